This design comes from an exercise in tuning for small area on the open sky130 flow, not from production work.
In this exercise RTL edits were held to simulation tests only and were not proved equivalent to the original.
Runs are listed by start time; runs that overlapped did not see each other's results, and the first one shown may already differ from the original design.
Some runs may be left out. An edit can pass the tests and still lose a function that they never use.
Power is estimated from default activity; no workload was simulated.

`flow/constraint.sdc`:
```
create_clock -name core_clock -period 20.0 [get_ports {spi_clk}]
set_input_delay 4.0000 -clock core_clock [delete_from_list [all_inputs] [get_ports {spi_clk}]]
set_output_delay 4.0000 -clock core_clock [all_outputs]
set_load 0.01 [all_outputs]
```
`flow/design.v`:
```
module spi_slave (
    input  wire        rst_n,
    input  wire        spi_clk,
    input  wire        mosi,
    output reg         miso,
    input  wire        csb,
    input  wire        ldb,        
    input  wire [10:0] sensor_data_0,
    input  wire [10:0] sensor_data_1,
    input  wire [10:0] sensor_data_2,
    input  wire [10:0] sensor_data_3,
    input  wire [10:0] sensor_data_4,
    input  wire [10:0] sensor_data_5,
    input  wire [10:0] sensor_data_6,
    input  wire [10:0] sensor_data_7,
    input  wire [10:0] sensor_data_8,
    input  wire [10:0] sensor_data_9,
    input  wire [10:0] sensor_data_10,
    input  wire [10:0] sensor_data_11,
    input  wire [10:0] sensor_data_12,
    input  wire [10:0] sensor_data_13,
    input  wire [10:0] sensor_data_14,
    input  wire [10:0] sensor_data_15
);
    typedef enum reg [2:0] {
        IDLE       = 3'b000,   
        RW_BIT     = 3'b001,   
        ADDR_BITS  = 3'b010,   
        DATA_BITS  = 3'b100    
    } spi_state_t;
    spi_state_t current_state, next_state;
    reg [15:0] shift_reg;
    reg [4:0]  bit_counter;
    reg        read_mode;
    reg [3:0]  target_addr;
    reg [3:0]  addr_shift;
    reg [10:0] read_data_reg;
    reg        addr_received;
    reg        transaction_active;
    reg [10:0] internal_ram [0:15];
    integer i;
    always @(negedge spi_clk or negedge rst_n) begin
        if (!rst_n) begin
            current_state <= IDLE;
        end else if (csb) begin
            current_state <= IDLE;
        end else begin
            current_state <= next_state;
        end
    end
    always @(*) begin
        next_state = current_state;
        case (current_state)
            IDLE: begin
                if (!csb) begin
                    next_state = RW_BIT;
                end
            end
            RW_BIT: begin
                if (bit_counter >= 5'd0) begin
                    next_state = ADDR_BITS;
                end
            end
            ADDR_BITS: begin
                if (bit_counter > 5'd4) begin
                    next_state = DATA_BITS;
                end
            end
            DATA_BITS: begin
                if (bit_counter >= 5'd15) begin
                    next_state = RW_BIT;   
                end
            end
            default: begin
                next_state = IDLE;
            end
        endcase
    end
    always @(negedge spi_clk or negedge rst_n) begin
        if (!rst_n) begin
            shift_reg <= 16'b0;
            bit_counter <= 5'b0;
            transaction_active <= 1'b0;
            read_mode <= 1'b0;
            target_addr <= 4'b0;
            addr_shift <= 4'b0;
            read_data_reg <= 11'b0;
            addr_received <= 1'b0;
            for (i = 0; i < 16; i = i + 1) begin
                internal_ram[i] <= 11'h0;
            end
        end else if (csb) begin
            transaction_active <= 1'b0;
            bit_counter <= 5'b0;
            read_mode <= 1'b0;
            addr_received <= 1'b0;
            addr_shift <= 4'b0;
            target_addr <= 4'b0;
            shift_reg <= 16'b0;
            read_data_reg <= 11'b0;
        end else begin
            if (bit_counter <= 5'd4 && !ldb) begin
                internal_ram[0] <= sensor_data_0;
                internal_ram[1] <= sensor_data_1;
                internal_ram[2] <= sensor_data_2;
                internal_ram[3] <= sensor_data_3;
                internal_ram[4] <= sensor_data_4;
                internal_ram[5] <= sensor_data_5;
                internal_ram[6] <= sensor_data_6;
                internal_ram[7] <= sensor_data_7;
                internal_ram[8] <= sensor_data_8;
                internal_ram[9] <= sensor_data_9;
                internal_ram[10] <= sensor_data_10;
                internal_ram[11] <= sensor_data_11;
                internal_ram[12] <= sensor_data_12;
                internal_ram[13] <= sensor_data_13;
                internal_ram[14] <= sensor_data_14;
                internal_ram[15] <= sensor_data_15;
            end else begin
                case (current_state)
                    IDLE: begin
                        if (!transaction_active) begin
                            transaction_active <= 1'b1;
                            bit_counter <= 5'b0;
                            shift_reg <= 16'b0;
                            addr_received <= 1'b0;
                            addr_shift <= 4'b0;
                        end
                    end
                    RW_BIT: begin
                        if (bit_counter == 5'd0) begin
                            read_mode <= mosi;
                            addr_shift <= 4'b0000;
                        end
                        shift_reg <= {shift_reg[14:0], mosi};
                        bit_counter <= bit_counter + 1'b1;
                    end
                    ADDR_BITS: begin
                        if (bit_counter >= 5'd1 && bit_counter <= 5'd4) begin
                            addr_shift <= {addr_shift[2:0], mosi};
                            if (bit_counter == 5'd4) begin
                                target_addr <= {addr_shift[2:0], mosi};
                                addr_received <= 1'b1;
                                if (read_mode) begin
                                    read_data_reg <= internal_ram[{addr_shift[2:0], mosi}];
                                end
                            end
                        end
                        shift_reg <= {shift_reg[14:0], mosi};
                        bit_counter <= bit_counter + 1'b1;
                    end
                    DATA_BITS: begin
                        if (bit_counter == 5'd15) begin
                            if (!read_mode) begin
                                internal_ram[target_addr] <= {shift_reg[9:0], mosi};
                            end
                            bit_counter <= 5'b0;   
                        end else begin
                            shift_reg <= {shift_reg[14:0], mosi};
                            bit_counter <= bit_counter + 1'b1;
                        end
                    end
                    default: begin
                    end
                endcase
            end
        end
    end
    always @(posedge spi_clk or negedge rst_n) begin
        if (!rst_n) begin
            miso <= 1'b0;
        end else begin
            if (transaction_active && read_mode && !csb) begin
                if (addr_received) begin
                    if (bit_counter >= 5'd5 && bit_counter <= 5'd15) begin
                        case (bit_counter - 5'd5)
                            5'd0:  miso <= read_data_reg[10];
                            5'd1:  miso <= read_data_reg[9];
                            5'd2:  miso <= read_data_reg[8];
                            5'd3:  miso <= read_data_reg[7];
                            5'd4:  miso <= read_data_reg[6];
                            5'd5:  miso <= read_data_reg[5];
                            5'd6:  miso <= read_data_reg[4];
                            5'd7:  miso <= read_data_reg[3];
                            5'd8:  miso <= read_data_reg[2];
                            5'd9:  miso <= read_data_reg[1];
                            5'd10: miso <= read_data_reg[0];
                            default: miso <= 1'b0;
                        endcase
                    end else begin
                        miso <= 1'b0;
                    end
                end else begin
                    miso <= 1'b0;
                end
            end else begin
                miso <= 1'b0;
            end
        end
    end
endmodule
```
`flow/config.mk`:
```
export PLATFORM = sky130hd
export DESIGN_NAME = spi_slave
export DESIGN_NICKNAME = spi_slave
export VERILOG_FILES = /design/flow/design.v
export SDC_FILE = /design/flow/constraint.sdc
export NUM_CORES = 4
export LEC_CHECK = 0
export CAP_MARGIN = 20
export CORE_MARGIN = 2
export CORE_UTILIZATION = 40
export SLEW_MARGIN = 20
```
`flow/run.sh`:
```
#!/bin/bash
# synth_recipe.tcl (not shown) runs the flow's synth.tcl, then flattens the netlist and writes it again
# the make line also repeats each setting of config.mk as NAME=value (left out here)
make -C /OpenROAD-flow-scripts/flow DESIGN_CONFIG=/design/flow/config.mk WORK_HOME=/design/flow/orfs CLKGATE_MAP_FILE= SYNTH_SCRIPT=/design/flow/synth_recipe.tcl finish
```
==> run notes, run 1 <==
* CP max stage cell: buf_4
* Root buf cell: clkbuf_16
* Lkg Pwr at 5.84 nW
* Top cells by area, synth: dfrtn_1 (47%), a21oi_1 (9.3%), nand2_1 (7.3%), o21ai_0 (7.1%), o21ai_1 (2.1%)
* DP HPWL at 29700 um
* Max-slew violations at 0
* Port bufs at approximately 180
* CP startpoint: ldb
* Worst hold path class: reg2reg
* Yosys top cell by area: dfrtn_1
* Top Layer Used: met4
* Post-synth EDFFs at 0
* Worst path bufs/invs at 2
* Critical path's largest stage delay at 0.88 ns
* Area share of the largest cell type after synthesis at 0.465
* Routability Congestion at between 0.9 and 1
* Post-synthesis mux area share at 0.0289
* Reg-to-reg slack, setup at between 7 and 8 ns
* Status: timing/DRC/antenna clean
* M1 WL at 17400 um
* Largest register FFs at ~180
* I/O pin count at 182
* N_diodes at 0
* Area growth from synthesis to final layout at 24.8%
* Post-synthesis register bit count at 216
* Final WL at 41800 um
* Number of warnings issued by yosys at 2
* Pin count of the biggest net entering global routing at 112
* WL met3 at 2910 um
* Crit path cell chain: clkdlybuf4s50_1, nor3_4, buf_4, nor2b_2, a21oi_1, o21ai_0
* Initial Utilization at 0.405
* Syn_nets at 1503
* Pwr dens at 83.6 nW/um2
* RR Startpoint: bit_counter[0]
* Slew margin rel. at 0.179
* CP startpoint kind: primary input
* Post-synth ARST share at 1.00
* ANT nets after route at 0
* Clock Tree Buf Depth at 3
* Mean number of vias per cell at roughly 5.8
* Final count of negative-setup-slack endpoints at 0
* Main synth FF type: dfrtn_1
* R2r endpoint: miso
* Post-Synth Simple-Gate Area at 0.157
* Hold WS at about 0.42 ns
* Syn Inst Count at about 1300
* Initial drt markers at 1103
* CP max FO at 105
* Die height at ~170 um
* Wire length per cell at 22.8 um
* Synth unique cells at 78
* Layout Skew at 0.00930 ns
* Reg clk slew, reported paths at about 0.04 ns
* Layout cells sized above 1 at 0.0814
* Worst Path Arrival at 6.83 ns
* WS Path Type: in2reg
* CTS sink count at 216
* Synth cell count leaders: nand2_1 (225), a21oi_1 (215), dfrtn_1 (215), o21ai_0 (165), clkbuf_1 (56)
* Crit path required time at 10.36 ns
* Grt total ovfl at 0
* Worst setup EP type: flop
* Syn_area_per_cell at 8.80 um2
* Post-synthesis xor/xnor area fraction at 0
* H-tree depth at 1
* Post-layout util at 0.505
* Min-delay src: shift_reg[9]
* # nets final at roughly 1600
* Non-Filler Instances at 1834
* Inst Count DP at around 1800
* DRC at 0
* Num rows at 62
* CTS tree: built
* Metal2 WL at 19200 um
* Complex-gate fraction of the synthesized area at 0.277
* GRT Util Overall at 0.274
* Vias in the first global route at 10300
* Unrepaired setup endpoints after global routing: false
* Cell area after synthesis at ~12000 um2
* Post-Synth Adder-Cell Area at 0.00866
* Hold Path Sink: shift_reg[9]
* Worst vdd ir at 0.0504 mV
* Die span in x at roughly 170 um
* Antenna violations before repair at 0
* Via count at 10600
* Max cap viols at 0
* Post-CTS setup buffer count at 0
* Count leader, synth: nand2_1
* Post_cts resized at 0
* Hold path cells at 2
* DRT Pass-1 Iters at 5
* Worst Tran Pin Value at between 1 and 1.5 ns
* Crit path max-delay family: buffers and inverters
* Register-to-Register Path Depth at 7
* Sequential share of the synthesized area at 0.468
* Setup TNS at 0 ns
* CTS Hold Bufs at 0
* Final Hold Fails at 0
* Area of the core at 28500 um2
* First-pass GRT wire length at roughly 63000 um
* Die ar. at 30300 um2
* CTS Buf Count at 25
* Largest family of logic cells by synthesized area: compound AO/OA/AOI/OAI gates
* Clock latency (worst-skew pair) at 0.53 ns
[area by class of cell]
class | instances | area (um2)
sequential | 216 | 5410
inverter | 13 | 48.8
tap | 384 | 480
clock inverter | 16 | 265
multi-input combinational | 965 | 5500
timing repair buffer | 212 | 2060
clock buffer | 28 | 667
fill | 2749 | 14100
[metrics by stage]
stage          cell area (um2)  total power [mW]  setup WS (ns)
4_1_cts                  14400              1.21           3.53
2_1_floorplan            11600             0.598           4.39
3_5_place_dp             13500             0.689           2.96
6_report                 14400              1.21           3.53
3_3_place_gp             13500             0.686           3.09
5_1_grt                  14400              1.25           3.28
[where the power goes]
group	internal (mW)	total, mW	switching [mW]
clock network	0.330	0.521	0.192
registers	0.484	0.520	0.0364
logic	0.0745	0.164	0.0900
total	0.888	1.21	0.318
[worst reg2reg max path, stage by stage, from the launching register on]
cell	delay, ns
dfrtn_1	0.43
inv_1	0.16
ha_1	0.26
nor4bb_1	0.29
o21ai_0	0.12
a2111oi_0	0.45
a41oi_1	0.10
a31oi_1	0.14
[metal layers]
metal,vias to the layer above,track usage
li1,4950,-
met4,0,0.131
met1,5094,0.372
met3,111,0.0424
met2,468,0.430
met5,-,0
[cells by family after synthesis]
| logic type | Yosys count |
|---|---|
| flops | 216 |
| fa+ha+maj | 8 |
| compound gates | 552 |
| mux | 27 |
| buf+inv | 133 |
| simple gates | 378 |
[cells in the final DEF, fill, tap and decap left out, types with 5 or more instances in the layout]
| cell | n |
|---|---|
| inv_1 | 11 |
| nor2b_2 | 7 |
| a31oi_1 | 7 |
| dfrtn_1 | 215 |
| mux2i_1 | 12 |
| nand2b_1 | 6 |
| nor2b_1 | 20 |
| nand2_1 | 225 |
| nor3_1 | 10 |
| a22oi_1 | 16 |
| and2_1 | 6 |
| buf_4 | 29 |
| o2bb2ai_1 | 16 |
| clkinv_2 | 6 |
| and3_1 | 7 |
| nor3b_1 | 8 |
| clkbuf_16 | 25 |
| bufinv_16 | 7 |
| a2111oi_0 | 7 |
| nor4_1 | 5 |
| o21ai_1 | 49 |
| nor4b_1 | 6 |
| a32oi_1 | 10 |
| a21oi_1 | 213 |
| nand3_1 | 19 |
| a22o_1 | 18 |
| mux2_2 | 11 |
| o21ai_0 | 165 |
| nor2_1 | 27 |
| clkdlybuf4s50_1 | 179 |
| ha_1 | 8 |
| a32o_1 | 6 |
[worst max-delay path by stage]
stage	endpoint	slack (ns)	cells after the start
CTS	internal_ram[10][7]	3.53	6
global placement	internal_ram[10][7]	3.09	6
global route	internal_ram[8][7]	3.28	6
detailed placement	internal_ram[10][7]	2.96	6
floorplan	read_data_reg[4]	4.39	7
finish	internal_ram[8][7]	3.53	6
==> run 2: changes to the inputs <==
==> flow/design.v (replaced) <==
module spi_slave (
    input  wire        rst_n,
    input  wire        spi_clk,
    input  wire        mosi,
    output reg         miso,
    input  wire        csb,
    input  wire        ldb,
    input  wire [10:0] sensor_data_0,
    input  wire [10:0] sensor_data_1,
    input  wire [10:0] sensor_data_2,
    input  wire [10:0] sensor_data_3,
    input  wire [10:0] sensor_data_4,
    input  wire [10:0] sensor_data_5,
    input  wire [10:0] sensor_data_6,
    input  wire [10:0] sensor_data_7,
    input  wire [10:0] sensor_data_8,
    input  wire [10:0] sensor_data_9,
    input  wire [10:0] sensor_data_10,
    input  wire [10:0] sensor_data_11,
    input  wire [10:0] sensor_data_12,
    input  wire [10:0] sensor_data_13,
    input  wire [10:0] sensor_data_14,
    input  wire [10:0] sensor_data_15
);
    wire [175:0] sensors = {sensor_data_15, sensor_data_14, sensor_data_13, sensor_data_12,
                            sensor_data_11, sensor_data_10, sensor_data_9,  sensor_data_8,
                            sensor_data_7,  sensor_data_6,  sensor_data_5,  sensor_data_4,
                            sensor_data_3,  sensor_data_2,  sensor_data_1,  sensor_data_0};
    reg  [3:0]  cnt;         
    reg         started;     
    reg         skip;        
    reg         active;      
    reg         rd;          
    reg  [3:0]  addr;        
    reg  [9:0]  sh;          
    reg         clr;         
    reg  [10:0] mem [0:15];
    wire load  = !csb && !ldb && (cnt <= 4'd4);
    wire step  = !csb && !load && started;    
    wire wr    = !csb && (cnt == 4'd15) && !rd;
    wire [10:0] wdata = {sh, mosi};
    reg  [3:0]  cnt_d;
    reg  [3:0]  addr_d;
    always @(*) begin
        cnt_d = cnt;
        if (csb)
            cnt_d = 4'd0;
        else if (step)
            cnt_d = cnt + 4'd1;
        addr_d = addr;
        if (step && cnt >= 4'd1 && cnt <= 4'd4)
            addr_d = {addr[2:0], mosi};
    end
    always @(posedge spi_clk or negedge rst_n) begin
        if (!rst_n) begin
            cnt     <= 4'd0;
            started <= 1'b0;
            skip    <= 1'b0;
            active  <= 1'b0;
            rd      <= 1'b0;
        end else begin
            cnt <= cnt_d;
            if (csb) begin
                started <= 1'b0;
                skip    <= 1'b0;
                active  <= 1'b0;
                rd      <= 1'b0;
            end else begin
                started <= 1'b1;
                if (!started && !load)
                    active <= 1'b1;
                if (started && cnt == 4'd0) begin
                    if (load)
                        skip <= 1'b1;
                    else begin
                        skip <= 1'b0;
                        if (!skip)
                            rd <= mosi;
                    end
                end
            end
        end
    end
    always @(posedge spi_clk or negedge rst_n) begin
        if (!rst_n)
            clr <= 1'b1;
        else
            clr <= 1'b0;
    end
    always @(posedge spi_clk) begin
        sh   <= {sh[8:0], mosi};
        addr <= addr_d;
    end
    genvar w;
    generate
        for (w = 0; w < 16; w = w + 1) begin : g_word
            wire we = wr && addr == w;
            wire [10:0] nxt = ({11{load}} & sensors[11*w +: 11])
                            | ({11{we}} & wdata)
                            | ({11{!load && !we && !clr}} & mem[w]);
            always @(posedge spi_clk)
                mem[w] <= nxt;
        end
    endgenerate
    wire [10:0] word = mem[addr_d];
    wire [3:0]  bidx = ~cnt_d;
    wire        miso_d = active && !csb && rd && (cnt_d >= 4'd5) && word[bidx];
    always @(posedge spi_clk or negedge rst_n) begin
        if (!rst_n)
            miso <= 1'b0;
        else
            miso <= miso_d;
    end
endmodule
==> flow/flow/run.sh (new file) <==
#!/bin/bash
# Standard layout, with the port buffers made of buf_1 cells and a clock tree
# built from small clock buffers.
set -euo pipefail
export BUFFER_PORTS_ARGS="-buffer_cell sky130_fd_sc_hd__buf_1"
bash standard.sh finish > flow_standard.log 2>&1
==> flow/standard.sh (new file) <==
#!/bin/bash
# synth_recipe.tcl (not shown) runs the flow's synth.tcl, then flattens the netlist and writes it again
# the make line also repeats each setting of config.mk as NAME=value (left out here)
make -C /OpenROAD-flow-scripts/flow DESIGN_CONFIG=/design/flow/config.mk WORK_HOME=/design/flow/orfs CLKGATE_MAP_FILE= SYNTH_SCRIPT=/design/flow/synth_recipe.tcl "${@:-finish}"
--- a/flow/config.mk
+++ b/flow/config.mk
@@ -9,3 +9,3 @@
 export CORE_MARGIN = 2
-export CORE_UTILIZATION = 40
+export CORE_UTILIZATION = 55
 export SLEW_MARGIN = 20
removed: flow/run.sh
==> run 2 against run 1 <==
  * Still clean on timing, DRC and antenna
  * Clock skew is 0.0051 ns higher
  * Sequential share of layout area is 2.3 points higher
  * Non-clock buffer count is 19 lower
  * Cell area is 29% lower
==> run notes, run 2 <==
* # nets final at 1288 (-21%)
* Syn Inst Count at 994 (-24%)
* CTS sink count at 200 (-7.4%)
* Top cells by area, synth: dfxtp_1 (42%), a222oi_1 (21%), inv_1 (7.7%), clkbuf_1 (3.1%), a22oi_1 (2.7%)
* Wire length per cell at 26.0 um (+14%)
* Antenna violations before repair at 0 (unchanged)
* Post-synth EDFFs at 0 (unchanged)
* Status: timing/DRC/antenna clean
* Area share of the largest cell type after synthesis at 0.424 (-0.0418)
* Port bufs at 181 (unchanged)
* Max cap viols at 0 (unchanged)
* ANT nets after route at 0 (unchanged)
* First-pass GRT wire length at 51500 um (-18%)
* H-tree depth at 4 (+3)
* N_diodes at 0 (unchanged)
* Die ar. at 17400 um2 (-43%)
* Fin crit share at 0.341
* Area growth from synthesis to final layout at 13.7%
* Final count of negative-setup-slack endpoints at 0 (unchanged)
* Die height at 132 um (-24%)
* Largest register FFs at 176 (unchanged)
* Clock latency (worst-skew pair) at 0.44 ns (-0.09 ns)
* Crit path required time at 20.31 ns (+9.95 ns)
* Syn_nets at 1178 (-22%)
* GRT Util Overall at 0.389 (+0.115)
* CTS tree: built
* Count leader, synth: a222oi_1
* Grt total ovfl at 0 (unchanged)
* Lkg Pwr at 4.69 nW (-20%)
* Min Clock Period, post-route at 6.82 ns
* Post-synthesis register bit count at 200 (-7.4%)
* Final WL at 34600 um (-17%)
* Number of warnings issued by yosys at 2 (unchanged)
* I/O pin count at 182 (unchanged)
* Layout Skew at 0.0144 ns (+0.00510 ns)
* Pin count of the biggest net entering global routing at 99 (-12%)
* WS Path Type: in2reg
* Worst Path Arrival at 7.13 ns (+0.30 ns)
* Routability Congestion at 1.00 (+6.6%)
* Num rows at 46 (-26%)
* Inst Count DP at 1301 (-27%)
* Unrepaired setup endpoints after global routing: false
* Worst slack, placed at 12.73 ns (+9.77 ns)
* Most frequent cells in the layout: a222oi_1 (191), dfxtp_1 (190), inv_1 (185)
* Reg clk slew, reported paths at 0.08 ns (+0.04 ns)
* CP max FO at 18 (-83%)
* Initial Utilization at 0.563 (+0.158)
* Setup ws final at 13.18 ns (+9.66 ns)
* Cell area after synthesis at 8980 um2 (-22%)
* Main synth FF type: dfxtp_1
* Max-slew violations at 0 (unchanged)
* Area of the core at 15900 um2 (-44%)
* Worst hold path class: reg2reg
* Worst Tran Pin Value at 1.16 ns (-0.0429 ns)
* CP startpoint kind: primary input
* DP HPWL at 24400 um (-18%)
* Final Hold Fails at 0 (unchanged)
* Total design power at 0.995 mW (-18%)
* CTS Buf Count at 17 (-32%)
* Post-synth ARST share at 0.0500 (-0.950)
* Initial drt markers at 2247 (+100%)
* Mean number of vias per cell at 6.89 (+19%)
* Root buf cell: clkbuf_16
* FMAX at 147 MHz
* Post-CTS setup buffer count at 0 (unchanged)
* Sequential share of the synthesized area at 0.452 (-0.0159)
* Non-Filler Instances at 1332 (-27%)
* Worst vdd ir at 0.0577 mV (+15%)
* DRC at 0 (unchanged)
* CTS Hold Bufs at 0 (unchanged)
* Most common cell after layout, fill and taps aside: a222oi_1
* Synth cell count leaders: a222oi_1 (191), dfxtp_1 (190), inv_1 (185), clkbuf_1 (75), nand2_1 (52)
* Top reg by flops: mem
* Via count at 9181 (-14%)
* Vias in the first global route at 8647 (-16%)
* Setup TNS at 0 ns (unchanged)
* DRT Pass-1 Iters at 15 (+10)
* Worst setup EP type: flop
* Syn_area_per_cell at 9.03 um2 (+2.7%)
* Layout cells sized above 1 at 0.0556 (-0.0258)
* Slew margin rel. at 0.226 (+0.0464)
* Synth unique cells at 61 (-22%)
* Pwr dens at 97.5 nW/um2 (+17%)
* Post_cts resized at 0 (unchanged)
* Clock Tree Buf Depth at 2 (-1)
* Yosys top cell by area: dfxtp_1
* Die span in x at 132 um (-24%)
-- run 2: changes by cell type after synthesis, sizes merged, moves of 20 or more --
| cell | change |
|---|---|
| dfrtn | -215 |
| a21oi | -202 |
| o21ai | -194 |
| a222oi | +191 |
| dfxtp | +190 |
| inv | +174 |
| nand2 | -172 |
| buf | -33 |
| nor2 | +26 |
| nor2b | -22 |
| nand4 | +20 |
-- run 2: worst paths after layout --
path	from	endpoint	slack, ns	cells after the start
min reg2reg	mem[0][8]	mem[0][8]	0.48	2
min	mem[0][8]	mem[0][8]	0.48	2
max	csb	miso	13.18	10
min in group asynchronous	rst_n	cnt[2]	3.56	1
max in group asynchronous	rst_n	cnt[1]	16.01	1
max reg2reg	cnt[0]	miso	15.98	11
-- run 2: critical path, cell delays in order --
cell       delay (ns)
buf_1            0.35
nand2b_1         0.27
a21o_1           0.45
nor2_8           0.15
mux2_4           0.42
a2111oi_0        0.74
nand3_1          0.22
o31ai_1          0.28
o21a_1           0.16
o311ai_1         0.08
-- run 2: cell families after synthesis --
kind of cell / Yosys count / synth area share
xor gates and xnor gates: 3 / 0.00293
AOI/OAI and AO/OA: 302 / 0.301
other: 1 / 0.000418
buffers and inverters: 287 / 0.125
muxes: 6 / 0.00794
adders and majority gates: 3 / 0.00418
and+or+nand+nor: 192 / 0.106
DFF: 200 / 0.452
-- run 2: power by group --
| part | internal [mW] | switching, mW | total [mW] |
|---|---|---|---|
| Combinational | 0.0602 | 0.116 | 0.176 |
| Clock | 0.170 | 0.177 | 0.347 |
| Sequential | 0.429 | 0.0425 | 0.471 |
| Total | 0.659 | 0.336 | 0.995 |
-- run 2: through the flow --
stage | hold slack (ns) | cell area, um2 | util
finish | 0.484 | 10200 | 0.640
global route | 0.494 | 10200 | 0.640
CTS | 0.474 | 10200 | 0.640
detailed placement | 0.455 | 9590 | 0.602
global placement | 0.453 | 9590 | 0.602
floorplan | 0.329 | 8980 | -
-- run 2: metal layers --
layer  global-route usage  share of wire
met5                    0              0
met4                0.175          0.043
met3               0.0769           0.12
met2                0.623           0.46
met1                0.510           0.38
-- run 2: layout make-up --
class | count | area, um2
Clock inverter | 14 | 179
Tap cell | 216 | 270
Fill cell | 1436 | 5740
Clock buffer | 17 | 425
Inverter | 185 | 694
Sequential cell | 200 | 4060
Timing Repair Buffer | 193 | 769
Multi-Input combinational cell | 507 | 3810
==> run 3: changes to the inputs <==
==> flow/run.sh (new file) <==
#!/bin/bash
# synth_recipe.tcl (not shown) runs the flow's synth.tcl, then flattens the netlist and writes it again
# the make line also repeats each setting of config.mk as NAME=value (left out here)
make -C /OpenROAD-flow-scripts/flow DESIGN_CONFIG=/design/flow/config.mk WORK_HOME=/design/flow/orfs CLKGATE_MAP_FILE= SYNTH_SCRIPT=/design/flow/synth_recipe.tcl finish
removed: flow/flow/run.sh
removed: flow/standard.sh
==> run 3 against run 2 <==
  * Fmax decreased by 5.9%
  * Still clean
  * Critical path depth unchanged
  * Non-clock buffer count decreased by 2
  * Flip-flop and latch count unchanged
  * Critical endpoint unchanged
  * Global-route usage increased by 1.3 points
  * Routed wire length increased by 3.7%
  * Combinational power increased by 18%
==> run notes, run 3 <==
* FMAX at 138 MHz (-5.9%)
* RR Startpoint: cnt[0]
* CTS sink count at 200 (unchanged)
* Post-CTS setup buffer count at 0 (unchanged)
* Slew margin rel. at 0.178 (-0.0475)
* Largest register FFs at 176 (unchanged)
* Area growth from synthesis to final layout at 26.1%
* Min-delay src: mem[0][10]
* Hold Path Sink: mem[0][10]
* Top cells by area, synth: dfxtp_1 (42%), a222oi_1 (21%), inv_1 (7.7%), clkbuf_1 (3.1%), a22oi_1 (2.7%)
* Post-synth ARST share at 0.0500 (unchanged)
* NetSw at 0.340 mW (+1.2%)
* Synth unique cells at 61 (unchanged)
* CTS Hold Bufs at 0 (unchanged)
* Final WL at 35900 um (+3.7%)
* Setup ws final at 12.76 ns (-0.424 ns)
* Clk pwr share at 0.339 (-0.010)
* Initial Utilization at 0.563 (unchanged)
* Cell area after synthesis at 8980 um2 (unchanged)
* Lkg Pwr at 5.18 nW (+10%)
* # nets final at 1286 (-0.16%)
* Reg-to-reg slack, setup at 15.82 ns (-0.16 ns)
* Top reg by flops: mem
* Final Hold Fails at 0 (unchanged)
* CP startpoint kind: primary input
* P_int at 0.682 mW (+3.6%)
* Die span in x at 132 um (unchanged)
* Area share of the largest cell type after synthesis at 0.424 (unchanged)
* Crit path required time at 20.34 ns (+0.03 ns)
* CTS Buf Count at 17 (unchanged)
* Sequential share of the synthesized area at 0.452 (unchanged)
* Via count at 9438 (+2.8%)
* Pwr dens at 90.3 nW/um2 (-7.3%)
* Clock latency (worst-skew pair) at 0.45 ns (about the same)
* Antenna violations before repair at 0 (unchanged)
* Syn_nets at 1178 (unchanged)
* DRC at 0 (unchanged)
* ANT nets after route at 0 (unchanged)
* Post_cts resized at 0 (unchanged)
* Status: timing/DRC/antenna clean
* Filler cell count at 1267 (-12%)
* Worst slack, placed at 12.44 ns (-0.299 ns)
* Most common cell after layout, fill and taps aside: a222oi_1
* Die ar. at 17400 um2 (unchanged)
* Comb pwr share at 0.202 (+0.025)
* Final count of negative-setup-slack endpoints at 0 (unchanged)
* Worst setup EP type: flop
* Worst Tran Pin Value at 1.23 ns (+0.0755 ns)
* Register-to-Register Path Depth at 11 (unchanged)
* Reg area at 4060 um2 (unchanged)
* Pin count of the biggest net entering global routing at 106 (+7.1%)
* Worst hold path class: reg2reg
* H-tree depth at 4 (unchanged)
* Layout cells sized above 1 at 0.0530 (-0.00259)
* Root buf cell: clkbuf_16
* Count leader, synth: a222oi_1
* Most frequent cells in the layout: a222oi_1 (191), dfxtp_1 (190), inv_1 (185)
* Routability Congestion at 0.986 (-1.4%)
* Mean number of vias per cell at 7.10 (+3.0%)
* Clock Tree Buf Depth at 2 (unchanged)
* Area of the core at 15900 um2 (unchanged)
* Hold path cells at 2 (unchanged)
* Number of warnings issued by yosys at 2 (unchanged)
* Num rows at 46 (unchanged)
* Sequential fraction of design power at 0.459 (-0.015)
* Area of the multi-input gates at 3810 um2 (about the same)
* Grt total ovfl at 0 (unchanged)
* DP HPWL at 25300 um (+3.5%)
* Min Clock Period, post-route at 7.24 ns (+0.424 ns)
* Worst vdd ir at 0.0788 mV (+36%)
* Max cap viols at 0 (unchanged)
* Fin crit share at 0.362 (+0.0212)
* Port bufs at 181 (unchanged)
* Unrepaired setup endpoints after global routing: false
* CTS tree: built
* Worst Path Arrival at 7.58 ns (+0.45 ns)
* CP max FO at 18 (unchanged)
* GRT Util Overall at 0.402 (+0.0131)
* N_diodes at 0 (unchanged)
* Vias in the first global route at 8960 (+3.6%)
* Hold WS at 0.479 ns (-0.00523 ns)
* DRT Pass-1 Iters at 11 (-4)
* WS Path Type: in2reg
* Yosys top cell by area: dfxtp_1
* Setup TNS at 0 ns (unchanged)
* Reg clk slew, reported paths at 0.08 ns (about the same)
* First-pass GRT wire length at 53300 um (+3.5%)
* I/O pin count at 182 (unchanged)
* Max-slew violations at 0 (unchanged)
* Syn Inst Count at 994 (unchanged)
* Net Sw Frac at 0.333 (-0.00518)
* Main synth FF type: dfxtp_1
* R2r endpoint: miso
* Post-synth EDFFs at 0 (unchanged)
* Syn_area_per_cell at 9.03 um2 (unchanged)
* Wire length per cell at 27.0 um (+3.9%)
* Post-synthesis register bit count at 200 (unchanged)
* Synth cell count leaders: a222oi_1 (191), dfxtp_1 (190), inv_1 (185), clkbuf_1 (75), nand2_1 (52)
* Layout Skew at 0.0119 ns (-0.00250 ns)
* Die height at 132 um (unchanged)
* Initial drt markers at 2343 (+4.3%)
## run 3: metal layers
layer  up-vias  global-route usage  wire length (um)
met2       808               0.666             16700
met3       140              0.0865              4690
met5         -                   0                 0
met1      4468               0.500             12600
met4         0               0.193              1930
li1       4022                   -                 -
## run 3: cells by family (layout without fill, tap and decap cells)
kind of cell               count (synthesis)  in the layout  share of synthesized area
other                                      1              1                   0.000418
and+or+nand+nor                          192            192                      0.106
buffers and inverters                    287            407                      0.125
xor gates and xnor gates                   3              3                    0.00293
AOI/OAI and AO/OA                        302            302                      0.301
muxes                                      6              6                    0.00794
adders and majority gates                  3              3                    0.00418
DFF                                      200            200                      0.452
## run 3: area by class of cell
| type | count | share of cell area |
|---|---|---|
| sequential | 200 | 0.358 |
| multi-input combinational | 507 | 0.337 |
| timing repair buffer | 191 | 0.167 |
| inverter | 185 | 0.0614 |
| clock buffer | 17 | 0.0376 |
| tap | 216 | 0.0239 |
| clock inverter | 14 | 0.0155 |
## run 3: how the worst max path moves through the flow
stage          start   end  slack (ns)
5_1_grt          csb  miso       12.64
3_5_place_dp     csb  miso       12.44
4_1_cts          csb  miso       12.88
3_3_place_gp     csb  miso       12.54
2_1_floorplan    csb  miso       13.89
6_report         csb  miso       12.76
## run 3: power groups by stage
| stage | clock network [mW] | registers [mW] | logic [mW] |
|---|---|---|---|
| global placement | 0 | 0.475 | 0.197 |
| CTS | 0.349 | 0.466 | 0.199 |
| finish | 0.347 | 0.469 | 0.207 |
| floorplan | 0 | 0.450 | 0.130 |
| global route | 0.363 | 0.470 | 0.219 |
| detailed placement | 0 | 0.475 | 0.198 |
## run 3: critical path: stages
cell and delay (ns):
clkdlybuf4s50_1 0.59, nand2b_1 0.30, a21oi_4 0.45, nand3_1 0.26, o22ai_1 1.00, a221oi_1 0.27
nand4_1 0.13, o221ai_1 0.12, a211o_1 0.35, o311ai_1 0.09
## run 3: stage by stage
| stage | area [um2] | instances | util | power [mW] |
|---|---|---|---|---|
| 4_1_cts | 11300 | 1330 | 0.710 | 1.01 |
| 3_5_place_dp | 10700 | 1299 | 0.672 | 0.673 |
| 6_report | 11300 | 1330 | 0.710 | 1.02 |
| 5_1_grt | 11300 | 1330 | 0.710 | 1.05 |
| 3_3_place_gp | 10700 | 1299 | 0.672 | 0.672 |
| 2_1_floorplan | 8980 | 994 | - | 0.580 |
==> run 4: changes to the inputs <==
==> flow/flow/run.sh (new file) <==
#!/bin/bash
# Standard layout with three changes:
#  - synthesis is the standard flow's own script, with ABC run on an area-oriented script
#    (abc_area.script here) instead of ORFS's speed script;
#  - the port buffers are buf_1 cells;
#  - the clock tree is built from small clock buffers, without dummy loads.
set -euo pipefail
W=$PWD
export FLOW_WORK=$W
export MY_ABC_SCRIPT=$W/flow/abc_area.script
export BUFFER_PORTS_ARGS="-buffer_cell sky130_fd_sc_hd__buf_1"
export CTS_ARGS="-sink_clustering_enable -repair_clock_nets -dont_use_dummy_load -buf_list {sky130_fd_sc_hd__clkbuf_2 sky130_fd_sc_hd__clkbuf_4 sky130_fd_sc_hd__clkbuf_8}"
bash standard.sh SYNTH_SCRIPT=$W/flow/synth.tcl finish > flow_standard.log 2>&1
==> flow/flow/abc_area.script (new file) <==
&get -n
&st
&dch -f
&nf -a
&st
&dch -f
&nf -a
&put
==> flow/flow/synth.tcl (new file) <==
# The standard flow's synthesis script, with ABC given the script in MY_ABC_SCRIPT and no
# delay target. Everything else, registers included, is unchanged.
proc abc {args} {
  set i [lsearch $args -script]
  if {$i >= 0} { lset args [expr {$i+1}] $::env(MY_ABC_SCRIPT) }
  set i [lsearch $args -D]
  if {$i >= 0} { set args [lreplace $args $i [expr {$i+1}]] }
  yosys abc {*}$args
}
source $::env(FLOW_WORK)/synth_recipe.tcl
==> flow/standard.sh (new file) <==
#!/bin/bash
# synth_recipe.tcl (not shown) runs the flow's synth.tcl, then flattens the netlist and writes it again
# the make line also repeats each setting of config.mk as NAME=value (left out here)
make -C /OpenROAD-flow-scripts/flow DESIGN_CONFIG=/design/flow/config.mk WORK_HOME=/design/flow/orfs CLKGATE_MAP_FILE= SYNTH_SCRIPT=/design/flow/synth_recipe.tcl "${@:-finish}"
--- a/flow/config.mk
+++ b/flow/config.mk
@@ -9,3 +9,3 @@
 export CORE_MARGIN = 2
-export CORE_UTILIZATION = 55
+export CORE_UTILIZATION = 40
 export SLEW_MARGIN = 20
removed: flow/run.sh
==> run 4 against run 3 <==
  * Setup slack lost 2.1 ns
  * Utilization shrank 22 points
  * Final cell count decreased by 3.8%
  * Routed wire length decreased by 5.0%
  * Clock power decreased by 42%
  * Power fell by 13%
  * Synthesized cell count is 20% lower
  * Register-to-register slack lost 2.3 ns
  * Worst hold slack got worse by 0.0098 ns
  * Non-clock buffer count is 12 higher
  * Combinational power rose by 6%
  * Die area increased by 22%
  * Largest power group unchanged
  * Highest routed layer is now met5
==> run notes, run 4 <==
* Register-to-Register Path Depth at 14 (+3)
* CTS tree: built
* First-pass GRT wire length at 50000 um (-6.2%)
* Filler cell count at 1913 (+51%)
* Wire length per cell at 26.7 um (-1.2%)
* Reg-to-reg slack, setup at 13.51 ns (-2.31 ns)
* Hold path cells at 2 (unchanged)
* Post-synth EDFFs at 0 (unchanged)
* WL met3 at 3560 um (-24%)
* Worst Path Arrival at 9.61 ns (+2.03 ns)
* Top cells by area, synth: dfxtp_1 (48%), a222oi_1 (23%), clkinv_1 (8.7%), a22oi_1 (6.4%), dfrtp_1 (2.8%)
* Main synth FF type: dfxtp_1
* Top reg by flops: mem
* ANT nets after route at 0 (unchanged)
* CTS Buf Count at 17 (unchanged)
* Antenna violations before repair at 1 (+1)
* Hold WS at 0.469 ns (-0.00981 ns)
* Top Layer Used: met5
* H-tree depth at 4 (unchanged)
* Num rows at 51 (+11%)
* DRT Pass-1 Iters at 12 (+1)
* Syn Inst Count at 794 (-20%)
* Status: timing/DRC/antenna clean
* CP max FO at 11 (-7)
* Non-Filler Instances at 1279 (-3.8%)
* Post_cts resized at 0 (unchanged)
* Grt total ovfl at 0 (unchanged)
* WS Path Type: in2reg
* Routability Congestion at 0.979 (-0.72%)
* Yosys top cell by area: dfxtp_1
* Worst Tran Pin Value at 1.22 ns (-0.00853 ns)
* Initial Utilization at 0.409 (-0.154)
* CP startpoint kind: primary input
* Largest register FFs at 176 (unchanged)
* Port bufs at 181 (unchanged)
* Most frequent cells in the layout: dfxtp_1 (190), clkinv_1 (185), a222oi_1 (182)
* Layout Skew at 0.0385 ns (+0.0266 ns)
* Pwr dens at 92.3 nW/um2 (+2.2%)
* Worst setup EP type: flop
* FMAX at 107 MHz (-22%)
* Final WL at 34100 um (-5.0%)
* Die span in x at 145 um (+10%)
* Die ar. at 21100 um2 (+22%)
* Worst hold path class: reg2reg
* Root buf cell: clkbuf_8
* Mean number of vias per cell at 6.54 (-7.8%)
* Post-synthesis register bit count at 200 (unchanged)
* RR Startpoint: cnt[0]
* Syn_area_per_cell at 10.1 um2 (+11%)
* Pin count of the biggest net entering global routing at 97 (-8.5%)
* Synth unique cells at 37 (-39%)
* Metal2 WL at 15100 um (-9.6%)
* Unrepaired setup endpoints after global routing: false
* Slew margin rel. at 0.181 (+0.00267)
* Fin crit share at 0.466 (+0.104)
* Initial drt markers at 1757 (-25%)
* Final count of negative-setup-slack endpoints at 0 (unchanged)
* Vias in the first global route at 7884 (-12%)
* M1 WL at 14400 um (+14%)
* DRC at 0 (unchanged)
* Min Clock Period, post-route at 9.32 ns (+2.08 ns)
* Inst Count DP at 1262 (-2.8%)
* Via count at 8371 (-11%)
* Layout cells sized above 1 at 0.0621 (+0.00917)
* Max cap viols at 0 (unchanged)
* Cell area after synthesis at 7990 um2 (-11%)
* I/O pin count at 182 (unchanged)
* CTS sink count at 200 (unchanged)
* Count leader, synth: dfxtp_1
* Clock Tree Buf Depth at 2 (unchanged)
* Setup TNS at 0 ns (unchanged)
* Reg clk slew, reported paths at 0.08 ns (about the same)
* Syn_nets at 978 (-17%)
* Max-slew violations at 0 (unchanged)
* N_diodes at 0 (unchanged)
* Crit path required time at 20.29 ns (-0.05 ns)
* Min-delay src: mem[1][10]
* Post-synth ARST share at 0.0500 (unchanged)
* Worst vdd ir at 0.0598 mV (-24%)
* Most common cell after layout, fill and taps aside: dfxtp_1
* Sequential share of the synthesized area at 0.508 (+0.0560)
* Area share of the largest cell type after synthesis at 0.476 (+0.0525)
* Die height at 145 um (+10%)
* Area growth from synthesis to final layout at 20.1%
* R2r endpoint: miso
* # nets final at 1200 (-6.7%)
* GRT Util Overall at 0.314 (-0.0879)
* Final Hold Fails at 0 (unchanged)
* Post-CTS setup buffer count at 0 (unchanged)
* Hold Path Sink: mem[1][10]
* DP HPWL at 23800 um (-5.9%)
* Synth cell count leaders: dfxtp_1 (190), clkinv_1 (185), a222oi_1 (182), a22oi_1 (68), nor2_1 (37)
* Lkg Pwr at 3.22 nW (-38%)
* CTS Hold Bufs at 0 (unchanged)
* Clock latency (worst-skew pair) at 0.47 ns (+0.02 ns)
* Number of warnings issued by yosys at 2 (unchanged)
* Area of the core at 19500 um2 (+22%)
* Post-layout util at 0.491 (-0.219)
[run 4: cell count changes after synthesis, sizes merged, moves of 17 or more]
cell	change
clkinv	+185
nor4	+17
nand2	-41
clkbuf	-75
inv	-185
a22oi	+35
buf	-27
[run 4: worst max-delay path, stage by stage]
cell and delay (ns):
buf_1 0.17, clkinv_1 0.15, o311ai_0 0.29, or4_1 0.76
mux2i_2 0.92, clkinv_1 0.72, nor4_2 1.18, a22oi_1 0.22
nand4_1 0.21, o221ai_1 0.14, a22oi_1 0.18, a21boi_0 0.11
a2111oi_0 0.56
[run 4: worst max-delay path by stage]
stage | start | endpoint | slack [ns] | cells after the start
finish | csb | miso | 10.68 | 13
global route | csb | miso | 10.53 | 13
CTS | csb | miso | 10.75 | 13
detailed placement | csb | miso | 10.28 | 13
global placement | csb | miso | 10.37 | 13
floorplan | csb | mem[0][0] | 1.87 | 3
[run 4: area by class of cell]
type	count	area (um2)	share of cell area
sequential	200	4060	0.423
inverter	185	694	0.0724
multi-input combinational	409	3430	0.358
timing repair buffer	203	845	0.0880
tap	265	332	0.0346
clock buffer	17	234	0.0244
[run 4: metrics by stage]
step,area [um2],power (mW),setup slack [ns]
3_5_place_dp,9320,0.680,10.28
2_1_floorplan,7990,0.575,1.87
4_1_cts,9550,0.876,10.75
3_3_place_gp,9270,0.671,10.37
5_1_grt,9590,0.922,10.53
6_report,9590,0.886,10.68
[run 4: logic make-up (layout without fill, tap and decap cells)]
family,Yosys count,count (layout),share of synthesized area
compound gates,288,288,0.321
simple gates,111,111,0.0713
other cells,1,1,0.000469
xor+xnor,1,1,0.00110
flops,200,200,0.508
fa+ha+maj,3,3,0.00470
buf+inv,185,405,0.0869
mux,5,5,0.00642
[run 4: report_power, final]
part | total, mW | switching [mW] | internal, mW
Sequential | 0.465 | 0.0359 | 0.429
Clock | 0.202 | 0.126 | 0.0756
Combinational | 0.219 | 0.146 | 0.0722
[run 4: per-layer routing]
metal,track usage,vias up
li1,-,3693
met2,0.476,520
met3,0.0704,63
met5,0,-
met4,0.114,2
met1,0.439,4093
==> run 5: changes to the inputs <==
--- a/flow/config.mk
+++ b/flow/config.mk
@@ -7,5 +7,6 @@
 export LEC_CHECK = 0
-export CAP_MARGIN = 20
+export CAP_MARGIN = 0
 export CORE_MARGIN = 2
 export CORE_UTILIZATION = 40
-export SLEW_MARGIN = 20
+export GPL_TIMING_DRIVEN = 0
+export SLEW_MARGIN = 0
==> run 5 against run 4 <==
  * Critical path depth unchanged
  * Synthesized cell count unchanged
  * Global-route usage is 1.0 points lower
  * Sequential power is 1% lower
  * Via count is 0.51% lower
  * Clock power about the same
  * Register-to-register slack improved by 0.10 ns
  * Flip-flop and latch count unchanged
  * Clock-buffer cell count is the same
  * Die area did not move
  * Utilization is 0.39 points higher
  * Sequential share of layout area decreased by 0.33 points
  * Critical path type unchanged
  * Largest cell class unchanged
==> run notes, run 5 <==
* I/O pin count at 182 (unchanged)
* Synth cell count leaders: dfxtp_1 (190), clkinv_1 (185), a222oi_1 (182), a22oi_1 (68), nor2_1 (37)
* CTS sink count at 200 (unchanged)
* Syn Inst Count at 794 (unchanged)
* Worst vdd ir at 0.0671 mV (+12%)
* N_diodes at 0 (unchanged)
* Reg clk slew, reported paths at 0.09 ns (about the same)
* Routability Congestion at 0.950 (-3.0%)
* Filler cell count at 1964 (+2.7%)
* Syn_nets at 978 (unchanged)
* Status: timing/DRC/antenna clean
* Pwr dens at 91.7 nW/um2 (-0.61%)
* Area of the core at 19500 um2 (unchanged)
* Top reg by flops: mem
* ANT nets after route at 0 (unchanged)
* DRT Pass-1 Iters at 13 (+1)
* CTS Buf Count at 17 (unchanged)
* Complex-gate fraction of the synthesized area at 0.321 (unchanged)
* RR Startpoint: cnt[0]
* Non-Filler Instances at 1295 (+1.3%)
* Unrepaired setup endpoints after global routing: false
* Wire length per cell at 25.4 um (-4.8%)
* Die span in x at 145 um (unchanged)
* Most common cell after layout, fill and taps aside: dfxtp_1
* Crit path required time at 20.26 ns (-0.03 ns)
* Slew margin rel. at 0.120 (-0.0614)
* Post-Synth Simple-Gate Area at 0.0713 (unchanged)
* Crit path cell chain: buf_1, clkinv_1, o311ai_0, or4_1, mux2i_1, clkinv_1, nor4_2, a22oi_1, nand4_1, o22ai_1, a22oi_1, a21boi_0, a2111oi_0
* CP max FO at 10 (-1)
* Post-Synth Adder-Cell Area at 0.00470 (unchanged)
* Setup TNS at 0 ns (unchanged)
* Clock Tree Buf Depth at 2 (unchanged)
* Max-slew violations at 0 (unchanged)
* DP HPWL at 23600 um (-0.82%)
* Port bufs at 181 (unchanged)
* # nets final at 1216 (+1.3%)
* Post-synth EDFFs at 0 (unchanged)
* Area growth from synthesis to final layout at 21.1%
* Initial drt markers at 1834 (+4.4%)
* Area share of the largest cell type after synthesis at 0.476 (unchanged)
* Worst hold path class: reg2reg
* CP startpoint: csb
* Total design power at 0.887 mW (+0.19%)
* Root buf cell: clkbuf_8
* Post-synthesis mux area share at 0.00642 (unchanged)
* Initial Utilization at 0.409 (unchanged)
* Final count of negative-setup-slack endpoints at 0 (unchanged)
* Setup ws final at 10.62 ns (-0.0580 ns)
* Grt total ovfl at 0 (unchanged)
* Worst Tran Pin Value at 1.32 ns (+0.0917 ns)
* Post-synthesis xor/xnor area fraction at 0.00110 (unchanged)
* First-pass GRT wire length at 48600 um (-2.8%)
* Post-synthesis register bit count at 200 (unchanged)
* DRC at 0 (unchanged)
* Inst Count DP at 1278 (+1.3%)
* Worst setup EP type: flop
* Largest family of logic cells by synthesized area: compound AO/OA/AOI/OAI gates
* Min Clock Period, post-route at 9.38 ns (+0.0580 ns)
* Lkg Pwr at 3.33 nW (+3.4%)
* Post-CTS setup buffer count at 0 (unchanged)
* Layout Skew at 0.0396 ns (+0.00107 ns)
* Number of warnings issued by yosys at 2 (unchanged)
* CP startpoint kind: primary input
* WS Path Type: in2reg
* Count leader, synth: dfxtp_1
* Syn_area_per_cell at 10.1 um2 (unchanged)
* Layout cells sized above 1 at 0.0748 (+0.0126)
* Worst slack, placed at 10.27 ns (-0.00370 ns)
* Main synth FF type: dfxtp_1
* Largest register FFs at 176 (unchanged)
* Synth unique cells at 37 (unchanged)
* GRT Util Overall at 0.303 (-0.0104)
* Sequential share of the synthesized area at 0.508 (unchanged)
* Worst Path Arrival at 9.64 ns (+0.03 ns)
* Post-synth ARST share at 0.0500 (unchanged)
* Yosys top cell by area: dfxtp_1
* Vias in the first global route at 7909 (+0.32%)
* CP max stage cell: nor4_2
* Critical path's largest stage delay at 0.99 ns (-0.19 ns)
* Mean number of vias per cell at 6.43 (-1.7%)
* Num rows at 51 (unchanged)
* Post-layout util at 0.495 (+0.00391)
* Post_cts resized at 0 (unchanged)
* Crit path max-delay family: simple AND/OR/NAND/NOR gates
* Final WL at 32900 um (-3.6%)
* Pin count of the biggest net entering global routing at 20 (-79%)
* Most frequent cells in the layout: dfxtp_1 (190), clkinv_1 (185), a222oi_1 (182)
* CTS tree: built
* Final Hold Fails at 0 (unchanged)
* Worst path bufs/invs at 3 (unchanged)
* H-tree depth at 4 (unchanged)
* Clock latency (worst-skew pair) at 0.48 ns (about the same)
* Cell area after synthesis at 7990 um2 (unchanged)
* Area of the multi-input gates at 3360 um2 (-2.0%)
* Max cap viols at 0 (unchanged)
* Antenna violations before repair at 0 (-1)
* CTS Hold Bufs at 0 (unchanged)
* Die height at 145 um (unchanged)
* Die ar. at 21100 um2 (unchanged)
* Fin crit share at 0.469 (+0.00290)
* Via count at 8328 (-0.51%)
* FMAX at 107 MHz (-0.62%)
* Top cells by area, synth: dfxtp_1 (48%), a222oi_1 (23%), clkinv_1 (8.7%), a22oi_1 (6.4%), dfrtp_1 (2.8%)
* Reg area at 4060 um2 (unchanged)
* Min-delay src: mem[5][10]
## run 5: final cells by class
type | count | area share
clock buffer | 17 | 0.0242
inverter | 185 | 0.0718
multi-input combinational | 409 | 0.348
sequential | 200 | 0.419
tap | 265 | 0.0343
timing repair buffer | 219 | 0.102
## run 5: path summary, 6_finish.rpt
kind	endpoint	slack [ns]	depth (start not counted)
hold / removal	mem[5][10]	0.47	2
hold reg to reg	mem[5][10]	0.47	2
min in group asynchronous	cnt[2]	3.50	1
setup / recovery	miso	10.62	13
setup reg to reg	miso	13.61	14
max in group asynchronous	cnt[3]	16.13	1
## run 5: kinds of logic after synthesis
kind of cell               after synthesis
AOI/OAI and AO/OA                      288
DFF                                    200
buffers and inverters                  185
and+or+nand+nor                        111
muxes                                    5
adders and majority gates                3
other                                    1
xor gates and xnor gates                 1
## run 5: per-stage QoR
stage	hold WS (ns)	area [um2]
finish	0.471	9670
detailed placement	0.450	9430
global placement	0.443	9000
floorplan	0.432	7990
CTS	0.471	9670
global route	0.492	9670
## run 5: power breakdown
part | total, mW | internal, mW | switching (mW)
Sequential | 0.460 | 0.429 | 0.0302
Clock | 0.202 | 0.0756 | 0.127
Combinational | 0.225 | 0.0770 | 0.148
Total | 0.887 | 0.582 | 0.305
## run 5: worst reg2reg max path: stages (launching register included)
cell	delay, ns
dfrtp_1	0.40
clkinv_1	0.10
ha_1	0.22
nor2b_1	0.21
o311ai_0	0.29
or4_1	0.73
mux2i_1	0.92
clkinv_1	0.66
nor4_2	0.99
a22oi_1	0.30
nand4_1	0.26
o22ai_1	0.13
a22oi_1	0.21
a21boi_0	0.12
a2111oi_0	0.68
## run 5: metal layers
layer / global-route usage / share of wire / up-vias
met3: 0.0770 / 0.11 / 54
met1: 0.408 / 0.41 / 4026
li1: - / - / 3708
met4: 0.106 / 0.032 / 0
met5: 0 / 0 / -
met2: 0.475 / 0.45 / 540
==> run 6: changes to the inputs <==
--- a/flow/config.mk
+++ b/flow/config.mk
@@ -7,6 +7,5 @@
 export LEC_CHECK = 0
-export CAP_MARGIN = 0
+export CAP_MARGIN = 20
 export CORE_MARGIN = 2
-export CORE_UTILIZATION = 40
-export GPL_TIMING_DRIVEN = 0
-export SLEW_MARGIN = 0
+export CORE_UTILIZATION = 50
+export SLEW_MARGIN = 20
==> run 6 against run 5 <==
  * Routed wire length up 3.3%
  * Die area shrank 19%
  * Sequential power rose by 2%
  * Clock power decreased by 2%
  * First-iteration DRC count shrank 1.6%
  * Final cell count fell by 4.6%
  * Via count is 4.6% higher
  * Area after synthesis did not move
  * Global-route usage grew 9.2 points
  * Cell area is 1.4% lower
  * Largest cell class unchanged
  * Worst hold slack better by 0.0026 ns
==> run notes, run 6 <==
* Most frequent cells in the layout: dfxtp_1 (190), clkinv_1 (185), a222oi_1 (182)
* Pin count of the biggest net entering global routing at 101 (+410%)
* Max-slew violations at 0 (unchanged)
* Worst Path Arrival at 9.30 ns (-0.34 ns)
* I/O pin count at 182 (unchanged)
* Setup TNS at 0 ns (unchanged)
* Post-synth EDFFs at 0 (unchanged)
* WL met3 at 4190 um (+11%)
* Critical path's largest stage delay at 1.11 ns (+0.12 ns)
* Die span in x at 130 um (-10%)
* Post-synth ARST share at 0.0500 (unchanged)
* Mean number of vias per cell at 7.05 (+9.6%)
* Worst Tran Pin Value at 1.17 ns (-0.147 ns)
* Top cells by area, synth: dfxtp_1 (48%), a222oi_1 (23%), clkinv_1 (8.7%), a22oi_1 (6.4%), dfrtp_1 (2.8%)
* Syn Inst Count at 794 (unchanged)
* Unrepaired setup endpoints after global routing: false
* Most common cell after layout, fill and taps aside: dfxtp_1
* Crit path max-delay family: simple AND/OR/NAND/NOR gates
* First-pass GRT wire length at 49100 um (+1.1%)
* CTS Hold Bufs at 0 (unchanged)
* Reg-to-reg slack, setup at 13.89 ns (+0.28 ns)
* CP max FO at 11 (+1)
* Die height at 130 um (-10%)
* Number of warnings issued by yosys at 2 (unchanged)
* Via count at 8714 (+4.6%)
* CP max stage cell: nor4_2
* Post_cts resized at 0 (unchanged)
* Largest register FFs at 176 (unchanged)
* Final WL at 34000 um (+3.3%)
* Metal2 WL at 15300 um (+3.9%)
* Pwr dens at 91.6 nW/um2 (-0.14%)
* DRT Pass-1 Iters at 11 (-2)
* Fin crit share at 0.450 (-0.0189)
* R2r endpoint: miso
* Vias in the first global route at 8079 (+2.1%)
* Reg clk slew, reported paths at 0.08 ns (about the same)
* Min Clock Period, post-route at 9.00 ns (-0.379 ns)
* Grt total ovfl at 0 (unchanged)
* Hold path cells at 2 (unchanged)
* Die ar. at 17000 um2 (-19%)
* M1 WL at 12700 um (-4.9%)
* CP startpoint kind: primary input
* Final Hold Fails at 0 (unchanged)
* Crit path cell chain: buf_1, clkinv_1, o311ai_0, or4_1, mux2i_2, clkinv_1, nor4_2, a22oi_1, nand4_1, o22ai_1, a22oi_1, a21boi_0, a2111oi_0
* Area of the core at 15800 um2 (-19%)
* WS Path Type: in2reg
* ANT nets after route at 0 (unchanged)
* RR Startpoint: cnt[0]
* # nets final at 1206 (-0.82%)
* DRC at 0 (unchanged)
* Status: timing/DRC/antenna clean
* Layout cells sized above 1 at 0.0676 (-0.00711)
* Register-to-Register Path Depth at 14 (unchanged)
* Post-synthesis register bit count at 200 (unchanged)
* Count leader, synth: dfxtp_1
* Post-CTS setup buffer count at 0 (unchanged)
* Routability Congestion at 1.02 (+7.4%)
* H-tree depth at 4 (unchanged)
* Worst path bufs/invs at 3 (unchanged)
* Clock latency (worst-skew pair) at 0.47 ns (about the same)
* Min-delay src: mem[15][10]
* CTS Buf Count at 17 (unchanged)
* Max cap viols at 0 (unchanged)
* Cell area after synthesis at 7990 um2 (unchanged)
* CTS tree: built
* Top Layer Used: met5
* Final count of negative-setup-slack endpoints at 0 (unchanged)
* Slew margin rel. at 0.214 (+0.0946)
* Clock Tree Buf Depth at 2 (unchanged)
* Syn_nets at 978 (unchanged)
* N_diodes at 0 (unchanged)
* Crit path required time at 20.30 ns (+0.04 ns)
* Root buf cell: clkbuf_8
* Top reg by flops: mem
* Synth cell count leaders: dfxtp_1 (190), clkinv_1 (185), a222oi_1 (182), a22oi_1 (68), nor2_1 (37)
* Area growth from synthesis to final layout at 19.4%
* Worst setup EP type: flop
* Sequential share of the synthesized area at 0.508 (unchanged)
* Worst hold path class: reg2reg
* DP HPWL at 24400 um (+3.2%)
* Area share of the largest cell type after synthesis at 0.476 (unchanged)
* CTS sink count at 200 (unchanged)
* Main synth FF type: dfxtp_1
* Layout Skew at 0.0363 ns (-0.00326 ns)
* Synth unique cells at 37 (unchanged)
* Initial Utilization at 0.507 (+0.0974)
* Worst vdd ir at 0.0535 mV (-20%)
* Num rows at 46 (-9.8%)
* Inst Count DP at 1219 (-4.6%)
* Initial drt markers at 1804 (-1.6%)
* Port bufs at 181 (unchanged)
* Hold Path Sink: mem[15][10]
* FMAX at 111 MHz (+4.2%)
* Syn_area_per_cell at 10.1 um2 (unchanged)
* Antenna violations before repair at 1 (+1)
* Yosys top cell by area: dfxtp_1
* Non-Filler Instances at 1236 (-4.6%)
* GRT Util Overall at 0.395 (+0.0917)
* Wire length per cell at 27.5 um (+8.3%)
* Lkg Pwr at 3.25 nW (-2.5%)
[run 6: how the worst max path moves through the flow]
stage / startpoint / end / slack (ns) / cells after the start
4_1_cts: csb / miso / 10.95 / 13
5_1_grt: csb / miso / 10.73 / 13
3_5_place_dp: csb / miso / 10.51 / 13
2_1_floorplan: csb / mem[0][0] / 1.87 / 3
6_report: csb / miso / 11.00 / 13
3_3_place_gp: csb / miso / 10.92 / 13
[run 6: final cells by class]
class / count / area (um2)
Fill cell: 1417 / 6230
Multi-Input combinational cell: 409 / 3390
Sequential cell: 200 / 4060
Inverter: 185 / 694
Tap cell: 216 / 270
Timing Repair Buffer: 209 / 890
Clock buffer: 17 / 234
[run 6: tightest hold or removal path, cell delays in order (launching register included)]
cell	delay [ns]
dfxtp_1	0.34
a222oi_1	0.07
clkinv_1	0.05
[run 6: metrics by stage]
| step | hold slack (ns) | utilization | setup slack, ns | area [um2] | power (mW) |
|---|---|---|---|---|---|
| 2_1_floorplan | 0.432 | - | 1.87 | 7990 | 0.575 |
| 3_3_place_gp | 0.445 | 0.587 | 10.92 | 9250 | 0.663 |
| 3_5_place_dp | 0.454 | 0.587 | 10.51 | 9250 | 0.668 |
| 4_1_cts | 0.474 | 0.602 | 10.95 | 9490 | 0.860 |
| 5_1_grt | 0.495 | 0.605 | 10.73 | 9540 | 0.905 |
| 6_report | 0.474 | 0.605 | 11.00 | 9540 | 0.874 |
[run 6: metal layers]
| metal | vias to the layer above | GRT usage |
|---|---|---|
| li1 | 3697 | - |
| met1 | 4191 | 0.515 |
| met2 | 712 | 0.617 |
| met3 | 112 | 0.0900 |
| met4 | 2 | 0.206 |
| met5 | - | 0 |
[run 6: kinds of logic (layout without fill, tap and decap cells)]
family                   count (synthesis)  in the layout  synth area share
other                                    1              1          0.000469
AND/OR/NAND/NOR                        111            111            0.0713
adder cells (fa/ha/maj)                  3              3           0.00470
buffers and inverters                  185            411            0.0869
flip-flops                             200            200             0.508
multiplexers                             5              5           0.00642
AO/OA/AOI/OAI                          288            288             0.321
XOR/XNOR                                 1              1           0.00110
[run 6: power breakdown]
| group | internal, mW | leakage (nW) | total [mW] | switching, mW |
|---|---|---|---|---|
| clock network | 0.0755 | 0.122 | 0.198 | 0.122 |
| logic | 0.0715 | 1.42 | 0.208 | 0.136 |
| registers | 0.429 | 1.70 | 0.468 | 0.0387 |
==> run 7: changes to the inputs <==
--- a/flow/config.mk
+++ b/flow/config.mk
@@ -7,5 +7,5 @@
 export LEC_CHECK = 0
-export CAP_MARGIN = 20
+export CAP_MARGIN = 0
 export CORE_MARGIN = 2
-export CORE_UTILIZATION = 50
-export SLEW_MARGIN = 20
+export CORE_UTILIZATION = 40
+export SLEW_MARGIN = 0
==> run 7 against run 6 <==
  * Largest power group unchanged
  * Sequential share of layout area rose by 0.067 points
  * Cell area fell by 0.16%
  * Via count fell by 4.7%
  * Highest routed layer is now met4
  * Non-clock buffer count fell by 4
==> run notes, run 7 <==
* FMAX at 107 MHz (-3.4%)
* Pin count of the biggest net entering global routing at 97 (-4.0%)
* Post-synth EDFFs at 0 (unchanged)
* Grt total ovfl at 0 (unchanged)
* Most common cell after layout, fill and taps aside: dfxtp_1
* RR Startpoint: cnt[0]
* Initial drt markers at 1623 (-10%)
* Pwr dens at 91.7 nW/um2 (+0.10%)
* Register-to-Register Path Depth at 14 (unchanged)
* Worst Tran Pin Value at 1.36 ns (+0.190 ns)
* Final Hold Fails at 0 (unchanged)
* # nets final at 1202 (-0.33%)
* N_diodes at 0 (unchanged)
* Wire length per cell at 26.6 um (-3.2%)
* Port bufs at 181 (unchanged)
* Vias in the first global route at 7719 (-4.5%)
* DRT Pass-1 Iters at 14 (+3)
* ANT nets after route at 0 (unchanged)
* Root buf cell: clkbuf_8
* NetSw at 0.299 mW (+0.42%)
* Fin crit share at 0.466 (+0.0159)
* Layout Skew at 0.0442 ns (+0.00790 ns)
* Syn_nets at 978 (unchanged)
* Net Sw Frac at 0.342 (+0.00162)
* Min Clock Period, post-route at 9.32 ns (+0.318 ns)
* Final count of negative-setup-slack endpoints at 0 (unchanged)
* Yosys top cell by area: dfxtp_1
* Synth unique cells at 37 (unchanged)
* Antenna violations before repair at 0 (-1)
* Initial Utilization at 0.409 (-0.0974)
* Top reg by flops: mem
* Status: timing/DRC/antenna clean
* Max-slew violations at 0 (unchanged)
* Die span in x at 145 um (+11%)
* Clock Tree Buf Depth at 2 (unchanged)
* Top cells by area, synth: dfxtp_1 (48%), a222oi_1 (23%), clkinv_1 (8.7%), a22oi_1 (6.4%), dfrtp_1 (2.8%)
* CTS tree: built
* Crit path cell chain: buf_1, clkinv_1, o311ai_0, or4_1, mux2i_1, clkinv_1, nor4_2, a22oi_1, nand4_1, o22ai_1, a22oi_1, a21boi_0, a2111oi_0
* Post_cts resized at 0 (unchanged)
* Unrepaired setup endpoints after global routing: false
* Sequential share of the synthesized area at 0.508 (unchanged)
* Reg-to-reg slack, setup at 13.55 ns (-0.34 ns)
* Syn Inst Count at 794 (unchanged)
* Lkg Pwr at 3.25 nW (about the same)
* Comb pwr share at 0.238 (about the same)
* Worst setup EP type: flop
* Layout cells sized above 1 at 0.0581 (-0.00958)
* Max cap viols at 0 (unchanged)
* Post-CTS setup buffer count at 0 (unchanged)
* Final WL at 34100 um (+0.36%)
* Area growth from synthesis to final layout at 19.2%
* CP max FO at 11 (unchanged)
* CTS Hold Bufs at 0 (unchanged)
* Die height at 145 um (+11%)
* Via count at 8304 (-4.7%)
* Worst Path Arrival at 9.64 ns (+0.34 ns)
* Critical Path End: miso
* Setup TNS at 0 ns (unchanged)
* Synth cell count leaders: dfxtp_1 (190), clkinv_1 (185), a222oi_1 (182), a22oi_1 (68), nor2_1 (37)
* GRT Util Overall at 0.313 (-0.0823)
* Non-Filler Instances at 1281 (+3.6%)
* Area share of the largest cell type after synthesis at 0.476 (unchanged)
* Inst Count DP at 1263 (+3.6%)
* Reg clk slew, reported paths at 0.08 ns (about the same)
* Crit path required time at 20.32 ns (+0.02 ns)
* Cell area after synthesis at 7990 um2 (unchanged)
* Most frequent cells in the layout: dfxtp_1 (190), clkinv_1 (185), a222oi_1 (182)
* CTS Buf Count at 17 (unchanged)
* First-pass GRT wire length at 49500 um (+0.77%)
* Mean number of vias per cell at 6.48 (-8.1%)
* Filler cell count at 1907 (+35%)
* CP startpoint kind: primary input
* Num rows at 51 (+11%)
* DP HPWL at 23800 um (-2.1%)
* H-tree depth at 4 (unchanged)
* Sequential fraction of design power at 0.531 (-0.005)
* CP startpoint: csb
* Post-synth ARST share at 0.0500 (unchanged)
* Main synth FF type: dfxtp_1
* Clock latency (worst-skew pair) at 0.48 ns (about the same)
* R2r endpoint: miso
* CTS sink count at 200 (unchanged)
* Number of warnings issued by yosys at 2 (unchanged)
* Routability Congestion at 0.979 (-4.0%)
* WS Path Type: in2reg
* Clk pwr share at 0.231 (+0.005)
* CP max stage cell: nor4_2
* Largest register FFs at 176 (unchanged)
* DRC at 0 (unchanged)
* Post-synthesis register bit count at 200 (unchanged)
* Worst hold path class: reg2reg
* Count leader, synth: dfxtp_1
* Syn_area_per_cell at 10.1 um2 (unchanged)
* Slew margin rel. at 0.0863 (-0.128)
* Critical path's largest stage delay at 1.27 ns (+0.16 ns)
* I/O pin count at 182 (unchanged)
* P_int at 0.575 mW (-0.30%)
* Worst vdd ir at 0.0608 mV (+14%)
* Area of the core at 19500 um2 (+24%)
* Die ar. at 21100 um2 (+24%)
run 7: cell types whose count changed in the layout (fill, tap and decap cells not counted), sizes merged:
cell,previous run,this run
buf,209,205
run 7: worst max-delay path, delay by kind of cell:
kind	cells	cell delay, ns
AND/OR/NAND/NOR	3	2.24
AO/OA/AOI/OAI	6	1.48
buffers and inverters	3	0.99
multiplexers	1	0.91
run 7: worst min path at each step:
stage,from,endpoint,depth (start not counted)
4_1_cts,mem[8][10],mem[8][10],2
2_1_floorplan,mem[7][10],mem[7][10],2
5_1_grt,mem[8][10],mem[8][10],2
3_5_place_dp,mem[8][10],mem[8][10],2
6_report,mem[15][3],mem[15][3],2
3_3_place_gp,mem[14][10],mem[14][10],2
run 7: layout make-up:
type / count / area [um2] / area share
Inverter: 185 / 694 / 0.0729
Timing Repair Buffer: 205 / 863 / 0.0907
Tap cell: 265 / 332 / 0.0348
Clock buffer: 17 / 234 / 0.0246
Sequential cell: 200 / 4060 / 0.426
Multi-Input combinational cell: 409 / 3340 / 0.351
run 7: logic make-up (layout without fill, tap and decap cells):
group / after synthesis / in the layout / synth area share
AO/OA/AOI/OAI: 288 / 288 / 0.321
XOR/XNOR: 1 / 1 / 0.00110
adder cells (fa/ha/maj): 3 / 3 / 0.00470
buffers and inverters: 185 / 407 / 0.0869
flip-flops: 200 / 200 / 0.508
multiplexers: 5 / 5 / 0.00642
other: 1 / 1 / 0.000469
AND/OR/NAND/NOR: 111 / 111 / 0.0713
run 7: through the flow:
| stage | worst slack, ns | hold WS (ns) | power, mW | cell area [um2] | util |
|---|---|---|---|---|---|
| after floorplan | 1.87 | 0.432 | 0.575 | 7990 | - |
| after global placement | 10.37 | 0.444 | 0.671 | 9270 | 0.475 |
| after detailed placement | 10.50 | 0.452 | 0.673 | 9280 | 0.475 |
| after CTS | 10.95 | 0.474 | 0.870 | 9520 | 0.487 |
| after global routing | 10.38 | 0.483 | 0.909 | 9520 | 0.488 |
| final | 10.68 | 0.475 | 0.873 | 9520 | 0.488 |
run 7: power groups by stage:
stage / Combinational, mW / Clock [mW] / Sequential [mW]
6_report: 0.208 / 0.201 / 0.464
2_1_floorplan: 0.119 / 0 / 0.456
3_5_place_dp: 0.202 / 0 / 0.471
5_1_grt: 0.222 / 0.220 / 0.467
3_3_place_gp: 0.198 / 0 / 0.473
4_1_cts: 0.203 / 0.205 / 0.462
run 7: routing by layer:
metal,GRT usage,wire [um],share of wire
met1,0.438,14100,0.41
met2,0.479,15100,0.44
met3,0.0695,3790,0.11
met4,0.103,1090,0.032
met5,0,0,0
==> run 8: changes to the inputs <==
--- a/flow/flow/run.sh
+++ b/flow/flow/run.sh
@@ -10,2 +10,3 @@
 export MY_ABC_SCRIPT=$W/flow/abc_area.script
+export MY_ABC_DONT_USE="sky130_fd_sc_hd__nor4_1 sky130_fd_sc_hd__nor4_2 sky130_fd_sc_hd__nor4_4 sky130_fd_sc_hd__nand4_1 sky130_fd_sc_hd__nor3_1 sky130_fd_sc_hd__nor4b_1 sky130_fd_sc_hd__nor4bb_1"
 export BUFFER_PORTS_ARGS="-buffer_cell sky130_fd_sc_hd__buf_1"
==> flow/flow/synth.tcl (replaced) <==
# The standard flow's synthesis script, with ABC given the script in MY_ABC_SCRIPT, no
# delay target, and the weak multi-input NOR/NAND cells in MY_ABC_DONT_USE
# kept out of its mapping. Everything else, registers included, is unchanged.
proc abc {args} {
  set i [lsearch $args -script]
  if {$i >= 0} { lset args [expr {$i+1}] $::env(MY_ABC_SCRIPT) }
  set i [lsearch $args -D]
  if {$i >= 0} { set args [lreplace $args $i [expr {$i+1}]] }
  foreach c $::env(MY_ABC_DONT_USE) { lappend args -dont_use $c }
  yosys abc {*}$args
}
source $::env(FLOW_WORK)/synth_recipe.tcl
==> run 8 against run 7 <==
  * Still clean on timing, DRC and antenna
  * Register-to-register slack improved by 1.8 ns
  * First-iteration DRC count increased by 9.6%
  * Global-route usage increased by 0.13 points
  * Fmax increased by 22%
==> run notes, run 8 <==
* Status: timing/DRC/antenna clean
* Final WL at 34700 um (+1.6%)
* Worst path bufs/invs at 3 (unchanged)
* Antenna violations before repair at 0 (unchanged)
* Port bufs at 181 (unchanged)
* Post-synthesis register bit count at 200 (unchanged)
* Worst setup EP type: flop
* Initial drt markers at 1778 (+9.6%)
* Reg clk slew, reported paths at 0.08 ns (about the same)
* Via count at 8466 (+2.0%)
* I/O pin count at 182 (unchanged)
* Lkg Pwr at 3.30 nW (+1.7%)
* CP max FO at 13 (+2)
* ANT nets after route at 0 (unchanged)
* Clock latency (worst-skew pair) at 0.49 ns (about the same)
* Post-synth EDFFs at 0 (unchanged)
* Fin crit share at 0.383 (-0.0830)
* Slew margin rel. at 0.212 (+0.125)
* Max cap viols at 0 (unchanged)
* Area growth from synthesis to final layout at 17.2%
* Num rows at 52 (+2.0%)
* Initial Utilization at 0.405 (-0.00429)
* Pwr dens at 88.8 nW/um2 (-3.2%)
* Pin count of the biggest net entering global routing at 98 (+1.0%)
* Syn Inst Count at 808 (+1.8%)
* H-tree depth at 4 (unchanged)
* # nets final at 1211 (+0.75%)
* Mean number of vias per cell at 6.54 (+0.85%)
* Min Clock Period, post-route at 7.66 ns (-1.66 ns)
* Worst Path Arrival at 7.98 ns (-1.66 ns)
* Vias in the first global route at 7892 (+2.2%)
* CP startpoint kind: primary input
* Worst vdd ir at 0.0389 mV (-36%)
* CP max stage cell: o21ai_0
* Synth cell count leaders: dfxtp_1 (190), clkinv_1 (189), a222oi_1 (183), a22oi_1 (41), nor2_1 (41)
* Yosys top cell by area: dfxtp_1
* GRT Util Overall at 0.314 (+0.00125)
* Most frequent cells in the layout: dfxtp_1 (190), clkinv_1 (189), a222oi_1 (183)
* FMAX at 131 MHz (+22%)
* Final Hold Fails at 0 (unchanged)
* CTS sink count at 200 (unchanged)
* Count leader, synth: dfxtp_1
* Top cells by area, synth: dfxtp_1 (47%), a222oi_1 (23%), clkinv_1 (8.7%), a22oi_1 (3.8%), dfrtp_1 (2.8%)
* Die height at 146 um (+0.75%)
* Grt total ovfl at 0 (unchanged)
* Syn_nets at 992 (+1.4%)
* DP HPWL at 24700 um (+3.7%)
* Post-synth ARST share at 0.0500 (unchanged)
* CTS Hold Bufs at 0 (unchanged)
* Crit path cell chain: buf_1, clkinv_1, o311a_1, and2_0, o21ai_0, clkinv_1, and3_1, a22o_1, a221oi_1, a31oi_1, nor3b_1, o21a_1, a221oi_1
* CTS tree: built
* Critical path's largest stage delay at 0.68 ns (-0.59 ns)
* Post-layout util at 0.475 (-0.0131)
* Wire length per cell at 26.8 um (+0.53%)
* Sequential share of the synthesized area at 0.500 (-0.00775)
* Crit path required time at 20.32 ns (about the same)
* Die ar. at 21400 um2 (+1.5%)
* Final count of negative-setup-slack endpoints at 0 (unchanged)
* Post-CTS setup buffer count at 0 (unchanged)
* Area of the core at 20000 um2 (+2.6%)
* Setup TNS at 0 ns (unchanged)
* Unrepaired setup endpoints after global routing: false
* Cell area after synthesis at 8110 um2 (+1.6%)
* Number of warnings issued by yosys at 2 (unchanged)
* DRT Pass-1 Iters at 10 (-4)
* Most common cell after layout, fill and taps aside: dfxtp_1
* Crit path max-delay family: compound AO/OA/AOI/OAI gates
* Clock Tree Buf Depth at 2 (unchanged)
* Worst Tran Pin Value at 1.18 ns (-0.181 ns)
* Post_cts resized at 0 (unchanged)
* Synth unique cells at 43 (+16%)
* Root buf cell: clkbuf_8
* Die span in x at 146 um (+0.75%)
* Largest register FFs at 176 (unchanged)
* DRC at 0 (unchanged)
* Main synth FF type: dfxtp_1
* Area share of the largest cell type after synthesis at 0.469 (-0.00727)
* N_diodes at 0 (unchanged)
* WS Path Type: in2reg
* Layout cells sized above 1 at 0.0371 (-0.0210)
* Max-slew violations at 0 (unchanged)
* First-pass GRT wire length at 49800 um (+0.54%)
* Worst hold path class: reg2reg
* CTS Buf Count at 17 (unchanged)
* Syn_area_per_cell at 10.0 um2 (-0.21%)
* Layout Skew at 0.0450 ns (+0.000756 ns)
* Routability Congestion at 0.972 (-0.68%)
* Top reg by flops: mem
run 8: cell types whose count changed in the layout (fill, tap and decap cells not counted), sizes merged, moves of 5 or more:
| cell | delta |
|---|---|
| and4 | +14 |
| a221oi | +13 |
| a22oi | -27 |
| a22o | +12 |
| buf | -5 |
| o221ai | -5 |
| nand4 | -19 |
| o21ai | +6 |
| nor3 | -6 |
| nor4 | -17 |
| a21oi | +5 |
| and3 | +17 |
run 8: layout make-up:
cell class              instances  area, um2
clock buffers                  17        234
fillers                      2008      10500
inverters                     189        709
multi-input cells             419       3350
flip-flops and latches        200       4060
well taps                     270        338
repair buffers                200        822
run 8: path summary, 6_finish.rpt:
| path | from | endpoint | slack [ns] | cells past startpoint |
|---|---|---|---|---|
| setup / recovery | csb | miso | 12.34 | 13 |
| hold / removal | mem[10][10] | mem[10][10] | 0.49 | 2 |
| setup reg to reg | cnt[0] | miso | 15.37 | 14 |
| hold reg to reg | mem[10][10] | mem[10][10] | 0.49 | 2 |
| max in group asynchronous | rst_n | cnt[1] | 16.08 | 1 |
| min in group asynchronous | rst_n | miso | 3.51 | 1 |
run 8: worst reg2reg max path, cell delays in order, from the launching register on:
cell	delay, ns
dfrtp_1	0.42
clkinv_1	0.09
ha_1	0.23
or3b_1	0.17
nor3b_1	0.75
nand3_1	0.23
o21ai_0	0.38
clkinv_1	0.40
and3_1	0.45
a22o_1	0.30
a221oi_1	0.44
a31oi_1	0.16
nor3b_1	0.25
o21a_1	0.15
a221oi_1	0.09
run 8: cell families (layout without fill, tap and decap cells):
| group | count (synthesis) | in the layout | share of synthesized area |
|---|---|---|---|
| AOI/OAI and AO/OA | 300 | 300 | 0.329 |
| xor gates and xnor gates | 1 | 1 | 0.00108 |
| muxes | 1 | 1 | 0.00139 |
| other | 1 | 1 | 0.000462 |
| DFF | 200 | 200 | 0.500 |
| buffers and inverters | 189 | 406 | 0.0875 |
| adders and majority gates | 3 | 3 | 0.00463 |
| and+or+nand+nor | 113 | 113 | 0.0757 |
run 8: stage by stage:
stage / total power [mW] / hold WS [ns] / instance area (um2) / setup slack (ns) / cells
final: 0.844 / 0.487 / 9510 / 12.34 / 1295
after global routing: 0.877 / 0.506 / 9510 / 12.01 / 1295
after CTS: 0.842 / 0.481 / 9510 / 12.54 / 1295
after detailed placement: 0.643 / 0.451 / 9280 / 12.03 / 1278
after global placement: 0.643 / 0.455 / 9280 / 12.31 / 1278
after floorplan: 0.567 / 0.432 / 8110 / 5.34 / 808
run 8: per-layer routing:
layer / part of all wire / track usage
met5: 0 / 0
met4: 0.032 / 0.121
met3: 0.10 / 0.0475
met2: 0.46 / 0.507
met1: 0.41 / 0.426
run 8: report_power, final:
part	switching (mW)	internal [mW]	leakage (nW)
Combinational	0.110	0.0628	1.47
Clock	0.127	0.0755	0.122
Sequential	0.0384	0.430	1.70
Total	0.276	0.569	3.30

## separate check: timing with driven ports
In the flow no input, the clock included, has a driving cell. The finished layouts below were timed again as built, in two steps.
Step 1 assumes that a clkbuf_16 drives the clock port and a buf_2 every other input.
Step 2 moves the port delays by t, midway between the first and last clock arrival at a register: inputs arrive t later, outputs are due t later. That takes back most of the time a late clock gives input paths.
Slacks: no drivers / after step 1 / after step 2; pairs: no drivers / after step 1.
| run | t, ns | setup slack, ns | clock arrival spread, ns | worst register clock-pin slew, ns |
|---|---|---|---|---|
| run 2 | 0.483 | 13.183 / 13.205 / 12.722 | 0.015 / 0.014 | 0.08 / 0.08 |
| run 3 | 0.484 | 12.759 / 12.781 / 12.296 | 0.014 / 0.013 | 0.08 / 0.08 |
| run 4 | 0.493 | 10.678 / 10.699 / 10.206 | 0.039 / 0.038 | 0.11 / 0.11 |
| run 5 | 0.500 | 10.620 / 10.642 / 10.142 | 0.039 / 0.040 | 0.11 / 0.11 |
| run 6 | 0.493 | 10.999 / 11.020 / 10.527 | 0.038 / 0.038 | 0.11 / 0.11 |
| run 7 | 0.494 | 10.680 / 10.701 / 10.207 | 0.045 / 0.045 | 0.11 / 0.11 |
| run 8 | 0.511 | 12.340 / 12.357 / 11.846 | 0.045 / 0.046 | 0.12 / 0.12 |
After both steps every run listed still meets setup and hold. For run 8, which loses most, drivers alone change the setup slack by +0.017 ns; drivers and shift together by -0.494 ns.
